What follows belongs to an exercise in optimizing a design on an open flow for small area; a production flow would make more cautious choices. RTL that was checked went through simulation tests only; none was proved equivalent to the original. Order is by start time. A run may have started before the one above it ended, and the first run may already hold edits. Some runs may be left out. An edit can pass the tests and still lose a function that they never use. No functional check of the RTL was part of runs 4 to 6. Power is estimated from default activity; no workload was simulated.

===== flow/config.mk =====
export PLATFORM = sky130hd
export DESIGN_NAME = fifo
export DESIGN_NICKNAME = fifo
export VERILOG_FILES = /design/flow/design.v
export SDC_FILE = /design/flow/constraint.sdc
export NUM_CORES = 4
export LEC_CHECK = 0
export CAP_MARGIN = 20
export CORE_MARGIN = 2
export CORE_UTILIZATION = 40
export SLEW_MARGIN = 20

===== flow/constraint.sdc =====
create_clock -name core_clock -period 4.0 [get_ports {clk}]
set_input_delay 0.8000 -clock core_clock [delete_from_list [all_inputs] [get_ports {clk}]]
set_output_delay 0.8000 -clock core_clock [all_outputs]
set_load 0.01 [all_outputs]

===== flow/design.v =====
module fifo(
    input clk,
    input rst_n,
    input input_valid,
    output input_enable,
    output output_valid,
    input output_enable,
    input [15:0] data_in,
    output reg [7:0] data_out
);
reg [15:0] mem [15:0];           
reg [3:0] write_addr;           
reg [3:0] read_addr;            
reg rd_byte_sel;                
reg [4:0] word_count;           
wire fifo_full;
wire fifo_empty;
wire [3:0] next_write_addr;
wire [3:0] next_read_addr;
wire do_write;
wire do_pop;
assign next_write_addr = (write_addr == 4'd15) ? 4'd0 : write_addr + 1'b1;
assign next_read_addr = (read_addr == 4'd15) ? 4'd0 : read_addr + 1'b1;
assign fifo_full = (word_count == 5'd16);       
assign fifo_empty = (word_count == 5'd0);       
assign input_enable = !fifo_full;              
assign output_valid = !fifo_empty;             
assign do_write = input_valid && !fifo_full;
assign do_pop = output_enable && !fifo_empty && rd_byte_sel;
always @(posedge clk or negedge rst_n) begin
    if (!rst_n) begin
        for (integer i = 0; i < 16; i = i + 1) begin
            mem[i] <= 16'd0;
        end
        write_addr   <= 4'd0;
        read_addr    <= 4'd0;
        rd_byte_sel  <= 1'b0;
        word_count   <= 5'd0;
        data_out     <= 8'd0;
    end else begin
        if (do_write) begin
            mem[write_addr] <= data_in;
            write_addr <= next_write_addr;
        end
        if (output_enable && !fifo_empty) begin
            if (rd_byte_sel == 1'b0) begin
                data_out <= mem[read_addr][7:0];       
            end else begin
                data_out <= mem[read_addr][15:8];      
                read_addr <= next_read_addr;
            end
            rd_byte_sel <= ~rd_byte_sel;
        end
        if (do_write && !do_pop)
            word_count <= word_count + 1'b1;
        else if (do_pop && !do_write)
            word_count <= word_count - 1'b1;
    end
end
endmodule

===== flow/run.sh =====
#!/bin/bash
# synth_recipe.tcl (not shown) runs the flow's synth.tcl, then flattens the netlist and writes it again
# the make line also repeats each setting of config.mk as NAME=value (left out here)
make -C /OpenROAD-flow-scripts/flow DESIGN_CONFIG=/design/flow/config.mk WORK_HOME=/design/flow/orfs CLKGATE_MAP_FILE= SYNTH_SCRIPT=/design/flow/synth_recipe.tcl finish

==> results of run 1 <==
==> final timing paths <==
kind / slack [ns] / endpoint / start / depth (start not counted)
max: 1.13 / data_out[5] / read_addr[0] / 8
min: 0.22 / mem[4][8] / rst_n / 1
max reg2reg: 1.13 / data_out[5] / read_addr[0] / 8
min reg2reg: 0.49 / mem[4][5] / mem[4][5] / 1
max in group asynchronous: 2.80 / mem[2][12] / rst_n / 2
min in group core_clock: 0.49 / mem[4][5] / mem[4][5] / 1
==> registers in the layout, indices dropped and copies added (netlist names) <==
name / cells
read_addr: 4
rd_byte_sel: 1
word_count: 5
mem: 256
data_out: 8
write_addr: 4
==> placed cells by master (no fill, tap or decap), types with 8 or more instances in the layout <==
| master | count |
|---|---|
| sky130_fd_sc_hd__dfrtp_1 | 276 |
| sky130_fd_sc_hd__mux2_2 | 230 |
| sky130_fd_sc_hd__nand2_1 | 42 |
| sky130_fd_sc_hd__a22oi_1 | 31 |
| sky130_fd_sc_hd__clkbuf_16 | 31 |
| sky130_fd_sc_hd__mux2_4 | 30 |
| sky130_fd_sc_hd__a21oi_1 | 28 |
| sky130_fd_sc_hd__clkdlybuf4s50_1 | 28 |
| sky130_fd_sc_hd__buf_4 | 26 |
| sky130_fd_sc_hd__o21ai_0 | 24 |
| sky130_fd_sc_hd__nand3_1 | 23 |
| sky130_fd_sc_hd__mux2i_1 | 22 |
| sky130_fd_sc_hd__a221oi_1 | 16 |
| sky130_fd_sc_hd__a31oi_1 | 14 |
| sky130_fd_sc_hd__inv_1 | 12 |
| sky130_fd_sc_hd__nand3_4 | 12 |
| sky130_fd_sc_hd__o211ai_1 | 12 |
| sky130_fd_sc_hd__clkbuf_1 | 12 |
| sky130_fd_sc_hd__nor2_1 | 11 |
| sky130_fd_sc_hd__a22o_1 | 10 |
| sky130_fd_sc_hd__o22ai_1 | 10 |
| sky130_fd_sc_hd__xnor2_1 | 8 |
| sky130_fd_sc_hd__ha_1 | 8 |
| sky130_fd_sc_hd__clkbuf_8 | 8 |
==> power breakdown <==
part	switching, W	internal (W)	leakage, nW
clock network	0.00114	0.00157	0.478
logic	0.00252	0.00231	2.47
registers	0.000825	0.00414	3.47
total	0.00448	0.00802	6.42
==> cell families (layout without fill, tap and decap cells) <==
| kind of cell | count (synthesis) | after routing | synth area share, % |
|---|---|---|---|
| mux | 287 | 287 | 25.0 |
| compound gates | 195 | 195 | 10.5 |
| xor+xnor | 9 | 9 | 0.591 |
| fa+ha+maj | 13 | 13 | 1.28 |
| simple gates | 121 | 121 | 5.89 |
| flops | 278 | 278 | 52.2 |
| buf+inv | 99 | 126 | 4.49 |
==> routing by layer <==
metal | share of wire, % | GRT usage, %
met2 | 46 | 33.0
met1 | 46 | 30.6
met5 | 0 | 0
met4 | 2.1 | 5.04
met3 | 5.0 | 2.56
==> final cells by class <==
| cell class | instances | area share [%] |
|---|---|---|
| clock inverters | 6 | 0.228 |
| inverters | 13 | 0.329 |
| clock buffers | 51 | 6.28 |
| repair buffers | 56 | 3.44 |
| flip-flops and latches | 278 | 46.9 |
| multi-input cells | 625 | 39.1 |
| well taps | 442 | 3.73 |
==> cell usage after synthesis, types with 6 or more instances <==
cell type,number,area [um^2]
sky130_fd_sc_hd__a21oi_1,28,140
sky130_fd_sc_hd__a221oi_1,16,140
sky130_fd_sc_hd__a22o_1,10,87.6
sky130_fd_sc_hd__a22oi_1,31,233
sky130_fd_sc_hd__a31oi_1,14,87.6
sky130_fd_sc_hd__buf_1,16,60.1
sky130_fd_sc_hd__buf_2,17,85.1
sky130_fd_sc_hd__buf_4,7,52.6
sky130_fd_sc_hd__buf_6,6,67.6
sky130_fd_sc_hd__buf_8,9,135
sky130_fd_sc_hd__clkbuf_1,29,109
sky130_fd_sc_hd__dfrtp_1,278,6960
sky130_fd_sc_hd__ha_1,12,150
sky130_fd_sc_hd__inv_1,12,45.0
sky130_fd_sc_hd__mux2_2,230,2590
sky130_fd_sc_hd__mux2_4,30,450
sky130_fd_sc_hd__mux2i_1,22,220
sky130_fd_sc_hd__nand2_1,42,158
sky130_fd_sc_hd__nand3_1,23,115
sky130_fd_sc_hd__nand3_4,12,210
sky130_fd_sc_hd__nor2_1,11,41.3
sky130_fd_sc_hd__o211ai_1,12,90.1
sky130_fd_sc_hd__o21ai_0,24,120
sky130_fd_sc_hd__o22ai_1,10,62.6
sky130_fd_sc_hd__xnor2_1,8,70.1
==> stage by stage <==
stage	power [W]	hold slack (ns)
2_1_floorplan	0.00831	0.464
3_3_place_gp	0.00967	0.474
3_5_place_dp	0.00979	0.485
4_1_cts	0.0125	0.267
5_1_grt	0.0132	0.287
6_report	0.0125	0.216
==> worst register-to-register path, delay by kind of cell, from the launching register on <==
| family | cells | cell delay, ns |
|---|---|---|
| adder cells (fa/ha/maj) | 1 | 0.76 |
| flip-flops | 1 | 0.42 |
| AO/OA/AOI/OAI | 4 | 0.58 |
| buffers and inverters | 2 | 0.56 |
| multiplexers | 1 | 0.48 |
==> impl_metrics.yaml, run 1 <==
clock_network:
  cts_sinks: 278
  cts.hold.buffers_added: 0
  clk-insertion-delay-late_ns: 0.57
  resized_cells_post_cts: 0
  h-tree-depth: 1
  cts-buffers-inserted: 31
  clk_path_buf_depth: 3
  cts.repair_timing.setup_buffer_count: 0
  clock-root-buffer: "sky130_fd_sc_hd__clkbuf_16"
  cts_tree: "done"
  cts.reportedPaths.clkPinSlew_ns: 0.06
sta:
  min_period_over_period_pct: 71.9
  layout_min_cycle_time_ns: 2.87
  slew-limit-headroom_pct: 27.4
  achievable-frequency_ghz: 0.348
  timing_hold_violations_final: 0
  final.setup.tns_ns: 0
  grt_setup_unrepaired: "false"
  timing.clock.skew_ns: 0.0141
  setup_violations: 0
  fin_ws_ns: 1.13
  max_transition_viols_final: 0
  tightestPinTransition_ns: 1.09
detailed_routing:
  drt-total-wl_um: 36300
  detail_route.iter0.violations: 654
  drt-vias-per-instance: 5.80
  drc_violations: 0
  routed-via-count: 8527
  avgRoutedWirePerCell_um: 24.7
  dr_pass1_iterations: 5
  drt.antenna.violating_nets: 0
grt:
  grt_antenna_before_repair: 0
  overflow: 0
  grt_pass1_wl_um: 55700
  grt_usage_pct: 20.9
  maximum_number_of_pins_on_one_net_before_global_route_repair: 87
  via_count_of_the_first_global_routing_pass: 8521
worst_setup_path:
  crit_path_cell_trace: "inv_1 -> ha_2 -> buf_4 -> a22o_1 -> a221oi_1 -> mux4_2 -> a31oi_1 -> a221o_1"
  timing.critical_path.buf_inv: 2
  path_delay_family: "adder cells"
  critPathLaunchType: "flip-flop"
  worstPathMaxFanout: 29
  timing.critical_path.arrival_ns: 3.37
  setup.worst_path.end_class: "flip-flop"
  setup_cp_type: "reg2reg"
  critPathMaxStageDelay_ns: 0.76
  cell_with_the_biggest_individual_delay_on_the_critical_path: "sky130_fd_sc_hd__ha_2"
  crit_required_ns: 4.50
place:
  placement.io_buffers: 29
  place_congestion: 0.748
  post_dp_cell_area_mm2: 0.0139
  preCtsSetupSlack_ns: 0.723
  place_hpwl_um: 20700
  placed_cells_incl_taps: 1414
floorplanning:
  initial_utilization_pct: 40.8
  die_width_um: 187
  die_h_um: 187
  design.die.area_mm2: 0.0348
  rows: 66
  core_area_mm2: 0.0327
  design.portCount: 30
finish:
  fillers: 3057
  nNetsFinal: 1038
  seqCellArea_mm2: 0.00696
  fin_area_mm2: 0.0148
  share_of_post_route_cells_with_drive_strength_above_1_pct: 35.4
  n_antenna_cell: 0
  layoutNonFillerInstCount: 1471
  finish.utilization_pct: 45.4
  area_of_combinational_cells_with_multiple_inputs_mm2: 0.00580
  area_growth_pct: 11.3
synthesis:
  yosysSeqAreaShare_pct: 52.2
  seq_cells_post_synth: 278
  post_synth_num_cell_types: 71
  postSynthAreaPerCell_um2: 13.3
  synth_top_flop_cell: "sky130_fd_sc_hd__dfrtp_1"
  postSynthCellCount: 1002
  synth_area_mm2: 0.0133
  synth_enable_flop_cells: 0
  async_set_or_reset_flop_fraction_in_the_synthesized_netlist_pct: 100
  synth.net_count: 1035
  synth.yosys.warnings: 2
power:
  power.static_leakage_nw: 6.42
  power_density_relative_to_cell_area_mw_per_mm2: 843
  ir_drop_mv: 0.409
worst_hold_path:
  hold_path_class: "in2async"
job:
  max_cap_viol_count: 0
run_status:
  status: "no timing/DRC/antenna violations"
==> run 2: changes to the inputs <==
==> flow/design.v (replaced) <==
module fifo(
    input clk,
    input rst_n,
    input input_valid,
    output input_enable,
    output output_valid,
    input output_enable,
    input [15:0] data_in,
    output reg [7:0] data_out
);
reg [15:0] mem [0:15];
reg [4:0] wr_ptr;
reg [4:0] rd_ptr;
reg       rd_hi;           
wire same_idx = (wr_ptr[3:0] == rd_ptr[3:0]);
wire empty = same_idx & (wr_ptr[4] == rd_ptr[4]);
wire full  = same_idx & (wr_ptr[4] != rd_ptr[4]);
assign input_enable = !full;
assign output_valid = !empty;
wire do_write = input_valid & !full;
wire do_read  = output_enable & !empty;
always @(posedge clk) begin
    if (do_write)
        mem[wr_ptr[3:0]] <= data_in;
end
reg [15:0] rsel;
reg [15:0] rword;
integer k;
always @(*) begin
    for (k = 0; k < 16; k = k + 1)
        rsel[k] = (rd_ptr[3:0] == k);
    rword = 16'd0;
    for (k = 0; k < 16; k = k + 1)
        rword = rword | ({16{rsel[k]}} & mem[k]);
end
always @(posedge clk or negedge rst_n) begin
    if (!rst_n) begin
        wr_ptr   <= 5'd0;
        rd_ptr   <= 5'd0;
        rd_hi    <= 1'b0;
        data_out <= 8'd0;
    end else begin
        if (do_write)
            wr_ptr <= wr_ptr + 1'b1;
        if (do_read) begin
            data_out <= rd_hi ? rword[15:8] : rword[7:0];
            rd_hi <= ~rd_hi;
            if (rd_hi)
                rd_ptr <= rd_ptr + 1'b1;
        end
    end
end
endmodule
==> run 2 against run 1 <==
  * Final cell count is 26% lower
  * Sequential cell count is 3 lower
  * Largest power group unchanged
  * Total power is 25% lower
  * Sequential share of layout area is 18 points higher
  * Highest routed layer unchanged
  * Non-clock buffer count is 6 higher
  * Design area is 15% lower
==> impl_metrics.yaml, run 2 <==
floorplanning:
  design.portCount: 30
  core_area_mm2: 0.0269
  initial_utilization_pct: 40.7
  die_width_um: 169
  rows: 60
  design.die.area_mm2: 0.0287
  die_h_um: 169
sta:
  final.setup.tns_ns: 0
  slew-limit-headroom_pct: 42.8
  setup_violations: 0
  achievable-frequency_ghz: 0.322
  max_transition_viols_final: 0
  min_period_over_period_pct: 77.6
  timing.clock.skew_ns: 0.0166
  fin_ws_ns: 0.894
  tightestPinTransition_ns: 0.858
  timing.hold.ws_ns: 0.501
  layout_min_cycle_time_ns: 3.11
  timing_hold_violations_final: 0
  grt_setup_unrepaired: "false"
grt:
  grt_pass1_wl_um: 44200
  overflow: 0
  maximum_number_of_pins_on_one_net_before_global_route_repair: 55
  grt_antenna_before_repair: 0
  via_count_of_the_first_global_routing_pass: 6695
  gr-max-usage-layer: "met2"
  grt.met3_usage_pct: 3.73
  grt.met2_usage_pct: 33.6
  global_route.usage.met1_pct: 29.4
  grt_usage_pct: 20.9
worst_setup_path:
  crit_required_ns: 3.20
  setup.worst_path.end_class: "output pin"
  critPathLaunchType: "flip-flop"
  setup_cp_type: "reg2out"
  timing.critical_path.arrival_ns: 2.31
  worstPathMaxFanout: 10
worst_hold_path:
  hold_path_class: "reg2reg"
clock_network:
  cts.reportedPaths.clkPinSlew_ns: 0.07
  clk-insertion-delay-late_ns: 0.54
  resized_cells_post_cts: 0
  cts-buffers-inserted: 29
  cts.hold.buffers_added: 0
  clk_path_buf_depth: 3
  cts_tree: "done"
  h-tree-depth: 1
  cts.repair_timing.setup_buffer_count: 0
  clock-root-buffer: "sky130_fd_sc_hd__clkbuf_16"
  cts_sinks: 275
finish:
  n_antenna_cell: 0
  area_growth_pct: 15.4
  share_of_post_route_cells_with_drive_strength_above_1_pct: 15.2
  largest_reg_flops: 256
  mostFrequentLayoutCells: "sky130_fd_sc_hd__edfxtp_1 (256), sky130_fd_sc_hd__nand2_1 (36), sky130_fd_sc_hd__buf_4 (32)"
  layoutNonFillerInstCount: 1082
  fillers: 2298
  fin_area_mm2: 0.0126
  nNetsFinal: 748
  layout.cells.most_common: "sky130_fd_sc_hd__edfxtp_1"
detailed_routing:
  drt.antenna.violating_nets: 0
  detail_route.iter0.violations: 728
  routed-via-count: 6609
  drt-total-wl_um: 29700
  drt-vias-per-instance: 6.11
  drc_violations: 0
  avgRoutedWirePerCell_um: 27.5
  dr_pass1_iterations: 6
synthesis:
  post_synth_num_cell_types: 60
  synth_top_flop_cell: "sky130_fd_sc_hd__edfxtp_1"
  synth.top_cells.by_area: "sky130_fd_sc_hd__edfxtp_1 (70%), sky130_fd_sc_hd__dfrtp_1 (4.4%), sky130_fd_sc_hd__a22oi_1 (2.1%)"
  synth.largest_area_cell: "sky130_fd_sc_hd__edfxtp_1"
  ys_top_cells_by_count: "sky130_fd_sc_hd__edfxtp_1 (256), sky130_fd_sc_hd__nand2_1 (36), sky130_fd_sc_hd__a22oi_1 (31), sky130_fd_sc_hd__buf_2 (26)"
  synth_area_mm2: 0.0109
  async_set_or_reset_flop_fraction_in_the_synthesized_netlist_pct: 6.91
  synth.yosys.warnings: 1
  yosysSeqAreaShare_pct: 74.7
  synth_enable_flop_cells: 256
  post-synth-top-area-fraction_pct: 70.3
  postSynthAreaPerCell_um2: 16.2
  postSynthCellCount: 676
  seq_cells_post_synth: 275
  synth_most_common_cell: "sky130_fd_sc_hd__edfxtp_1"
  synth.net_count: 704
place:
  placement.io_buffers: 29
  post_dp_cell_area_mm2: 0.0117
  place_hpwl_um: 17400
  placed_cells_incl_taps: 1030
  preCtsSetupSlack_ns: 0.927
  place_congestion: 0.827
job:
  max_cap_viol_count: 0
power:
  power_density_relative_to_cell_area_mw_per_mm2: 744
  power.static_leakage_nw: 4.10
  ir_drop_mv: 0.367
run_status:
  status: "no timing/DRC/antenna violations"
==> run 2: cell types whose count changed after synthesis, moves of 13 or more <==
cell	previous run	this run
sky130_fd_sc_hd__mux2_2	230	8
sky130_fd_sc_hd__clkbuf_1	29	9
sky130_fd_sc_hd__dfrtp_1	278	19
sky130_fd_sc_hd__buf_1	16	3
sky130_fd_sc_hd__mux2_4	30	0
sky130_fd_sc_hd__edfxtp_1	0	256
==> run 2: kinds of logic (layout without fill, tap and decap cells) <==
| family | Yosys count | in the layout | synth area share, % |
|---|---|---|---|
| muxes | 26 | 26 | 2.70 |
| DFF | 275 | 275 | 74.7 |
| and+or+nand+nor | 115 | 115 | 5.50 |
| adders and majority gates | 8 | 8 | 0.916 |
| AOI/OAI and AO/OA | 178 | 178 | 12.1 |
| xor gates and xnor gates | 15 | 15 | 1.20 |
| buffers and inverters | 59 | 124 | 2.84 |
==> run 2: worst max-delay path, stage by stage (launching register included) <==
cell                              delay, ns
sky130_fd_sc_hd__dfrtp_1               0.62
sky130_fd_sc_hd__xor2_1                0.17
sky130_fd_sc_hd__nor4_4                0.39
sky130_fd_sc_hd__nand2_1               0.09
sky130_fd_sc_hd__clkdlybuf4s50_1       0.49
==> run 2: area by class of cell <==
class                           count  area (um^2)  area share (%)
Inverter                           10         37.5           0.298
Tap cell                          341          427            3.38
Multi-Input combinational cell    342         2510            19.9
Sequential cell                   275         8170            64.8
Timing Repair Buffer               62          551            4.37
Clock buffer                       34          754            5.98
Clock inverter                     18          165            1.31
==> run 2: final timing paths <==
kind | startpoint | to | slack [ns] | cells past startpoint
worst max-delay path | wr_ptr[3] | output_valid | 0.89 | 4
worst min-delay path | data_out[6] | data_out[6] | 0.50 | 2
max in group asynchronous | rst_n | rd_ptr[3] | 3.07 | 2
worst min register to register | data_out[6] | data_out[6] | 0.50 | 2
min in group asynchronous | rst_n | data_out[7] | 0.65 | 2
worst max register to register | rd_ptr[0] | data_out[0] | 1.09 | 9
==> run 2: power by group <==
| part | internal, W | switching (W) | total [W] |
|---|---|---|---|
| clock | 0.00153 | 0.00107 | 0.00261 |
| combinational | 0.00103 | 0.00200 | 0.00303 |
| sequential | 0.00352 | 0.000228 | 0.00375 |
| total | 0.00609 | 0.00330 | 0.00939 |
==> run 2: metrics by stage <==
stage / util, % / total power (W)
2_1_floorplan: - / 0.00568
3_3_place_gp: 43.5 / 0.00676
6_report: 46.9 / 0.00939
5_1_grt: 46.9 / 0.00976
3_5_place_dp: 43.5 / 0.00679
4_1_cts: 46.9 / 0.00939
==> run 2: metal layers <==
metal  vias up  routed length (um)
li1       2810                   -
met1      3410               12400
met3        62                2520
met5         -                   0
met4         0                 775
met2       327               14100
==> run 3: changes to the inputs <==
--- a/flow/design.v
+++ b/flow/design.v
@@ -23,16 +23,49 @@
     if (do_write)
         mem[wr_ptr[3:0]] <= data_in;
 end
-reg [15:0] rsel;
-reg [15:0] rword;
-integer k;
-always @(*) begin
-    for (k = 0; k < 16; k = k + 1)
-        rsel[k] = (rd_ptr[3:0] == k);
-    rword = 16'd0;
-    for (k = 0; k < 16; k = k + 1)
-        rword = rword | ({16{rsel[k]}} & mem[k]);
-end
+wire [3:0] pa_n;
+wire [7:0] pb_n;
+genvar i, j, b;
+generate
+    for (i = 0; i < 4; i = i + 1) begin : g_pa
+        g_nand2 u (.a(rd_ptr[0] == i[0]), .b(rd_ptr[1] == i[1]), .y(pa_n[i]));
+    end
+    for (j = 0; j < 8; j = j + 1) begin : g_pb
+        g_nand4 u (.a(do_read), .b(rd_hi == j[0]), .c(rd_ptr[2] == j[1]), .d(rd_ptr[3] == j[2]), .y(pb_n[j]));
+    end
+endgenerate
+wire [31:0] sel;
+generate
+    for (i = 0; i < 16; i = i + 1) begin : g_sel
+        g_nor2 ulo (.a(pa_n[i % 4]), .b(pb_n[{i[3:2], 1'b0}]), .y(sel[i]));
+        g_nor2 uhi (.a(pa_n[i % 4]), .b(pb_n[{i[3:2], 1'b1}]), .y(sel[16 + i]));
+    end
+endgenerate
+wire hold = !do_read;
+wire [7:0] dnext;
+generate
+    for (b = 0; b < 8; b = b + 1) begin : g_bit
+        wire [32:0] s, d;
+        for (i = 0; i < 16; i = i + 1) begin : g_in
+            assign s[i]      = sel[i];
+            assign d[i]      = mem[i][b];
+            assign s[16 + i] = sel[16 + i];
+            assign d[16 + i] = mem[i][8 + b];
+        end
+        assign s[32] = hold;
+        assign d[32] = data_out[b];
+        wire [10:0] t;
+        for (j = 0; j < 11; j = j + 1) begin : g_aoi
+            g_aoi222 u (.a1(s[3*j]), .a2(d[3*j]), .b1(s[3*j+1]), .b2(d[3*j+1]),
+                        .c1(s[3*j+2]), .c2(d[3*j+2]), .y(t[j]));
+        end
+        wire o0, o1, o2;
+        g_nand4 n0 (.a(t[0]), .b(t[1]), .c(t[2]), .d(t[3]), .y(o0));
+        g_nand4 n1 (.a(t[4]), .b(t[5]), .c(t[6]), .d(t[7]), .y(o1));
+        g_nand3 n2 (.a(t[8]), .b(t[9]), .c(t[10]), .y(o2));
+        g_or3   o  (.a(o0), .b(o1), .c(o2), .y(dnext[b]));
+    end
+endgenerate
 always @(posedge clk or negedge rst_n) begin
     if (!rst_n) begin
         wr_ptr   <= 5'd0;
@@ -40,10 +73,10 @@
         rd_hi    <= 1'b0;
         data_out <= 8'd0;
     end else begin
+        data_out <= dnext;
         if (do_write)
             wr_ptr <= wr_ptr + 1'b1;
         if (do_read) begin
-            data_out <= rd_hi ? rword[15:8] : rword[7:0];
             rd_hi <= ~rd_hi;
             if (rd_hi)
                 rd_ptr <= rd_ptr + 1'b1;
@@ -51,3 +84,21 @@
     end
 end
 endmodule
+module g_aoi222(input a1, input a2, input b1, input b2, input c1, input c2, output y);
+    assign y = ~((a1 & a2) | (b1 & b2) | (c1 & c2));
+endmodule
+module g_nand2(input a, input b, output y);
+    assign y = ~(a & b);
+endmodule
+module g_nand3(input a, input b, input c, output y);
+    assign y = ~(a & b & c);
+endmodule
+module g_nand4(input a, input b, input c, input d, output y);
+    assign y = ~(a & b & c & d);
+endmodule
+module g_nor2(input a, input b, output y);
+    assign y = ~(a | b);
+endmodule
+module g_or3(input a, input b, input c, output y);
+    assign y = a | b | c;
+endmodule
--- a/flow/config.mk
+++ b/flow/config.mk
@@ -9,3 +9,5 @@
 export CORE_MARGIN = 2
 export CORE_UTILIZATION = 40
 export SLEW_MARGIN = 20
+export SYNTH_HIERARCHICAL = 1
+export SYNTH_MINIMUM_KEEP_SIZE = 0
==> run 3 against run 2 <==
  * Still clean on timing, DRC and antenna
  * Via count is 13% lower
  * Combinational power is 57% lower
  * Synthesized cell count is 22% lower
  * Non-clock buffer count is 12 lower
  * Largest cell class unchanged
  * Largest power group unchanged
  * Highest routed layer unchanged
==> impl_metrics.yaml, run 3 <==
synthesis:
  synth-xor-area-share_pct: 1.12
  synth.yosys.warnings: 7
  synth_top_family_by_area: "compound AO/OA/AOI/OAI gates"
  compound_cell_area_share_of_the_yosys_netlist_pct: 9.85
  synth_enable_flop_cells: 256
  muxShareOfSynthArea_pct: 0.225
  async_set_or_reset_flop_fraction_in_the_synthesized_netlist_pct: 6.91
  synth_area_mm2: 0.0100
  synth-adder-area-share_pct: 0.625
  synth_top_flop_cell: "sky130_fd_sc_hd__edfxtp_1"
  synth_most_common_cell: "sky130_fd_sc_hd__edfxtp_1"
  yosysSeqAreaShare_pct: 81.5
  postSynthCellCount: 524
  synth.top_cells.by_area: "sky130_fd_sc_hd__edfxtp_1 (77%), sky130_fd_sc_hd__a222oi_1 (8.8%), sky130_fd_sc_hd__dfrtp_1 (4.7%)"
  postSynthAreaPerCell_um2: 19.1
  post_synth_num_cell_types: 33
  ys_top_cells_by_count: "sky130_fd_sc_hd__edfxtp_1 (256), sky130_fd_sc_hd__a222oi_1 (88), sky130_fd_sc_hd__nor2_1 (43), sky130_fd_sc_hd__nand4_1 (25), sky130_fd_sc_hd__dfrtp_1 (19)"
  synth.largest_area_cell: "sky130_fd_sc_hd__edfxtp_1"
  seq_cells_post_synth: 275
  yosys.area_share.simple_pct: 5.42
  synth.net_count: 549
  post-synth-top-area-fraction_pct: 76.8
finish:
  layout.cells.most_common: "sky130_fd_sc_hd__edfxtp_1"
  finish.utilization_pct: 47.6
  largest_reg_flops: 256
  area_of_combinational_cells_with_multiple_inputs_mm2: 0.00175
  mostFrequentLayoutCells: "sky130_fd_sc_hd__edfxtp_1 (256), sky130_fd_sc_hd__a222oi_1 (88), sky130_fd_sc_hd__nor2_1 (43)"
  nNetsFinal: 616
  fillers: 1991
  area_growth_pct: 16.3
  seqCellArea_mm2: 0.00816
  share_of_post_route_cells_with_drive_strength_above_1_pct: 11.9
sta:
  slew-limit-headroom_pct: 45.6
  layout_min_cycle_time_ns: 3.71
  grt_setup_unrepaired: "false"
  max_transition_viols_final: 0
  timing_hold_violations_final: 0
  fin_ws_ns: 0.286
  setup_violations: 0
  min_period_over_period_pct: 92.8
  achievable-frequency_ghz: 0.269
  timing.clock.skew_ns: 0.0131
  final.setup.tns_ns: 0
  tightestPinTransition_ns: 0.813
clock_network:
  cts-buffers-inserted: 27
  cts.repair_timing.setup_buffer_count: 0
  clk-insertion-delay-late_ns: 0.53
  cts.hold.buffers_added: 0
  cts_tree: "done"
  cts_sinks: 275
  h-tree-depth: 1
  resized_cells_post_cts: 0
  cts.reportedPaths.clkPinSlew_ns: 0.06
  clock-root-buffer: "sky130_fd_sc_hd__clkbuf_16"
  clk_path_buf_depth: 3
floorplanning:
  core_area_mm2: 0.0245
  die_h_um: 162
  design.die.area_mm2: 0.0263
  rows: 57
  initial_utilization_pct: 40.9
  die_width_um: 162
  design.portCount: 30
grt:
  maximum_number_of_pins_on_one_net_before_global_route_repair: 20
  grt_antenna_before_repair: 0
  grt_usage_pct: 18.8
  via_count_of_the_first_global_routing_pass: 5568
  overflow: 0
  grt_pass1_wl_um: 36600
detailed_routing:
  detail_route.iter0.violations: 1018
  drt-total-wl_um: 24500
  drt.antenna.violating_nets: 0
  dr_pass1_iterations: 6
  drt-vias-per-instance: 6.12
  drc_violations: 0
  avgRoutedWirePerCell_um: 26.2
  routed-via-count: 5731
worst_setup_path:
  worst_r2r_path_depth: 9
  r2r-start: "wr_ptr[2]"
  r2r_setup_slack_ns: 0.29
  timing.rr.end: "data_out[4]"
  crit_required_ns: 4.40
  setup.worst_path.end_class: "flip-flop"
  worstPathMaxFanout: 11
  critPathLaunchType: "flip-flop"
  setup_cp_type: "reg2reg"
  timing.critical_path.arrival_ns: 4.12
job:
  max_cap_viol_count: 0
place:
  place_congestion: 0.887
  place_hpwl_um: 16100
  placement.io_buffers: 29
  preCtsSetupSlack_ns: 0.353
power:
  power.static_leakage_nw: 3.73
  power_density_relative_to_cell_area_mw_per_mm2: 646
  ir_drop_mv: 0.314
run_status:
  status: "no timing/DRC/antenna violations"
worst_hold_path:
  hold_path_class: "in2async"
==> run 3: changes by cell type in the layout (fill, tap and decap cells not counted), moves of 14 or more <==
cell                       delta
sky130_fd_sc_hd__o21ai_0     -17
sky130_fd_sc_hd__a222oi_1    +81
sky130_fd_sc_hd__nand2_1     -28
sky130_fd_sc_hd__a22o_1      -16
sky130_fd_sc_hd__mux2i_1     -16
sky130_fd_sc_hd__nor2_1      +38
sky130_fd_sc_hd__a22oi_1     -31
sky130_fd_sc_hd__a31oi_1     -14
sky130_fd_sc_hd__a21oi_1     -22
sky130_fd_sc_hd__nand4_1     +22
==> run 3: worst max path at each step <==
stage                     cells past startpoint  slack, ns           from     endpoint
final                                         9       0.29      wr_ptr[2]  data_out[4]
after global routing                          9       0.13      wr_ptr[2]  data_out[0]
after global placement                        8       0.32  output_enable  data_out[4]
after floorplan                               4       1.34      rd_ptr[4]    mem[0][0]
after detailed placement                      8       0.35  output_enable  data_out[4]
after CTS                                     9       0.38      wr_ptr[2]  data_out[4]
==> run 3: critical path, stage by stage (launching register included) <==
cell and delay, ns:
sky130_fd_sc_hd__dfrtp_1 0.52, sky130_fd_sc_hd__xnor2_1 0.27, sky130_fd_sc_hd__and4_1 0.41, sky130_fd_sc_hd__a21bo_2 0.37
sky130_fd_sc_hd__inv_1 0.20, sky130_fd_sc_hd__nand4_1 0.25, sky130_fd_sc_hd__nor2_1 0.21, sky130_fd_sc_hd__a222oi_1 0.70
sky130_fd_sc_hd__nand4_1 0.24, sky130_fd_sc_hd__or3_1 0.40
==> run 3: layer usage <==
metal / global-route usage (%) / vias to the layer above / routed length (um)
met5: 0 / - / 0
li1: - / 2437 / -
met2: 30.3 / 352 / 11800
met1: 26.6 / 2902 / 9870
met4: 5.27 / 0 / 578
met3: 3.29 / 40 / 2310
==> run 3: cells by family after synthesis <==
| kind of cell | count (synthesis) |
|---|---|
| compound gates | 100 |
| xor+xnor | 12 |
| fa+ha+maj | 5 |
| buf+inv | 21 |
| flops | 275 |
| mux | 2 |
| simple gates | 109 |
==> run 3: layout make-up <==
class	instances	share of cell area (%)
Multi-Input combinational cell	228	15.0
Tap cell	324	3.48
Timing Repair Buffer	50	3.80
Antenna cell	1	0.0215
Clock inverter	16	1.36
Sequential cell	275	70.1
Inverter	9	0.290
Clock buffer	33	5.99
==> run 3: report_power, final <==
group / leakage, nW / internal [W] / switching [W] / total (W)
logic: 0.764 / 0.000469 / 0.000844 / 0.00131
registers: 2.54 / 0.00352 / 0.000244 / 0.00377
clock network: 0.422 / 0.00143 / 0.00101 / 0.00245
==> run 3: metrics by stage <==
step           cells  area (um^2)  hold WS, ns  power, W
2_1_floorplan    524        10000        0.504   0.00456
3_3_place_gp     886        10800        0.542   0.00509
3_5_place_dp     886        10800        0.560   0.00512
4_1_cts          935        11700        0.573   0.00756
5_1_grt          935        11600        0.265   0.00780
6_report         936        11700        0.238   0.00753
==> run 3: per-module statistics from Yosys, one instance, submodules excluded <==
module | copies in the design | cell area, um^2
g_nand2 | 4 | 3.75
g_or3 | 8 | 6.26
fifo | 1 | 8760
g_nor2 | 32 | 3.75
g_aoi222 | 88 | 10.0
g_nand3 | 8 | 5.00
g_nand4 | 24 | 6.26
==> run 4: changes to the inputs <==
--- a/flow/design.v
+++ b/flow/design.v
@@ -9,20 +9,34 @@
     output reg [7:0] data_out
 );
 reg [15:0] mem [0:15];
-reg [4:0] wr_ptr;
-reg [4:0] rd_ptr;
+reg [3:0] wr_ptr;
+reg [3:0] rd_ptr;
 reg       rd_hi;           
-wire same_idx = (wr_ptr[3:0] == rd_ptr[3:0]);
-wire empty = same_idx & (wr_ptr[4] == rd_ptr[4]);
-wire full  = same_idx & (wr_ptr[4] != rd_ptr[4]);
+reg       full_eq;         
+wire same_idx = (wr_ptr == rd_ptr);
+wire empty = same_idx & !full_eq;
+wire full  = same_idx & full_eq;
 assign input_enable = !full;
 assign output_valid = !empty;
 wire do_write = input_valid & !full;
 wire do_read  = output_enable & !empty;
-always @(posedge clk) begin
-    if (do_write)
-        mem[wr_ptr[3:0]] <= data_in;
-end
+wire [3:0] qa_n;
+wire [3:0] qb_n;
+wire [15:0] we;
+genvar w;
+generate
+    for (w = 0; w < 4; w = w + 1) begin : g_wdec
+        g_nand2 ua (.a(wr_ptr[0] == w[0]), .b(wr_ptr[1] == w[1]), .y(qa_n[w]));
+        g_nand3 ub (.a(do_write), .b(wr_ptr[2] == w[0]), .c(wr_ptr[3] == w[1]), .y(qb_n[w]));
+    end
+    for (w = 0; w < 16; w = w + 1) begin : g_we
+        g_nor2 u (.a(qa_n[w % 4]), .b(qb_n[w / 4]), .y(we[w]));
+        always @(posedge clk) begin
+            if (we[w])
+                mem[w] <= data_in;
+        end
+    end
+endgenerate
 wire [3:0] pa_n;
 wire [7:0] pb_n;
 genvar i, j, b;
@@ -68,9 +82,10 @@
 endgenerate
 always @(posedge clk or negedge rst_n) begin
     if (!rst_n) begin
-        wr_ptr   <= 5'd0;
-        rd_ptr   <= 5'd0;
+        wr_ptr   <= 4'd0;
+        rd_ptr   <= 4'd0;
         rd_hi    <= 1'b0;
+        full_eq  <= 1'b0;
         data_out <= 8'd0;
     end else begin
         data_out <= dnext;
@@ -81,6 +96,10 @@
             if (rd_hi)
                 rd_ptr <= rd_ptr + 1'b1;
         end
+        if (do_write)
+            full_eq <= 1'b1;
+        else if (do_read & rd_hi)
+            full_eq <= 1'b0;
     end
 end
 endmodule
--- a/flow/config.mk
+++ b/flow/config.mk
@@ -8,6 +8,9 @@
 export CAP_MARGIN = 20
 export CORE_MARGIN = 2
 export CORE_UTILIZATION = 40
+export CTS_BUF_LIST = sky130_fd_sc_hd__clkbuf_16
+export CTS_CLUSTER_DIAMETER = 100
+export CTS_CLUSTER_SIZE = 30
 export SLEW_MARGIN = 20
 export SYNTH_HIERARCHICAL = 1
 export SYNTH_MINIMUM_KEEP_SIZE = 0
==> run 4 against run 3 <==
  * Critical path depth unchanged
  * Register-to-register slack worse by 0.096 ns
  * Setup slack lost 0.096 ns
  * Still clean on timing, DRC and antenna
  * Maximum frequency shrank 2.5%
  * Largest cell class unchanged
  * Worst hold slack gained 0.30 ns
  * Non-clock buffer count unchanged
==> impl_metrics.yaml, run 4 <==
run_status:
  status: "no timing/DRC/antenna violations"
worst_setup_path:
  timing.rr.end: "data_out[2]"
  worst_path_most_repeated_cell: "sky130_fd_sc_hd__nand4_1"
  r2r-start: "rd_ptr[0]"
  crit_required_ns: 4.39
  path_delay_family: "simple AND/OR/NAND/NOR gates"
  setup.worst_path.end_class: "flip-flop"
  setup_cp_type: "reg2reg"
  cell_with_the_biggest_individual_delay_on_the_critical_path: "sky130_fd_sc_hd__a222oi_1"
  worst_r2r_path_depth: 9
  r2r_setup_slack_ns: 0.19
  crit_path_cell_trace: "xor2_1 -> or4_1 -> o21ai_2 -> inv_1 -> nand4_1 -> nor2_1 -> a222oi_1 -> nand4_1 -> or3_1"
  critPathLaunchType: "flip-flop"
  timing.critical_path.arrival_ns: 4.20
  worstPathMaxFanout: 10
  timing.critical_path.buf_inv: 1
  critPathMaxStageDelay_ns: 0.60
job:
  max_cap_viol_count: 0
grt:
  overflow: 0
  grt_usage_pct: 18.0
  maximum_number_of_pins_on_one_net_before_global_route_repair: 32
  grt_pass1_wl_um: 34800
  grt_antenna_before_repair: 0
  via_count_of_the_first_global_routing_pass: 5475
floorplanning:
  design.portCount: 30
  initial_utilization_pct: 40.7
  core_area_mm2: 0.0243
  design.die.area_mm2: 0.0260
  rows: 57
  die_width_um: 161
  die_h_um: 161
clock_network:
  h-tree-depth: 1
  clk-insertion-delay-late_ns: 0.50
  cts_tree: "done"
  cts.hold.buffers_added: 0
  cts.reportedPaths.clkPinSlew_ns: 0.11
  resized_cells_post_cts: 0
  cts_sinks: 274
  clk_path_buf_depth: 3
  cts.repair_timing.setup_buffer_count: 0
  clock-root-buffer: "sky130_fd_sc_hd__clkbuf_16"
  cts-buffers-inserted: 13
sta:
  timing.hold.ws_ns: 0.538
  fin_ws_ns: 0.190
  setup_violations: 0
  timing.clock.skew_ns: 0.0334
  final.setup.tns_ns: 0
  layout_min_cycle_time_ns: 3.81
  timing_hold_violations_final: 0
  achievable-frequency_ghz: 0.262
  tightestPinTransition_ns: 0.876
  slew-limit-headroom_pct: 41.4
  min_period_over_period_pct: 95.2
  max_transition_viols_final: 0
  grt_setup_unrepaired: "false"
synthesis:
  synth_area_mm2: 0.00989
  postSynthCellCount: 523
  yosysSeqAreaShare_pct: 82.3
  post-synth-top-area-fraction_pct: 77.7
  synth_most_common_cell: "sky130_fd_sc_hd__edfxtp_1"
  async_set_or_reset_flop_fraction_in_the_synthesized_netlist_pct: 6.57
  synth_top_flop_cell: "sky130_fd_sc_hd__edfxtp_1"
  synth_enable_flop_cells: 256
  synth.top_cells.by_area: "sky130_fd_sc_hd__edfxtp_1 (78%), sky130_fd_sc_hd__a222oi_1 (8.9%), sky130_fd_sc_hd__dfrtp_1 (4.6%)"
  seq_cells_post_synth: 274
  synth.largest_area_cell: "sky130_fd_sc_hd__edfxtp_1"
  post_synth_num_cell_types: 27
  synth.net_count: 545
  ys_top_cells_by_count: "sky130_fd_sc_hd__edfxtp_1 (256), sky130_fd_sc_hd__a222oi_1 (88), sky130_fd_sc_hd__nor2_1 (49), sky130_fd_sc_hd__nand4_1 (24), sky130_fd_sc_hd__dfrtp_1 (18)"
  postSynthAreaPerCell_um2: 18.9
  synth.yosys.warnings: 8
worst_hold_path:
  hold_path_class: "reg2reg"
  hold-path-cell-count: 2
  worst_hold_startpoint: "full_eq"
  min_to: "full_eq"
detailed_routing:
  drc_violations: 0
  dr_pass1_iterations: 5
  drt-total-wl_um: 23400
  drt-vias-per-instance: 6.15
  drt.antenna.violating_nets: 0
  routed-via-count: 5587
  detail_route.iter0.violations: 983
  avgRoutedWirePerCell_um: 25.7
finish:
  largest_reg_flops: 256
  fillers: 2015
  nNetsFinal: 602
  seqCellArea_mm2: 0.00814
  n_antenna_cell: 0
  layout.cells.most_common: "sky130_fd_sc_hd__edfxtp_1"
  mostFrequentLayoutCells: "sky130_fd_sc_hd__edfxtp_1 (256), sky130_fd_sc_hd__a222oi_1 (88), sky130_fd_sc_hd__nor2_1 (49)"
  area_growth_pct: 11.9
  share_of_post_route_cells_with_drive_strength_above_1_pct: 7.01
  area_of_combinational_cells_with_multiple_inputs_mm2: 0.00165
power:
  power.static_leakage_nw: 3.47
  switching_share_pct: 29.0
  total_power_w: 0.00642
  power_density_relative_to_cell_area_mw_per_mm2: 580
  power_frac_seq_pct: 57.6
  pwr-share-clk_pct: 22.7
  ir_drop_mv: 0.258
  intPower_w: 0.00456
  power.switching_w: 0.00186
  power.share.combinational_pct: 19.6
place:
  place_congestion: 0.829
  place_hpwl_um: 15800
  preCtsSetupSlack_ns: 0.310
  placement.io_buffers: 29
## run 4: layout make-up
| class | instances | share of cell area [%] |
|---|---|---|
| flip-flops and latches | 274 | 73.5 |
| multi-input cells | 230 | 14.9 |
| repair buffers | 50 | 4.05 |
| well taps | 324 | 3.66 |
| clock buffers | 13 | 2.94 |
| clock inverters | 7 | 0.509 |
| inverters | 11 | 0.373 |
## run 4: cell families after synthesis
group	after synthesis	synth area share [%]
and+or+nand+nor	114	5.57
buffers and inverters	19	1.02
xor gates and xnor gates	12	1.06
DFF	274	82.3
adders and majority gates	2	0.253
AOI/OAI and AO/OA	102	9.83
## run 4: per-layer routing
metal  part of all wire (%)  vias to the layer above  global-route usage, %  wire [um]
met2                     49                      282                   30.0      11400
met5                      0                        -                      0          0
met1                     41                     2891                   25.4       9640
met3                    7.8                       30                   2.29       1810
met4                    2.0                        0                   4.63        473
li1                       -                     2384                      -          -
## run 4: through the flow
step | utilization [%] | cells | area (um^2)
final | 45.5 | 909 | 11100
after global routing | 45.5 | 909 | 11100
after global placement | 43.9 | 889 | 10700
after CTS | 45.5 | 909 | 11100
after detailed placement | 43.9 | 889 | 10700
after floorplan | - | 523 | 9890
## run 4: power groups by stage
stage / registers [W] / clock network [W] / logic, W
after global placement: 0.00375 / 0 / 0.00123
final: 0.00370 / 0.00146 / 0.00126
after detailed placement: 0.00376 / 0 / 0.00124
after floorplan: 0.00370 / 0 / 0.000754
after global routing: 0.00373 / 0.00160 / 0.00136
after CTS: 0.00370 / 0.00150 / 0.00125
## run 4: worst max-delay path by stage
stage,from,end,cells after the start
finish,rd_ptr[0],data_out[2],9
CTS,rd_ptr[0],data_out[2],9
global route,rd_ptr[0],data_out[2],9
global placement,rd_ptr[0],data_out[2],9
floorplan,rd_ptr[0],data_out[0],9
detailed placement,rd_ptr[0],data_out[0],9
## run 4: worst min-delay path, cell delays in order, from the launching register on
cell and delay [ns]:
sky130_fd_sc_hd__dfrtp_1 0.39, sky130_fd_sc_hd__nand2_1 0.06, sky130_fd_sc_hd__nand2_1 0.06
## run 4: per-module statistics from Yosys, one instance, submodules excluded
module,times used,area [um^2],flip-flops and latches,cells inside
g_nand4,24,6.26,0,1
g_aoi222,88,10.0,0,1
g_or3,8,6.26,0,1
g_nand3,12,5.00,0,1
g_nor2,48,3.75,0,1
g_nand2,8,3.75,0,1
fifo,1,8540,274,335
==> run 5: changes to the inputs <==
--- a/flow/config.mk
+++ b/flow/config.mk
@@ -8,9 +8,9 @@
 export CAP_MARGIN = 20
 export CORE_MARGIN = 2
 export CORE_UTILIZATION = 40
-export CTS_BUF_LIST = sky130_fd_sc_hd__clkbuf_16
-export CTS_CLUSTER_DIAMETER = 100
-export CTS_CLUSTER_SIZE = 30
+export CTS_BUF_LIST = sky130_fd_sc_hd__clkbuf_8
+export CTS_CLUSTER_DIAMETER = 60
+export CTS_CLUSTER_SIZE = 16
 export SLEW_MARGIN = 20
 export SYNTH_HIERARCHICAL = 1
 export SYNTH_MINIMUM_KEEP_SIZE = 0
==> run 5 against run 4 <==
  * Total power decreased by 1.8%
  * Utilization decreased by 0.12 points
  * Register-to-register slack about the same
  * Clock power decreased by 8%
  * Clock skew barely moved
  * Critical path type unchanged
  * Critical path depth unchanged
  * Routed wire length increased by 0.77%
  * Global-route usage rose by 0.12 points
  * Worst hold slack worse by 0.0029 ns
  * Design area decreased by 0.27%
==> impl_metrics.yaml, run 5 <==
detailed_routing:
  avgRoutedWirePerCell_um: 25.5
  drt-vias-per-instance: 6.08
  drc_violations: 0
  drt-total-wl_um: 23600
  drt.antenna.violating_nets: 0
  dr_pass1_iterations: 8
  detail_route.iter0.violations: 997
  routed-via-count: 5607
worst_setup_path:
  worst_path_most_repeated_cell: "sky130_fd_sc_hd__nand4_1"
  crit_required_ns: 4.44
  critPathLaunchType: "flip-flop"
  cell_with_the_biggest_individual_delay_on_the_critical_path: "sky130_fd_sc_hd__a222oi_1"
  setup.worst_path.end_class: "flip-flop"
  setup_cp_type: "reg2reg"
  timing.critical_path.arrival_ns: 4.24
  critPathMaxStageDelay_ns: 0.67
  worstPathMaxFanout: 10
  crit_path_cell_trace: "xor2_1 -> or4_1 -> o21ai_2 -> inv_1 -> nand4_1 -> nor2_1 -> a222oi_1 -> nand4_1 -> or3_1"
sta:
  min_period_over_period_pct: 95.1
  grt_setup_unrepaired: "false"
  layout_min_cycle_time_ns: 3.80
  achievable-frequency_ghz: 0.263
  timing_hold_violations_final: 0
  fin_ws_ns: 0.196
  slew-limit-headroom_pct: 42.4
  tightestPinTransition_ns: 0.862
  final.setup.tns_ns: 0
  timing.clock.skew_ns: 0.0338
  max_transition_viols_final: 0
  setup_violations: 0
floorplanning:
  initial_utilization_pct: 40.7
  rows: 57
  die_width_um: 161
  design.portCount: 30
  die_h_um: 161
  design.die.area_mm2: 0.0260
  core_area_mm2: 0.0243
power:
  power_density_relative_to_cell_area_mw_per_mm2: 572
  ir_drop_mv: 0.258
  power.static_leakage_nw: 3.48
grt:
  grt_pass1_wl_um: 35100
  overflow: 0
  grt_antenna_before_repair: 0
  global_route.usage.met1_pct: 25.4
  grt.met2_usage_pct: 29.9
  grt.met3_usage_pct: 2.65
  maximum_number_of_pins_on_one_net_before_global_route_repair: 19
  via_count_of_the_first_global_routing_pass: 5551
  grt_usage_pct: 18.1
  gr-max-usage-layer: "met2"
place:
  place_congestion: 0.829
  preCtsSetupSlack_ns: 0.310
  placed_cells_incl_taps: 889
  placement.io_buffers: 29
  place_hpwl_um: 15800
finish:
  mostFrequentLayoutCells: "sky130_fd_sc_hd__edfxtp_1 (256), sky130_fd_sc_hd__a222oi_1 (88), sky130_fd_sc_hd__nor2_1 (49)"
  fillers: 2032
  largest_reg_flops: 256
  share_of_post_route_cells_with_drive_strength_above_1_pct: 8.19
  area_growth_pct: 11.6
  n_antenna_cell: 0
  seqCellArea_mm2: 0.00814
  layout.cells.most_common: "sky130_fd_sc_hd__edfxtp_1"
  nNetsFinal: 610
  layoutNonFillerInstCount: 922
  area_of_combinational_cells_with_multiple_inputs_mm2: 0.00165
synthesis:
  muxShareOfSynthArea_pct: 0
  synth.net_count: 545
  yosys.area_share.simple_pct: 5.57
  synth_top_flop_cell: "sky130_fd_sc_hd__edfxtp_1"
  post_synth_num_cell_types: 27
  synth.yosys.warnings: 8
  postSynthCellCount: 523
  synth-xor-area-share_pct: 1.06
  compound_cell_area_share_of_the_yosys_netlist_pct: 9.83
  post-synth-top-area-fraction_pct: 77.7
  postSynthAreaPerCell_um2: 18.9
  synth.top_cells.by_area: "sky130_fd_sc_hd__edfxtp_1 (78%), sky130_fd_sc_hd__a222oi_1 (8.9%), sky130_fd_sc_hd__dfrtp_1 (4.6%)"
  synth_enable_flop_cells: 256
  synth-adder-area-share_pct: 0.253
  synth_most_common_cell: "sky130_fd_sc_hd__edfxtp_1"
  synth.largest_area_cell: "sky130_fd_sc_hd__edfxtp_1"
  async_set_or_reset_flop_fraction_in_the_synthesized_netlist_pct: 6.57
  synth_top_family_by_area: "compound AO/OA/AOI/OAI gates"
  ys_top_cells_by_count: "sky130_fd_sc_hd__edfxtp_1 (256), sky130_fd_sc_hd__a222oi_1 (88), sky130_fd_sc_hd__nor2_1 (49), sky130_fd_sc_hd__nand4_1 (24), sky130_fd_sc_hd__dfrtp_1 (18)"
  yosysSeqAreaShare_pct: 82.3
  synth_area_mm2: 0.00989
  seq_cells_post_synth: 274
clock_network:
  cts_sinks: 274
  cts.hold.buffers_added: 0
  h-tree-depth: 1
  resized_cells_post_cts: 0
  cts.reportedPaths.clkPinSlew_ns: 0.10
  clock-root-buffer: "sky130_fd_sc_hd__clkbuf_8"
  clk_path_buf_depth: 3
  cts.repair_timing.setup_buffer_count: 0
  clk-insertion-delay-late_ns: 0.55
  cts-buffers-inserted: 21
  cts_tree: "done"
run_status:
  status: "no timing/DRC/antenna violations"
worst_hold_path:
  hold_path_class: "reg2reg"
job:
  max_cap_viol_count: 0
run 5: power by group:
part | total, W | switching, W | internal [W]
clock | 0.00135 | 0.000850 | 0.000497
sequential | 0.00370 | 0.000189 | 0.00351
combinational | 0.00126 | 0.000832 | 0.000430
run 5: cells by family after synthesis:
logic type,after synthesis
adders and majority gates,2
xor gates and xnor gates,12
AOI/OAI and AO/OA,102
buffers and inverters,19
and+or+nand+nor,114
DFF,274
run 5: layout make-up:
| type | count | area share (%) |
|---|---|---|
| flip-flops and latches | 274 | 73.7 |
| multi-input cells | 230 | 15.0 |
| repair buffers | 50 | 4.06 |
| well taps | 324 | 3.67 |
| clock buffers | 21 | 2.62 |
| clock inverters | 12 | 0.567 |
| inverters | 11 | 0.374 |
run 5: path summary, 6_finish.rpt:
path / start / endpoint / slack [ns] / cells after the start
max: rd_ptr[0] / data_out[2] / 0.20 / 9
min: full_eq / full_eq / 0.54 / 2
max reg2reg: rd_ptr[0] / data_out[2] / 0.20 / 9
min reg2reg: full_eq / full_eq / 0.54 / 2
max in group asynchronous: rst_n / wr_ptr[0] / 2.71 / 1
min in group asynchronous: rst_n / rd_ptr[0] / 0.73 / 1
run 5: Yosys stat by module (local to each module, per instance):
module | cell area [um^2] | cells | flip-flops and latches
g_or3 | 6.26 | 1 | 0
g_aoi222 | 10.0 | 1 | 0
g_nor2 | 3.75 | 1 | 0
g_nand3 | 5.00 | 1 | 0
g_nand2 | 3.75 | 1 | 0
g_nand4 | 6.26 | 1 | 0
fifo | 8540 | 335 | 274
run 5: critical path, delay by kind of cell, from the launching register on:
family / cells / cell delay, ns
xor+xnor: 1 / 0.21
compound gates: 2 / 1.10
flops: 1 / 0.47
simple gates: 5 / 1.66
buf+inv: 1 / 0.24
run 5: through the flow:
| step | area [um^2] | power, W | utilization [%] | hold WS, ns |
|---|---|---|---|---|
| 6_report | 11000 | 0.00631 | 45.4 | 0.535 |
| 5_1_grt | 11000 | 0.00658 | 45.4 | 0.587 |
| 4_1_cts | 11000 | 0.00632 | 45.4 | 0.538 |
| 3_5_place_dp | 10700 | 0.00500 | 43.9 | 0.514 |
| 3_3_place_gp | 10700 | 0.00499 | 43.9 | 0.537 |
| 2_1_floorplan | 9890 | 0.00445 | - | 0.474 |
run 5: metal layers:
layer / share of wire, % / vias to the layer above
met4: 2.1 / 0
met5: 0 / -
met2: 49 / 260
li1: - / 2406
met3: 7.3 / 33
met1: 42 / 2908
==> run 6: changes to the inputs <==
==> flow/flow/run.sh (new file) <==
#!/bin/bash
# Standard layout, with a leaner clock tree (no dummy loads, larger clusters)
# and small port buffers.
set -euo pipefail
export CTS_ARGS="-sink_clustering_enable -repair_clock_nets -dont_use_dummy_load -buf_list sky130_fd_sc_hd__clkbuf_16 -sink_clustering_size 30 -sink_clustering_max_diameter 100"
export BUFFER_PORTS_ARGS="-buffer_cell sky130_fd_sc_hd__buf_1"
bash standard.sh > standard.log 2>&1
==> flow/standard.sh (new file) <==
#!/bin/bash
# synth_recipe.tcl (not shown) runs the flow's synth.tcl, then flattens the netlist and writes it again
# the make line also repeats each setting of config.mk as NAME=value (left out here)
make -C /OpenROAD-flow-scripts/flow DESIGN_CONFIG=/design/flow/config.mk WORK_HOME=/design/flow/orfs CLKGATE_MAP_FILE= SYNTH_SCRIPT=/design/flow/synth_recipe.tcl "${@:-finish}"
--- a/flow/config.mk
+++ b/flow/config.mk
@@ -8,9 +8,6 @@
 export CAP_MARGIN = 20
 export CORE_MARGIN = 2
 export CORE_UTILIZATION = 40
-export CTS_BUF_LIST = sky130_fd_sc_hd__clkbuf_8
-export CTS_CLUSTER_DIAMETER = 60
-export CTS_CLUSTER_SIZE = 16
 export SLEW_MARGIN = 20
 export SYNTH_HIERARCHICAL = 1
 export SYNTH_MINIMUM_KEEP_SIZE = 0
removed: flow/run.sh
==> run 6 against run 5 <==
  * Via count fell by 1.4%
  * Total power fell by 1.1%
  * Largest power group unchanged
  * Critical path type unchanged
  * Still clean
  * Highest routed layer unchanged
  * Non-clock buffer count fell by 5
  * Synthesized cell count did not move
==> impl_metrics.yaml, run 6 <==
power:
  power.static_leakage_nw: 3.32
  ir_drop_mv: 0.280
  total_power_w: 0.00624
  power_density_relative_to_cell_area_mw_per_mm2: 578
synthesis:
  ys_top_cells_by_count: "sky130_fd_sc_hd__edfxtp_1 (256), sky130_fd_sc_hd__a222oi_1 (88), sky130_fd_sc_hd__nor2_1 (49), sky130_fd_sc_hd__nand4_1 (24), sky130_fd_sc_hd__dfrtp_1 (18)"
  async_set_or_reset_flop_fraction_in_the_synthesized_netlist_pct: 6.57
  synth.largest_area_cell: "sky130_fd_sc_hd__edfxtp_1"
  synth.top_cells.by_area: "sky130_fd_sc_hd__edfxtp_1 (78%), sky130_fd_sc_hd__a222oi_1 (8.9%), sky130_fd_sc_hd__dfrtp_1 (4.6%)"
  postSynthCellCount: 523
  postSynthAreaPerCell_um2: 18.9
  post-synth-top-area-fraction_pct: 77.7
  synth_area_mm2: 0.00989
  yosysSeqAreaShare_pct: 82.3
  synth_enable_flop_cells: 256
  synth.yosys.warnings: 8
  synth.net_count: 545
  synth_most_common_cell: "sky130_fd_sc_hd__edfxtp_1"
  post_synth_num_cell_types: 27
  seq_cells_post_synth: 274
  synth_top_flop_cell: "sky130_fd_sc_hd__edfxtp_1"
finish:
  n_antenna_cell: 0
  share_of_post_route_cells_with_drive_strength_above_1_pct: 5.93
  layout.cells.most_common: "sky130_fd_sc_hd__edfxtp_1"
  largest_reg_flops: 256
  fin_area_mm2: 0.0108
  mostFrequentLayoutCells: "sky130_fd_sc_hd__edfxtp_1 (256), sky130_fd_sc_hd__a222oi_1 (88), sky130_fd_sc_hd__nor2_1 (49)"
  area_growth_pct: 9.11
  fillers: 2087
  nNetsFinal: 597
detailed_routing:
  detail_route.iter0.violations: 927
  drt.antenna.violating_nets: 0
  dr_pass1_iterations: 6
  drc_violations: 0
  routed-via-count: 5527
  drt-total-wl_um: 23200
  avgRoutedWirePerCell_um: 25.8
  drt-vias-per-instance: 6.16
place:
  placement.io_buffers: 29
  place_congestion: 0.823
  post_dp_cell_area_mm2: 0.0105
  place_hpwl_um: 15700
sta:
  tightestPinTransition_ns: 1.01
  timing.clock.skew_ns: 0.0652
  grt_setup_unrepaired: "false"
  max_transition_viols_final: 0
  final.setup.tns_ns: 0
  achievable-frequency_ghz: 0.268
  slew-limit-headroom_pct: 32.3
  min_period_over_period_pct: 93.4
  layout_min_cycle_time_ns: 3.74
  timing_hold_violations_final: 0
  setup_violations: 0
grt:
  grt_usage_pct: 18.0
  grt.met2_usage_pct: 29.7
  grt.met3_usage_pct: 2.41
  gr-max-usage-layer: "met2"
  via_count_of_the_first_global_routing_pass: 5522
  overflow: 0
  maximum_number_of_pins_on_one_net_before_global_route_repair: 31
  grt_pass1_wl_um: 34900
  grt_antenna_before_repair: 0
  global_route.usage.met1_pct: 24.7
floorplanning:
  initial_utilization_pct: 40.7
  die_width_um: 161
  design.die.area_mm2: 0.0260
  rows: 57
  design.portCount: 30
  die_h_um: 161
  core_area_mm2: 0.0243
worst_hold_path:
  hold_path_class: "in2async"
clock_network:
  cts.hold.buffers_added: 0
  cts.reportedPaths.clkPinSlew_ns: 0.11
  clock-root-buffer: "sky130_fd_sc_hd__clkbuf_16"
  cts_tree: "done"
  h-tree-depth: 1
  cts-buffers-inserted: 13
  resized_cells_post_cts: 0
  cts.repair_timing.setup_buffer_count: 0
  clk-insertion-delay-late_ns: 0.50
  cts_sinks: 274
  clk_path_buf_depth: 3
worst_setup_path:
  critPathMaxStageDelay_ns: 0.56
  worst_r2r_path_depth: 9
  setup.worst_path.end_class: "flip-flop"
  crit_path_cell_trace: "xor2_1 -> or4_1 -> o21ai_2 -> inv_1 -> nand4_1 -> nor2_1 -> a222oi_1 -> nand4_1 -> or3_1"
  timing.critical_path.arrival_ns: 4.12
  worstPathMaxFanout: 10
  worst_path_most_repeated_cell: "sky130_fd_sc_hd__nand4_1"
  setup_cp_type: "reg2reg"
  crit_required_ns: 4.38
  cell_with_the_biggest_individual_delay_on_the_critical_path: "sky130_fd_sc_hd__or4_1"
  critPathLaunchType: "flip-flop"
job:
  max_cap_viol_count: 0
run_status:
  status: "no timing/DRC/antenna violations"
run 6: cell families (layout without fill, tap and decap cells):
group	Yosys count	in the layout	synth area share [%]
AO/OA/AOI/OAI	102	102	9.83
XOR/XNOR	12	12	1.06
adder cells (fa/ha/maj)	2	2	0.253
buffers and inverters	19	69	1.02
flip-flops	274	274	82.3
AND/OR/NAND/NOR	114	114	5.57
run 6: per-stage QoR:
step | setup slack, ns | hold WS, ns | util [%] | std cells
3_5_place_dp | 0.276 | 0.523 | 43.0 | 884
5_1_grt | 0.0654 | 0.271 | 44.4 | 897
4_1_cts | 0.252 | 0.523 | 44.4 | 897
2_1_floorplan | 1.15 | 0.474 | - | 523
3_3_place_gp | 0.387 | 0.532 | 43.0 | 884
6_report | 0.263 | 0.263 | 44.4 | 897
run 6: area by class of cell:
class / count / area, um^2 / share of cell area (%)
Clock buffer: 13 / 325 / 3.01
Inverter: 11 / 41.3 / 0.383
Multi-Input combinational cell: 230 / 1650 / 15.3
Sequential cell: 274 / 8140 / 75.4
Tap cell: 324 / 405 / 3.76
Timing Repair Buffer: 45 / 230 / 2.13
run 6: where the power goes:
part / switching (W) / internal, W
Clock: 0.000785 / 0.000588
Combinational: 0.000802 / 0.000350
Sequential: 0.000205 / 0.00351
Total: 0.00179 / 0.00445
run 6: worst max-delay path: cells and delay by family, from the launching register on:
kind | cells | cell delay, ns
flops | 1 | 0.47
simple gates | 5 | 1.73
xor+xnor | 1 | 0.21
compound gates | 2 | 0.95
buf+inv | 1 | 0.27
run 6: routing by layer:
layer	share of wire, %	up-vias
met5	0	-
li1	-	2374
met2	49	290
met3	8.2	42
met4	3.0	0
met1	40	2821
run 6: per-module statistics from Yosys, one instance, submodules excluded:
module,cells inside,times used
g_nand3,1,12
g_nand2,1,8
g_or3,1,8
g_nand4,1,24
fifo,335,1
g_nor2,1,48
g_aoi222,1,88
run 6: final timing paths:
path / endpoint / startpoint / slack (ns)
max: data_out[2] / rd_ptr[0] / 0.26
min: wr_ptr[3] / rst_n / 0.26
max reg2reg: data_out[2] / rd_ptr[0] / 0.26
min reg2reg: full_eq / full_eq / 0.54
max in group asynchronous: full_eq / rst_n / 3.31
min in group core_clock: full_eq / full_eq / 0.54
==> run 7: changes to the inputs <==
--- a/flow/design.v
+++ b/flow/design.v
@@ -23,6 +23,7 @@
 wire [3:0] qa_n;
 wire [3:0] qb_n;
 wire [15:0] we;
+wire [15:0] we_hi;
 genvar w;
 generate
     for (w = 0; w < 4; w = w + 1) begin : g_wdec
@@ -30,10 +31,13 @@
         g_nand3 ub (.a(do_write), .b(wr_ptr[2] == w[0]), .c(wr_ptr[3] == w[1]), .y(qb_n[w]));
     end
     for (w = 0; w < 16; w = w + 1) begin : g_we
-        g_nor2 u (.a(qa_n[w % 4]), .b(qb_n[w / 4]), .y(we[w]));
+        g_nor2 ulo (.a(qa_n[w % 4]), .b(qb_n[w / 4]), .y(we[w]));
+        g_nor2 uhi (.a(qa_n[w % 4]), .b(qb_n[w / 4]), .y(we_hi[w]));
         always @(posedge clk) begin
             if (we[w])
-                mem[w] <= data_in;
+                mem[w][7:0] <= data_in[7:0];
+            if (we_hi[w])
+                mem[w][15:8] <= data_in[15:8];
         end
     end
 endgenerate
==> run 7 against run 6 <==
  * Critical path depth stayed put
  * Synthesized area is 0.61% higher
  * Sequential power hardly changed
  * Clock power hardly changed
  * Global-route usage is 0.62 points higher
  * First-iteration DRC count is 9.0% higher
  * Final cell count is 0.11% higher
  * Total power is 1.6% higher
  * Non-clock buffer count is 15 lower
  * Combinational power is 9.6% higher
  * Synthesized cell count is 3.1% higher
  * Critical endpoint is now data_out[6]
  * Highest routed layer unchanged
==> impl_metrics.yaml, run 7 <==
run_status:
  status: "no timing/DRC/antenna violations"
place:
  placement.io_buffers: 29
  preCtsSetupSlack_ns: 0.245
  place_hpwl_um: 16300
  place_congestion: 0.864
clock_network:
  cts_tree: "done"
  h-tree-depth: 1
  resized_cells_post_cts: 0
  cts.hold.buffers_added: 0
  cts.reportedPaths.clkPinSlew_ns: 0.11
  cts-buffers-inserted: 13
  cts_sinks: 274
  clock-root-buffer: "sky130_fd_sc_hd__clkbuf_16"
  cts.repair_timing.setup_buffer_count: 0
  clk-insertion-delay-late_ns: 0.49
  clk_path_buf_depth: 3
sta:
  achievable-frequency_ghz: 0.267
  slew-limit-headroom_pct: 33.5
  fin_ws_ns: 0.250
  max_transition_viols_final: 0
  timing.clock.skew_ns: 0.0769
  layout_min_cycle_time_ns: 3.75
  grt_setup_unrepaired: "false"
  final.setup.tns_ns: 0
  timing_hold_violations_final: 0
  min_period_over_period_pct: 93.7
  tightestPinTransition_ns: 0.997
  setup_violations: 0
finish:
  fillers: 2133
  largest_reg_flops: 256
  n_antenna_cell: 0
  layout.cells.most_common: "sky130_fd_sc_hd__edfxtp_1"
  area_growth_pct: 8.00
  mostFrequentLayoutCells: "sky130_fd_sc_hd__edfxtp_1 (256), sky130_fd_sc_hd__a222oi_1 (88), sky130_fd_sc_hd__nor2_1 (65)"
  nNetsFinal: 598
  share_of_post_route_cells_with_drive_strength_above_1_pct: 3.31
grt:
  maximum_number_of_pins_on_one_net_before_global_route_repair: 31
  grt_antenna_before_repair: 0
  grt_usage_pct: 18.6
  grt_pass1_wl_um: 36200
  via_count_of_the_first_global_routing_pass: 5578
  overflow: 0
worst_setup_path:
  critPathLaunchType: "flip-flop"
  setup_cp_type: "reg2reg"
  worstPathMaxFanout: 10
  crit_end: "data_out[6]"
  setup.worst_path.end_class: "flip-flop"
  r2r_setup_slack_ns: 0.25
  crit_path_start: "rd_ptr[0]"
  timing.critical_path.arrival_ns: 4.13
  r2r-start: "rd_ptr[0]"
  timing.rr.end: "data_out[6]"
  crit_required_ns: 4.38
  worst_r2r_path_depth: 9
floorplanning:
  core_area_mm2: 0.0244
  die_width_um: 162
  design.portCount: 30
  rows: 57
  design.die.area_mm2: 0.0262
  die_h_um: 162
  initial_utilization_pct: 40.8
detailed_routing:
  detail_route.iter0.violations: 1010
  drt.antenna.violating_nets: 0
  drt-total-wl_um: 24300
  drc_violations: 0
  routed-via-count: 5674
  drt-vias-per-instance: 6.32
  dr_pass1_iterations: 6
  avgRoutedWirePerCell_um: 27.1
synthesis:
  synth.net_count: 561
  synth_most_common_cell: "sky130_fd_sc_hd__edfxtp_1"
  yosysSeqAreaShare_pct: 81.8
  synth_top_flop_cell: "sky130_fd_sc_hd__edfxtp_1"
  postSynthCellCount: 539
  synth_area_mm2: 0.00995
  synth.largest_area_cell: "sky130_fd_sc_hd__edfxtp_1"
  ys_top_cells_by_count: "sky130_fd_sc_hd__edfxtp_1 (256), sky130_fd_sc_hd__a222oi_1 (88), sky130_fd_sc_hd__nor2_1 (65), sky130_fd_sc_hd__nand4_1 (24), sky130_fd_sc_hd__dfrtp_1 (18)"
  async_set_or_reset_flop_fraction_in_the_synthesized_netlist_pct: 6.57
  seq_cells_post_synth: 274
  post-synth-top-area-fraction_pct: 77.2
  synth_enable_flop_cells: 256
  synth.yosys.warnings: 8
  post_synth_num_cell_types: 27
  postSynthAreaPerCell_um2: 18.5
  synth.top_cells.by_area: "sky130_fd_sc_hd__edfxtp_1 (77%), sky130_fd_sc_hd__a222oi_1 (8.9%), sky130_fd_sc_hd__dfrtp_1 (4.5%)"
worst_hold_path:
  hold_path_class: "in2async"
power:
  ir_drop_mv: 0.246
  power.static_leakage_nw: 3.26
  power_density_relative_to_cell_area_mw_per_mm2: 590
job:
  max_cap_viol_count: 0
==> run 7: modules after synthesis, one instance, submodules excluded <==
module	cell area, um^2	times used	cells inside	flip-flops and latches
fifo	8540	1	335	274
g_aoi222	10.0	88	1	0
g_nand2	3.75	8	1	0
g_or3	6.26	8	1	0
g_nand3	5.00	12	1	0
g_nor2	3.75	64	1	0
g_nand4	6.26	24	1	0
==> run 7: per-stage QoR <==
step / total power (W) / utilization (%) / cell area, um^2 / std cells / hold slack (ns)
after floorplan: 0.00448 / - / 9950 / 539 / 0.474
after global placement: 0.00498 / 42.7 / 10400 / 885 / 0.541
after detailed placement: 0.00501 / 42.7 / 10400 / 885 / 0.536
after CTS: 0.00635 / 44.0 / 10700 / 898 / 0.254
after global routing: 0.00658 / 44.1 / 10700 / 898 / 0.268
final: 0.00634 / 44.1 / 10700 / 898 / 0.243
==> run 7: final cells by class <==
type	count	area (um^2)	share of cell area [%]
clock buffers	13	325	3.03
inverters	11	41.3	0.384
multi-input cells	246	1720	16.0
flip-flops and latches	274	8140	75.7
well taps	324	405	3.77
repair buffers	30	118	1.09
==> run 7: kinds of logic after synthesis <==
family | share of synthesized area, %
xor gates and xnor gates | 1.06
AOI/OAI and AO/OA | 9.77
and+or+nand+nor | 6.14
adders and majority gates | 0.251
buffers and inverters | 1.02
DFF | 81.8
==> run 7: critical path, stage by stage (launching register included) <==
cell and delay [ns]:
sky130_fd_sc_hd__dfrtp_1 0.47, sky130_fd_sc_hd__xor2_1 0.21, sky130_fd_sc_hd__or4_1 0.59, sky130_fd_sc_hd__o21ai_4 0.31, sky130_fd_sc_hd__inv_1 0.20, sky130_fd_sc_hd__nand4_1 0.27
sky130_fd_sc_hd__nor2_1 0.21, sky130_fd_sc_hd__a222oi_1 0.59, sky130_fd_sc_hd__nand4_1 0.34, sky130_fd_sc_hd__or3_1 0.44
==> run 7: worst min path at each step <==
stage,cells past startpoint,startpoint,endpoint,slack (ns)
floorplan,2,full_eq,full_eq,0.47
global placement,2,full_eq,full_eq,0.54
detailed placement,2,full_eq,full_eq,0.54
CTS,1,rst_n,data_out[3],0.25
global route,1,rst_n,wr_ptr[1],0.27
finish,1,rst_n,rd_hi,0.24
==> run 7: power by group <==
part	leakage, nW	total [W]	internal (W)	switching [W]
registers	2.53	0.00371	0.00351	0.000193
clock network	0.160	0.00137	0.000587	0.000783
logic	0.573	0.00126	0.000334	0.000927
==> run 7: metal layers <==
metal | GRT usage, % | up-vias | routed length, um
met2 | 30.2 | 321 | 11700
met1 | 26.8 | 2933 | 10100
met4 | 4.30 | 0 | 422
li1 | - | 2392 | -
met5 | 0 | - | 0
met3 | 2.86 | 28 | 2080
==> run 8: changes to the inputs <==
==> flow/flow/run.sh (replaced) <==
#!/bin/bash
# Standard layout, with a leaner clock tree (no dummy loads, clusters of up to
# 18 sinks on clkbuf_8, small root and tree buffers) and small port buffers.
set -euo pipefail
export CTS_ARGS="-sink_clustering_enable -repair_clock_nets -dont_use_dummy_load -buf_list sky130_fd_sc_hd__clkbuf_8 -sink_clustering_size 18 -sink_clustering_max_diameter 70 -root_buf sky130_fd_sc_hd__clkbuf_4 -tree_buf sky130_fd_sc_hd__clkbuf_4"
export BUFFER_PORTS_ARGS="-buffer_cell sky130_fd_sc_hd__buf_1"
bash standard.sh > standard.log 2>&1
==> run 8 against run 7 <==
  * Maximum frequency fell by 0.10%
  * Combinational power about the same
  * Total power is 3.0% lower
==> impl_metrics.yaml, run 8 <==
run_status:
  status: "no timing/DRC/antenna violations"
detailed_routing:
  wl_met1_um: 10300
  met3_wl_post_dr_um: 1920
  avgRoutedWirePerCell_um: 27.1
  detail_route.iter0.violations: 994
  dr_pass1_iterations: 6
  drc_violations: 0
  drt-vias-per-instance: 6.28
  drt-total-wl_um: 24500
  wl_met2_um: 11800
  drt.antenna.violating_nets: 0
  highest_metal_layer_with_signal_wires: "met4"
  routed-via-count: 5682
grt:
  grt_usage_pct: 18.8
  grt_pass1_wl_um: 36600
  overflow: 0
  grt_antenna_before_repair: 1
  via_count_of_the_first_global_routing_pass: 5622
  maximum_number_of_pins_on_one_net_before_global_route_repair: 19
synthesis:
  synth.yosys.warnings: 8
  synth_area_mm2: 0.00995
  yosysSeqAreaShare_pct: 81.8
  synth_top_flop_cell: "sky130_fd_sc_hd__edfxtp_1"
  ys_top_cells_by_count: "sky130_fd_sc_hd__edfxtp_1 (256), sky130_fd_sc_hd__a222oi_1 (88), sky130_fd_sc_hd__nor2_1 (65), sky130_fd_sc_hd__nand4_1 (24), sky130_fd_sc_hd__dfrtp_1 (18)"
  seq_cells_post_synth: 274
  post_synth_num_cell_types: 27
  synth_enable_flop_cells: 256
  synth.top_cells.by_area: "sky130_fd_sc_hd__edfxtp_1 (77%), sky130_fd_sc_hd__a222oi_1 (8.9%), sky130_fd_sc_hd__dfrtp_1 (4.5%)"
  postSynthAreaPerCell_um2: 18.5
  post-synth-top-area-fraction_pct: 77.2
  async_set_or_reset_flop_fraction_in_the_synthesized_netlist_pct: 6.57
  synth.largest_area_cell: "sky130_fd_sc_hd__edfxtp_1"
  postSynthCellCount: 539
  synth.net_count: 561
  synth_most_common_cell: "sky130_fd_sc_hd__edfxtp_1"
sta:
  max_transition_viols_final: 0
  final.setup.tns_ns: 0
  setup_violations: 0
  min_period_over_period_pct: 93.8
  layout_min_cycle_time_ns: 3.75
  timing.clock.skew_ns: 0.0947
  achievable-frequency_ghz: 0.266
  slew-limit-headroom_pct: 31.0
  timing_hold_violations_final: 0
  tightestPinTransition_ns: 1.03
  grt_setup_unrepaired: "false"
power:
  power_density_relative_to_cell_area_mw_per_mm2: 577
  ir_drop_mv: 0.247
  power.switching_w: 0.00191
  power.static_leakage_nw: 3.23
  pwr-share-clk_pct: 19.2
  power.share.combinational_pct: 20.5
  total_power_w: 0.00615
  intPower_w: 0.00424
  switching_share_pct: 31.0
  power_frac_seq_pct: 60.3
floorplanning:
  core_area_mm2: 0.0244
  die_h_um: 162
  design.portCount: 30
  die_width_um: 162
  design.die.area_mm2: 0.0262
  rows: 57
  initial_utilization_pct: 40.8
worst_setup_path:
  critPathLaunchType: "flip-flop"
  timing.critical_path.arrival_ns: 4.24
  crit_path_cell_trace: "xor2_1 -> or4_1 -> o21ai_2 -> inv_1 -> nand4_1 -> nor2_1 -> a222oi_1 -> nand4_1 -> or3_1"
  setup_cp_type: "reg2reg"
  critPathMaxStageDelay_ns: 0.56
  r2r-start: "rd_ptr[0]"
  crit_path_start: "rd_ptr[0]"
  setup.worst_path.end_class: "flip-flop"
  worstPathMaxFanout: 10
  crit_required_ns: 4.49
  cell_with_the_biggest_individual_delay_on_the_critical_path: "sky130_fd_sc_hd__or4_1"
  worst_path_most_repeated_cell: "sky130_fd_sc_hd__nand4_1"
finish:
  share_of_post_route_cells_with_drive_strength_above_1_pct: 4.31
  nNetsFinal: 604
  finish.utilization_pct: 43.7
  largest_reg_flops: 256
  mostFrequentLayoutCells: "sky130_fd_sc_hd__edfxtp_1 (256), sky130_fd_sc_hd__a222oi_1 (88), sky130_fd_sc_hd__nor2_1 (65)"
  layout.cells.most_common: "sky130_fd_sc_hd__edfxtp_1"
  fin_area_mm2: 0.0107
  area_growth_pct: 7.12
  layoutNonFillerInstCount: 905
place:
  placed_cells_incl_taps: 885
  placement.io_buffers: 29
  post_dp_cell_area_mm2: 0.0104
  place_hpwl_um: 16300
  place_congestion: 0.864
job:
  max_cap_viol_count: 0
clock_network:
  cts.reportedPaths.clkPinSlew_ns: 0.11
  cts_sinks: 274
  cts.repair_timing.setup_buffer_count: 0
  clock-root-buffer: "sky130_fd_sc_hd__clkbuf_4"
  clk-insertion-delay-late_ns: 0.69
  resized_cells_post_cts: 0
  cts_tree: "done"
  clk_path_buf_depth: 3
  h-tree-depth: 1
  cts.hold.buffers_added: 0
  cts-buffers-inserted: 19
worst_hold_path:
  hold_path_class: "in2async"
[run 8: area by class of cell]
class	instances	area [um^2]
inverters	11	41.3
flip-flops and latches	274	8140
clock buffers	19	243
multi-input cells	246	1710
well taps	324	405
diodes	1	2.50
fillers	2149	13700
repair buffers	30	118
[run 8: modules after synthesis, one instance, submodules excluded]
module	area, um^2	cells
fifo	8540	335
g_aoi222	10.0	1
g_nand4	6.26	1
g_or3	6.26	1
g_nand3	5.00	1
g_nand2	3.75	1
g_nor2	3.75	1
[run 8: path summary, 6_finish.rpt]
| path | to | slack [ns] | depth (start not counted) |
|---|---|---|---|
| setup reg to reg | data_out[0] | 0.25 | 9 |
| hold / removal | rd_hi | 0.04 | 1 |
| max in group asynchronous | wr_ptr[2] | 3.56 | 1 |
| setup / recovery | data_out[0] | 0.25 | 9 |
| min in group core_clock | wr_ptr[3] | 0.52 | 3 |
| hold reg to reg | full_eq | 0.56 | 2 |
[run 8: critical path: cells and delay by family, from the launching register on]
family	cells	cell delay, ns
DFF	1	0.47
xor gates and xnor gates	1	0.21
buffers and inverters	1	0.24
AOI/OAI and AO/OA	2	0.93
and+or+nand+nor	5	1.78
[run 8: power by group through the flow]
stage / Sequential (W) / Combinational [W] / Clock [W]
final: 0.00371 / 0.00126 / 0.00118
after global routing: 0.00374 / 0.00135 / 0.00130
after CTS: 0.00371 / 0.00125 / 0.00121
after detailed placement: 0.00377 / 0.00124 / 0
after global placement: 0.00376 / 0.00122 / 0
after floorplan: 0.00370 / 0.000785 / 0
[run 8: per-stage QoR]
stage / setup WS (ns) / hold WS, ns
2_1_floorplan: 1.15 / 0.474
3_3_place_gp: 0.321 / 0.541
3_5_place_dp: 0.245 / 0.536
4_1_cts: 0.270 / 0.0380
5_1_grt: 0.0561 / 0.0744
6_report: 0.246 / 0.0403
[run 8: cell families (layout without fill, tap and decap cells)]
group,Yosys count,count (layout),share of synthesized area [%]
buffers and inverters,19,60,1.02
adders and majority gates,2,2,0.251
AOI/OAI and AO/OA,102,102,9.77
DFF,274,274,81.8
xor gates and xnor gates,12,12,1.06
other,0,1,0
and+or+nand+nor,130,130,6.14
[run 8: per-layer routing]
metal,track usage (%),up-vias
met4,4.71,0
met3,2.30,38
met1,27.3,2951
li1,-,2397
met2,30.6,296
met5,0,-
==> run 9: changes to the inputs <==
==> flow/design.v (replaced) <==
module fifo(
    input clk,
    input rst_n,
    input input_valid,
    output input_enable,
    output output_valid,
    input output_enable,
    input [15:0] data_in,
    output reg [7:0] data_out
);
reg [15:0] mem [0:15];
reg [4:0] cnt;             
reg       rd_hi;           
wire full  = cnt[4];
wire empty = (cnt == 5'd0);
assign input_enable = !full;
assign output_valid = !empty;
wire do_write = input_valid & !full;
wire do_read  = output_enable & !empty;
wire do_pop   = do_read & rd_hi;
integer k;
always @(posedge clk) begin
    if (do_write) begin
        mem[0] <= data_in;
        for (k = 1; k < 16; k = k + 1)
            mem[k] <= mem[k - 1];
    end
end
wire [3:0] pa_n;
wire [7:0] pb_n;
genvar i, j, b;
generate
    for (i = 0; i < 4; i = i + 1) begin : g_pa
        g_nand2 u (.a(cnt[0] == i[0]), .b(cnt[1] == i[1]), .y(pa_n[i]));
    end
    for (j = 0; j < 8; j = j + 1) begin : g_pb
        g_nand4 u (.a(do_read), .b(rd_hi == j[0]), .c(cnt[2] == j[1]), .d(cnt[3] == j[2]), .y(pb_n[j]));
    end
endgenerate
wire [31:0] sel;
generate
    for (i = 0; i < 16; i = i + 1) begin : g_sel
        localparam [3:0] C = i + 1;
        g_nor2 ulo (.a(pa_n[C[1:0]]), .b(pb_n[{C[3:2], 1'b0}]), .y(sel[i]));
        g_nor2 uhi (.a(pa_n[C[1:0]]), .b(pb_n[{C[3:2], 1'b1}]), .y(sel[16 + i]));
    end
endgenerate
wire hold = !do_read;
wire [7:0] dnext;
generate
    for (b = 0; b < 8; b = b + 1) begin : g_bit
        wire [32:0] s, d;
        for (i = 0; i < 16; i = i + 1) begin : g_in
            assign s[i]      = sel[i];
            assign d[i]      = mem[i][b];
            assign s[16 + i] = sel[16 + i];
            assign d[16 + i] = mem[i][8 + b];
        end
        assign s[32] = hold;
        assign d[32] = data_out[b];
        wire [10:0] t;
        for (j = 0; j < 11; j = j + 1) begin : g_aoi
            g_aoi222 u (.a1(s[3*j]), .a2(d[3*j]), .b1(s[3*j+1]), .b2(d[3*j+1]),
                        .c1(s[3*j+2]), .c2(d[3*j+2]), .y(t[j]));
        end
        wire o0, o1, o2;
        g_nand4 n0 (.a(t[0]), .b(t[1]), .c(t[2]), .d(t[3]), .y(o0));
        g_nand4 n1 (.a(t[4]), .b(t[5]), .c(t[6]), .d(t[7]), .y(o1));
        g_nand3 n2 (.a(t[8]), .b(t[9]), .c(t[10]), .y(o2));
        g_or3   o  (.a(o0), .b(o1), .c(o2), .y(dnext[b]));
    end
endgenerate
always @(posedge clk or negedge rst_n) begin
    if (!rst_n) begin
        cnt      <= 5'd0;
        rd_hi    <= 1'b0;
        data_out <= 8'd0;
    end else begin
        data_out <= dnext;
        if (do_read)
            rd_hi <= ~rd_hi;
        if (do_write & !do_pop)
            cnt <= cnt + 1'b1;
        else if (do_pop & !do_write)
            cnt <= cnt - 1'b1;
    end
end
endmodule
module g_aoi222(input a1, input a2, input b1, input b2, input c1, input c2, output y);
    assign y = ~((a1 & a2) | (b1 & b2) | (c1 & c2));
endmodule
module g_nand2(input a, input b, output y);
    assign y = ~(a & b);
endmodule
module g_nand3(input a, input b, input c, output y);
    assign y = ~(a & b & c);
endmodule
module g_nand4(input a, input b, input c, input d, output y);
    assign y = ~(a & b & c & d);
endmodule
module g_nor2(input a, input b, output y);
    assign y = ~(a | b);
endmodule
module g_or3(input a, input b, input c, output y);
    assign y = a | b | c;
endmodule
==> run 9 against run 8 <==
  * Routed wire length down 17%
  * Synthesized area down 2.6%
  * Combinational power down 5%
  * Register-to-register slack better by 0.56 ns
  * Critical endpoint is now data_out[5]
  * Synthesized cell count shrank 9.5%
  * Still clean
  * Die area down 2.6%
  * Non-clock buffer count rose by 2
  * Setup slack improved by 0.56 ns
  * Maximum frequency up 18%
  * Final cell count decreased by 6.1%
==> impl_metrics.yaml, run 9 <==
synthesis:
  yosys.area_share.simple_pct: 4.92
  postSynthAreaPerCell_um2: 19.9
  postSynthCellCount: 488
  muxShareOfSynthArea_pct: 0.220
  async_set_or_reset_flop_fraction_in_the_synthesized_netlist_pct: 5.19
  synth-adder-area-share_pct: 0.723
  yosysSeqAreaShare_pct: 83.0
  synth_area_mm2: 0.00969
  synth_top_flop_cell: "sky130_fd_sc_hd__edfxtp_1"
  ys_top_cells_by_count: "sky130_fd_sc_hd__edfxtp_1 (256), sky130_fd_sc_hd__a222oi_1 (88), sky130_fd_sc_hd__nor2_1 (32), sky130_fd_sc_hd__nand4_1 (24), sky130_fd_sc_hd__dfrtp_1 (14)"
  post_synth_num_cell_types: 29
  synth-xor-area-share_pct: 0.349
  post-synth-top-area-fraction_pct: 79.3
  synth.yosys.warnings: 8
  synth.largest_area_cell: "sky130_fd_sc_hd__edfxtp_1"
  seq_cells_post_synth: 270
  compound_cell_area_share_of_the_yosys_netlist_pct: 9.83
  synth_enable_flop_cells: 256
  synth.top_cells.by_area: "sky130_fd_sc_hd__edfxtp_1 (79%), sky130_fd_sc_hd__a222oi_1 (9.1%), sky130_fd_sc_hd__dfrtp_1 (3.6%)"
  synth.net_count: 513
  synth_top_family_by_area: "compound AO/OA/AOI/OAI gates"
  synth_most_common_cell: "sky130_fd_sc_hd__edfxtp_1"
floorplanning:
  core_area_mm2: 0.0236
  initial_utilization_pct: 41.0
  design.portCount: 30
  die_h_um: 160
  rows: 56
  design.die.area_mm2: 0.0255
  die_width_um: 160
power:
  ir_drop_mv: 0.415
  power.static_leakage_nw: 3.26
  pwr-share-clk_pct: 17.5
  power.switching_w: 0.00201
  intPower_w: 0.00478
  power_density_relative_to_cell_area_mw_per_mm2: 651
  switching_share_pct: 29.6
  power.share.combinational_pct: 17.7
  power_frac_seq_pct: 64.9
clock_network:
  resized_cells_post_cts: 0
  cts.hold.buffers_added: 0
  cts-buffers-inserted: 19
  cts.repair_timing.setup_buffer_count: 0
  clk-insertion-delay-late_ns: 0.64
  cts_sinks: 270
  clk_path_buf_depth: 3
  cts.reportedPaths.clkPinSlew_ns: 0.12
  h-tree-depth: 1
  cts_tree: "done"
  clock-root-buffer: "sky130_fd_sc_hd__clkbuf_4"
grt:
  overflow: 0
  via_count_of_the_first_global_routing_pass: 5032
  grt_usage_pct: 15.6
  grt_antenna_before_repair: 1
  grt_pass1_wl_um: 30900
  maximum_number_of_pins_on_one_net_before_global_route_repair: 149
sta:
  max_transition_viols_final: 0
  timing_hold_violations_final: 0
  grt_setup_unrepaired: "false"
  slew-limit-headroom_pct: 31.8
  layout_min_cycle_time_ns: 3.19
  timing.clock.skew_ns: 0.0544
  achievable-frequency_ghz: 0.313
  min_period_over_period_pct: 79.8
  tightestPinTransition_ns: 1.02
  setup_violations: 0
place:
  placement.io_buffers: 29
  place_congestion: 0.834
  post_dp_cell_area_mm2: 0.0102
  place_hpwl_um: 13200
detailed_routing:
  detail_route.iter0.violations: 1040
  drt-total-wl_um: 20400
  routed-via-count: 5227
  avgRoutedWirePerCell_um: 24.0
  drt-vias-per-instance: 6.15
  drt.antenna.violating_nets: 0
  dr_pass1_iterations: 9
  drc_violations: 0
worst_setup_path:
  path_delay_family: "simple AND/OR/NAND/NOR gates"
  critPathMaxStageDelay_ns: 0.55
  crit_path_cell_trace: "or4_4 -> o21a_4 -> nand4_1 -> nor2_1 -> a222oi_1 -> nand4_1 -> or3_1"
  worstPathMaxFanout: 11
  crit_required_ns: 4.54
  timing.critical_path.buf_inv: 0
  timing.critical_path.arrival_ns: 3.73
  worst_path_most_repeated_cell: "sky130_fd_sc_hd__nand4_1"
  setup_cp_type: "reg2reg"
  setup.worst_path.end_class: "flip-flop"
  cell_with_the_biggest_individual_delay_on_the_critical_path: "sky130_fd_sc_hd__or4_4"
  critPathLaunchType: "flip-flop"
finish:
  nNetsFinal: 557
  share_of_post_route_cells_with_drive_strength_above_1_pct: 5.47
  layout.cells.most_common: "sky130_fd_sc_hd__edfxtp_1"
  largest_reg_flops: 256
  fin_area_mm2: 0.0104
  area_growth_pct: 7.62
  mostFrequentLayoutCells: "sky130_fd_sc_hd__edfxtp_1 (256), sky130_fd_sc_hd__a222oi_1 (88), sky130_fd_sc_hd__nor2_1 (32)"
  finish.utilization_pct: 44.2
job:
  max_cap_viol_count: 0
run_status:
  status: "no timing/DRC/antenna violations"
worst_hold_path:
  hold_path_class: "in2async"
## run 9: area by class of cell
cell class | instances | area (um^2)
Sequential cell | 270 | 8040
Timing Repair Buffer | 32 | 144
Tap cell | 319 | 399
Antenna cell | 1 | 2.50
Multi-Input combinational cell | 200 | 1570
Inverter | 9 | 33.8
Clock buffer | 19 | 243
Fill cell | 2082 | 13200
## run 9: cell families after synthesis
family | count (synthesis)
buffers and inverters | 18
AO/OA/AOI/OAI | 98
XOR/XNOR | 3
adder cells (fa/ha/maj) | 5
multiplexers | 2
flip-flops | 270
AND/OR/NAND/NOR | 92
## run 9: per-layer routing
metal | vias up | wire length, um | global-route usage (%) | share of wire [%]
met5 | - | 0 | 0 | 0
met4 | 0 | 566 | 4.26 | 2.8
met3 | 37 | 1600 | 2.44 | 7.9
met2 | 262 | 9580 | 24.7 | 47
met1 | 2686 | 8630 | 22.5 | 42
li1 | 2242 | - | - | -
## run 9: modules after synthesis (local to each module, per instance)
module / cells inside / times used / area [um^2]
g_aoi222: 1 / 88 / 10.0
g_or3: 1 / 8 / 6.26
g_nor2: 1 / 32 / 3.75
g_nand3: 1 / 8 / 5.00
fifo: 324 / 1 / 8430
g_nand2: 1 / 4 / 3.75
g_nand4: 1 / 24 / 6.26
## run 9: worst register-to-register path: stages, from the launching register on
cell	delay (ns)
sky130_fd_sc_hd__dfrtp_1	0.48
sky130_fd_sc_hd__or4_4	0.55
sky130_fd_sc_hd__o21a_4	0.26
sky130_fd_sc_hd__nand4_1	0.22
sky130_fd_sc_hd__nor2_1	0.29
sky130_fd_sc_hd__a222oi_1	0.51
sky130_fd_sc_hd__nand4_1	0.34
sky130_fd_sc_hd__or3_1	0.44
## run 9: final timing paths
path / cells past startpoint / to / slack [ns] / start
hold reg to reg: 0 / mem[14][1] / 0.42 / mem[13][1]
hold / removal: 1 / data_out[5] / 0.25 / rst_n
setup reg to reg: 7 / data_out[5] / 0.81 / cnt[0]
min in group core_clock: 1 / mem[0][5] / 0.33 / data_in[5]
setup / recovery: 7 / data_out[5] / 0.81 / cnt[0]
max in group asynchronous: 1 / data_out[6] / 3.19 / rst_n
## run 9: power groups by stage
stage | registers [W] | clock network [W] | logic (W)
after floorplan | 0.00431 | 0 | 0.000872
after global placement | 0.00443 | 0 | 0.00117
after detailed placement | 0.00447 | 0 | 0.00120
after CTS | 0.00441 | 0.00123 | 0.00121
after global routing | 0.00448 | 0.00133 | 0.00132
final | 0.00441 | 0.00119 | 0.00120
## run 9: stage by stage
step	total power, W	setup TNS (ns)	setup WS (ns)	instances	hold slack [ns]
after floorplan	0.00518	-1.51	-0.510	488	0.425
after global placement	0.00560	0	0.838	830	0.430
after detailed placement	0.00567	0	0.818	830	0.433
after CTS	0.00684	0	0.792	849	0.248
after global routing	0.00713	0	0.728	850	0.285
final	0.00679	0	0.810	850	0.249
==> run 10: changes to the inputs <==
--- a/flow/design.v
+++ b/flow/design.v
@@ -46,6 +46,8 @@
     end
 endgenerate
 wire hold = !do_read;
+wire [4:0] cnt_next;
+fifo_count u_count (.cnt(cnt), .up(do_write), .dn(do_pop), .cnt_next(cnt_next));
 wire [7:0] dnext;
 generate
     for (b = 0; b < 8; b = b + 1) begin : g_bit
@@ -79,10 +81,7 @@
         data_out <= dnext;
         if (do_read)
             rd_hi <= ~rd_hi;
-        if (do_write & !do_pop)
-            cnt <= cnt + 1'b1;
-        else if (do_pop & !do_write)
-            cnt <= cnt - 1'b1;
+        cnt <= cnt_next;
     end
 end
 endmodule
@@ -104,3 +103,14 @@
 module g_or3(input a, input b, input c, output y);
     assign y = a | b | c;
 endmodule
+module fifo_count(input [4:0] cnt, input up, input dn, output [4:0] cnt_next);
+    wire inc = up & !dn;
+    wire dec = dn & !up;
+    wire [4:0] t;
+    assign t[0] = up ^ dn;
+    assign t[1] = (inc &  cnt[0])            | (dec & !cnt[0]);
+    assign t[2] = (inc & (&cnt[1:0]))        | (dec & !(|cnt[1:0]));
+    assign t[3] = (inc & (&cnt[2:0]))        | (dec & !(|cnt[2:0]));
+    assign t[4] = (inc & (&cnt[3:0]))        | (dec & !(|cnt[3:0]));
+    assign cnt_next = cnt ^ t;
+endmodule
==> run 10 against run 9 <==
  * Clock skew decreased by 0.017 ns
  * Highest routed layer unchanged
  * Final cell count fell by 1.2%
  * Largest power group unchanged
  * Via count decreased by 2.6%
  * Routed wire length is 5.3% lower
  * Synthesized cell count fell by 2.5%
  * Critical endpoint is now data_out[4]
  * Global-route usage is 0.83 points lower
  * Synthesized area down 1.1%
  * Count of clock-buffer cells in the layout unchanged
  * Non-clock buffer count grew 1
  * Sequential cell count did not move
  * Total power fell by 3.0%
  * Critical path depth rose by 1
==> impl_metrics.yaml, run 10 <==
sta:
  grt_setup_unrepaired: "false"
  timing.hold.ws_ns: 0.271
  tightestPinTransition_ns: 0.894
  setup_violations: 0
  timing.clock.skew_ns: 0.0374
  timing_hold_violations_final: 0
  fin_ws_ns: 0.870
  min_period_over_period_pct: 78.3
  slew-limit-headroom_pct: 40.4
  final.setup.tns_ns: 0
  max_transition_viols_final: 0
  achievable-frequency_ghz: 0.319
  layout_min_cycle_time_ns: 3.13
power:
  intPower_w: 0.00469
  power_density_relative_to_cell_area_mw_per_mm2: 638
  power_frac_seq_pct: 66.8
  power.share.combinational_pct: 15.5
  power.switching_w: 0.00190
  power.static_leakage_nw: 3.24
  pwr-share-clk_pct: 17.7
  ir_drop_mv: 0.338
  switching_share_pct: 28.8
floorplanning:
  rows: 56
  die_h_um: 159
  core_area_mm2: 0.0235
  design.die.area_mm2: 0.0252
  die_width_um: 159
  initial_utilization_pct: 40.8
  design.portCount: 30
synthesis:
  synth.largest_area_cell: "sky130_fd_sc_hd__edfxtp_1"
  synth_enable_flop_cells: 256
  postSynthCellCount: 476
  synth.yosys.warnings: 8
  seq_cells_post_synth: 270
  synth_area_mm2: 0.00958
  ys_top_cells_by_count: "sky130_fd_sc_hd__edfxtp_1 (256), sky130_fd_sc_hd__a222oi_1 (88), sky130_fd_sc_hd__nor2_1 (34), sky130_fd_sc_hd__nand4_1 (25), sky130_fd_sc_hd__dfrtp_1 (14)"
  synth_top_flop_cell: "sky130_fd_sc_hd__edfxtp_1"
  post_synth_num_cell_types: 21
  post-synth-top-area-fraction_pct: 80.2
  postSynthAreaPerCell_um2: 20.1
  yosysSeqAreaShare_pct: 83.9
  async_set_or_reset_flop_fraction_in_the_synthesized_netlist_pct: 5.19
  synth_most_common_cell: "sky130_fd_sc_hd__edfxtp_1"
  synth.top_cells.by_area: "sky130_fd_sc_hd__edfxtp_1 (80%), sky130_fd_sc_hd__a222oi_1 (9.2%), sky130_fd_sc_hd__dfrtp_1 (3.7%)"
  synth.net_count: 498
detailed_routing:
  drt-vias-per-instance: 6.06
  detail_route.iter0.violations: 1071
  avgRoutedWirePerCell_um: 23.0
  drc_violations: 0
  drt-total-wl_um: 19300
  drt.antenna.violating_nets: 0
  dr_pass1_iterations: 8
  routed-via-count: 5090
clock_network:
  clock-root-buffer: "sky130_fd_sc_hd__clkbuf_4"
  clk_path_buf_depth: 3
  cts_sinks: 270
  resized_cells_post_cts: 0
  cts_tree: "done"
  cts.reportedPaths.clkPinSlew_ns: 0.11
  clk-insertion-delay-late_ns: 0.64
  cts.hold.buffers_added: 0
  cts.repair_timing.setup_buffer_count: 0
  cts-buffers-inserted: 19
  h-tree-depth: 1
job:
  max_cap_viol_count: 0
grt:
  maximum_number_of_pins_on_one_net_before_global_route_repair: 92
  via_count_of_the_first_global_routing_pass: 5011
  grt_usage_pct: 14.7
  grt_antenna_before_repair: 2
  overflow: 0
  grt_pass1_wl_um: 29200
finish:
  nNetsFinal: 544
  largest_reg_flops: 256
  area_growth_pct: 7.82
  finish.utilization_pct: 44.0
  layout.cells.most_common: "sky130_fd_sc_hd__edfxtp_1"
  seqCellArea_mm2: 0.00804
  mostFrequentLayoutCells: "sky130_fd_sc_hd__edfxtp_1 (256), sky130_fd_sc_hd__a222oi_1 (88), sky130_fd_sc_hd__nor2_1 (34)"
  fillers: 2027
  share_of_post_route_cells_with_drive_strength_above_1_pct: 5.38
  area_of_combinational_cells_with_multiple_inputs_mm2: 0.00145
worst_setup_path:
  crit_required_ns: 4.51
  crit_path_cell_trace: "nor3_2 -> a21bo_4 -> inv_1 -> nand4_1 -> nor2_1 -> a222oi_1 -> nand4_1 -> or3_1"
  critPathLaunchType: "flip-flop"
  worstPathMaxFanout: 11
  worst_path_most_repeated_cell: "sky130_fd_sc_hd__nand4_1"
  setup.worst_path.end_class: "flip-flop"
  r2r_setup_slack_ns: 0.87
  setup_cp_type: "reg2reg"
  timing.critical_path.arrival_ns: 3.64
  critPathMaxStageDelay_ns: 0.54
  cell_with_the_biggest_individual_delay_on_the_critical_path: "sky130_fd_sc_hd__a222oi_1"
place:
  place_congestion: 0.795
  place_hpwl_um: 12700
  preCtsSetupSlack_ns: 0.846
  placement.io_buffers: 29
worst_hold_path:
  hold_path_class: "in2async"
run_status:
  status: "no timing/DRC/antenna violations"
-- run 10: cell types whose count changed after synthesis, sizes merged, moves of 2 or more --
cell	previous run	this run
ha	4	2
o211ai	2	0
or4	3	0
xor2	0	4
nor2	32	34
a21oi	4	0
nor3b	2	0
-- run 10: power groups by stage --
| stage | clock network [W] | logic (W) | registers, W |
|---|---|---|---|
| finish | 0.00117 | 0.00102 | 0.00440 |
| global route | 0.00130 | 0.00111 | 0.00447 |
| CTS | 0.00122 | 0.00102 | 0.00440 |
| detailed placement | 0 | 0.00102 | 0.00445 |
| global placement | 0 | 0.000998 | 0.00443 |
| floorplan | 0 | 0.000723 | 0.00432 |
-- run 10: cell families (layout without fill, tap and decap cells) --
kind of cell / after synthesis / in the layout / synth area share [%]
XOR/XNOR: 6 / 6 / 0.549
other: 0 / 1 / 0
flip-flops: 270 / 270 / 83.9
buffers and inverters: 17 / 61 / 0.979
adder cells (fa/ha/maj): 2 / 2 / 0.261
AND/OR/NAND/NOR: 89 / 89 / 4.65
AO/OA/AOI/OAI: 92 / 92 / 9.66
-- run 10: worst max-delay path: cells and delay by family (launching register included) --
| kind | cells | cell delay, ns |
|---|---|---|
| flops | 1 | 0.52 |
| simple gates | 5 | 1.50 |
| compound gates | 2 | 0.82 |
| buf+inv | 1 | 0.17 |
-- run 10: Yosys stat by module (local to each module, per instance) --
module,cell area (um^2),cells inside,flops+latches,times used
fifo,8180,292,270,1
fifo_count,145,20,0,1
g_aoi222,10.0,1,0,88
g_nand4,6.26,1,0,24
g_or3,6.26,1,0,8
g_nand3,5.00,1,0,8
g_nand2,3.75,1,0,4
g_nor2,3.75,1,0,32
-- run 10: path summary, 6_finish.rpt --
| path | startpoint | to | cells past startpoint |
|---|---|---|---|
| setup / recovery | cnt[1] | data_out[4] | 8 |
| hold / removal | rst_n | cnt[3] | 1 |
| setup reg to reg | cnt[1] | data_out[4] | 8 |
| hold reg to reg | mem[9][3] | mem[10][3] | 0 |
| max in group asynchronous | rst_n | data_out[3] | 1 |
| min in group core_clock | data_in[0] | mem[0][0] | 1 |
-- run 10: layout make-up --
type	instances	area share, %
Clock buffer	19	2.35
Inverter	9	0.327
Antenna cell	1	0.0242
Multi-Input combinational cell	189	14.0
Timing Repair Buffer	33	1.59
Tap cell	319	3.86
Sequential cell	270	77.8
-- run 10: stage by stage --
| step | std cells | power (W) | area, um^2 |
|---|---|---|---|
| 3_3_place_gp | 820 | 0.00543 | 10100 |
| 6_report | 840 | 0.00659 | 10300 |
| 3_5_place_dp | 820 | 0.00547 | 10100 |
| 4_1_cts | 839 | 0.00663 | 10300 |
| 5_1_grt | 839 | 0.00688 | 10300 |
| 2_1_floorplan | 476 | 0.00504 | 9580 |
-- run 10: layer usage --
layer / share of wire, % / routed length [um] / global-route usage [%]
met4: 1.9 / 373 / 3.75
met3: 8.3 / 1610 / 2.40
met1: 42 / 8090 / 21.2
met5: 0 / 0 / 0
met2: 48 / 9220 / 23.5
==> run 11: changes to the inputs <==
--- a/flow/config.mk
+++ b/flow/config.mk
@@ -7,7 +7,8 @@
 export LEC_CHECK = 0
 export CAP_MARGIN = 20
 export CORE_MARGIN = 2
-export CORE_UTILIZATION = 40
+export CORE_UTILIZATION = 65
+export PLACE_DENSITY = 0.8
 export SLEW_MARGIN = 20
 export SYNTH_HIERARCHICAL = 1
 export SYNTH_MINIMUM_KEEP_SIZE = 0
==> run 11 against run 10 <==
  * Largest power group unchanged
  * Sequential cell count did not move
  * Highest routed layer is now met5
  * Sequential share of layout area is 1.4 points higher
  * Clock skew increased by 0.047 ns
  * Utilization is 26 points higher
  * Still clean
  * Clock power fell by 4%
  * First-iteration DRC count shrank 5.3%
  * Via count is 1.4% higher
  * Non-clock buffer count fell by 1
  * Register-to-register slack better by 0.17 ns
  * Count of clock-buffer cells in the layout decreased by 1
  * Synthesized area unchanged
  * Critical path type unchanged
==> impl_metrics.yaml, run 11 <==
grt:
  grt_antenna_before_repair: 3
  via_count_of_the_first_global_routing_pass: 5038
  grt_pass1_wl_um: 28400
  overflow: 0
  grt_usage_pct: 23.4
  maximum_number_of_pins_on_one_net_before_global_route_repair: 108
floorplanning:
  initial_utilization_pct: 66.2
  rows: 44
  design.die.area_mm2: 0.0157
  die_h_um: 125
  die_width_um: 125
  design.portCount: 30
  core_area_mm2: 0.0145
sta:
  setup_violations: 0
  slew-limit-headroom_pct: 41.7
  min_period_over_period_pct: 74.1
  tightestPinTransition_ns: 0.875
  timing_hold_violations_final: 0
  timing.clock.skew_ns: 0.0844
  max_transition_viols_final: 0
  achievable-frequency_ghz: 0.338
  final.setup.tns_ns: 0
  layout_min_cycle_time_ns: 2.96
  grt_setup_unrepaired: "false"
synthesis:
  post-synth-top-area-fraction_pct: 80.2
  yosysSeqAreaShare_pct: 83.9
  synth_area_mm2: 0.00958
  postSynthCellCount: 476
  synth.net_count: 498
  postSynthAreaPerCell_um2: 20.1
  synth_most_common_cell: "sky130_fd_sc_hd__edfxtp_1"
  synth.largest_area_cell: "sky130_fd_sc_hd__edfxtp_1"
  post_synth_num_cell_types: 21
  seq_cells_post_synth: 270
  ys_top_cells_by_count: "sky130_fd_sc_hd__edfxtp_1 (256), sky130_fd_sc_hd__a222oi_1 (88), sky130_fd_sc_hd__nor2_1 (34), sky130_fd_sc_hd__nand4_1 (25), sky130_fd_sc_hd__dfrtp_1 (14)"
  synth_enable_flop_cells: 256
  synth.top_cells.by_area: "sky130_fd_sc_hd__edfxtp_1 (80%), sky130_fd_sc_hd__a222oi_1 (9.2%), sky130_fd_sc_hd__dfrtp_1 (3.7%)"
  synth.yosys.warnings: 8
  async_set_or_reset_flop_fraction_in_the_synthesized_netlist_pct: 5.19
  synth_top_flop_cell: "sky130_fd_sc_hd__edfxtp_1"
finish:
  layout.cells.most_common: "sky130_fd_sc_hd__edfxtp_1"
  share_of_post_route_cells_with_drive_strength_above_1_pct: 5.02
  largest_reg_flops: 256
  fillers: 862
  mostFrequentLayoutCells: "sky130_fd_sc_hd__edfxtp_1 (256), sky130_fd_sc_hd__a222oi_1 (88), sky130_fd_sc_hd__nor2_1 (34)"
  nNetsFinal: 542
  area_of_combinational_cells_with_multiple_inputs_mm2: 0.00145
  area_growth_pct: 5.86
  seqCellArea_mm2: 0.00804
worst_hold_path:
  hold_path_class: "in2async"
detailed_routing:
  drt-total-wl_um: 18400
  avgRoutedWirePerCell_um: 26.1
  drt-vias-per-instance: 7.33
  dr_pass1_iterations: 9
  detail_route.iter0.violations: 1014
  drc_violations: 0
  drt.antenna.violating_nets: 0
  routed-via-count: 5159
worst_setup_path:
  crit_path_cell_trace: "nor3_2 -> a21bo_4 -> inv_1 -> nand4_1 -> nor2_1 -> a222oi_1 -> nand4_1 -> or3_1"
  worstPathMaxFanout: 11
  cell_with_the_biggest_individual_delay_on_the_critical_path: "sky130_fd_sc_hd__dfrtp_1"
  timing.critical_path.arrival_ns: 3.44
  setup_cp_type: "reg2reg"
  worst_path_most_repeated_cell: "sky130_fd_sc_hd__nand4_1"
  crit_required_ns: 4.48
  path_delay_family: "simple AND/OR/NAND/NOR gates"
  timing.critical_path.buf_inv: 1
  critPathLaunchType: "flip-flop"
  setup.worst_path.end_class: "flip-flop"
  critPathMaxStageDelay_ns: 0.51
power:
  power.static_leakage_nw: 3.23
  power_density_relative_to_cell_area_mw_per_mm2: 644
  intPower_w: 0.00467
  total_power_w: 0.00653
  power_frac_seq_pct: 67.6
  pwr-share-clk_pct: 17.2
  power.share.combinational_pct: 15.2
  power.switching_w: 0.00186
  ir_drop_mv: 0.422
  switching_share_pct: 28.5
clock_network:
  clk_path_buf_depth: 3
  resized_cells_post_cts: 0
  cts.reportedPaths.clkPinSlew_ns: 0.11
  clk-insertion-delay-late_ns: 0.66
  cts-buffers-inserted: 18
  cts_tree: "done"
  cts_sinks: 270
  clock-root-buffer: "sky130_fd_sc_hd__clkbuf_4"
  cts.repair_timing.setup_buffer_count: 0
  h-tree-depth: 1
  cts.hold.buffers_added: 0
place:
  placement.io_buffers: 29
  place_congestion: 0.871
  place_hpwl_um: 12300
job:
  max_cap_viol_count: 0
run_status:
  status: "no timing/DRC/antenna violations"
==> run 11: cell counts after synthesis <==
No cell type changed its count.
==> run 11: power by group through the flow <==
stage	Clock, W	Sequential (W)	Combinational, W
floorplan	0	0.00432	0.000723
finish	0.00112	0.00442	0.000989
global placement	0	0.00442	0.000944
CTS	0.00116	0.00441	0.000979
detailed placement	0	0.00447	0.000981
global route	0.00125	0.00448	0.00108
==> run 11: routing by layer <==
metal | GRT usage, % | vias up | share of wire [%]
met5 | 0 | - | 0.087
met4 | 6.86 | 2 | 2.3
met3 | 5.13 | 38 | 9.7
met2 | 37.8 | 359 | 50
met1 | 32.8 | 2563 | 38
li1 | - | 2197 | -
==> run 11: path summary, 6_finish.rpt <==
path	to	startpoint	cells past startpoint	slack, ns
setup / recovery	data_out[5]	cnt[1]	8	1.04
hold / removal	data_out[2]	rst_n	1	0.22
setup reg to reg	data_out[5]	cnt[1]	8	1.04
hold reg to reg	mem[4][9]	mem[3][9]	0	0.39
max in group asynchronous	data_out[1]	rst_n	1	3.17
min in group core_clock	mem[0][14]	data_in[14]	1	0.30
==> run 11: area by class of cell <==
| class | count | area share, % |
|---|---|---|
| antenna | 2 | 0.0493 |
| clock buffer | 18 | 2.26 |
| inverter | 9 | 0.333 |
| multi-input combinational | 189 | 14.3 |
| sequential | 270 | 79.3 |
| tap | 184 | 2.27 |
| timing repair buffer | 32 | 1.54 |
==> run 11: cells by family after synthesis <==
| logic type | after synthesis | synth area share (%) |
|---|---|---|
| buf+inv | 17 | 0.979 |
| xor+xnor | 6 | 0.549 |
| compound gates | 92 | 9.66 |
| flops | 270 | 83.9 |
| fa+ha+maj | 2 | 0.261 |
| simple gates | 89 | 4.65 |
==> run 11: per-module statistics from Yosys, one instance, submodules excluded <==
module      flip-flops and latches  area (um^2)  cells  copies in the design
fifo                           270         8180    292                     1
fifo_count                       0          145     20                     1
g_aoi222                         0         10.0      1                    88
g_nand2                          0         3.75      1                     4
g_nand3                          0         5.00      1                     8
g_nand4                          0         6.26      1                    24
g_nor2                           0         3.75      1                    32
g_or3                            0         6.26      1                     8
==> run 11: stage by stage <==
step / std cells / util (%) / hold slack [ns] / worst slack (ns) / cell area, um^2
floorplan: 476 / - / 0.425 / 0.230 / 9580
detailed placement: 684 / 68.4 / 0.433 / 0.911 / 9910
global route: 703 / 70.0 / 0.252 / 0.883 / 10100
CTS: 702 / 70.0 / 0.216 / 1.06 / 10100
global placement: 684 / 68.4 / 0.429 / 0.991 / 9910
finish: 704 / 70.0 / 0.220 / 1.04 / 10100
==> run 12: changes to the inputs <==
--- a/flow/design.v
+++ b/flow/design.v
@@ -11,12 +11,14 @@
 reg [15:0] mem [0:15];
 reg [4:0] cnt;             
 reg       rd_hi;           
-wire full  = cnt[4];
-wire empty = (cnt == 5'd0);
+wire full = cnt[4];
+wire nonempty;
+g_or5 u_ne (.a(cnt), .y(nonempty));
 assign input_enable = !full;
-assign output_valid = !empty;
-wire do_write = input_valid & !full;
-wire do_read  = output_enable & !empty;
+assign output_valid = nonempty;
+wire do_write, do_read;
+g_andn u_wr (.a(input_valid), .b(full), .y(do_write));
+g_and2 u_rd (.a(output_enable), .b(nonempty), .y(do_read));
 wire do_pop   = do_read & rd_hi;
 integer k;
 always @(posedge clk) begin
@@ -114,3 +116,12 @@
     assign t[4] = (inc & (&cnt[3:0]))        | (dec & !(|cnt[3:0]));
     assign cnt_next = cnt ^ t;
 endmodule
+module g_or5(input [4:0] a, output y);
+    assign y = |a;
+endmodule
+module g_and2(input a, input b, output y);
+    assign y = a & b;
+endmodule
+module g_andn(input a, input b, output y);
+    assign y = a & ~b;
+endmodule
==> flow/flow/run.sh (replaced) <==
#!/bin/bash
# Standard layout, with a leaner clock tree (no dummy loads, clusters of up to
# 20 sinks on clkbuf_8, small root and tree buffers) and small port buffers.
set -euo pipefail
export CTS_ARGS="-sink_clustering_enable -repair_clock_nets -dont_use_dummy_load -buf_list sky130_fd_sc_hd__clkbuf_8 -sink_clustering_size 20 -sink_clustering_max_diameter 60 -root_buf sky130_fd_sc_hd__clkbuf_4 -tree_buf sky130_fd_sc_hd__clkbuf_4"
export BUFFER_PORTS_ARGS="-buffer_cell sky130_fd_sc_hd__buf_1"
bash standard.sh > standard.log 2>&1
==> run 12 against run 11 <==
  * Still clean on timing, DRC and antenna
  * Setup slack better by 0.20 ns
  * Final cell count down 0.28%
  * Sequential cell count unchanged
  * Worst hold slack better by 0.057 ns
  * Utilization down 0.15 points
  * Synthesized area about the same
  * Critical path type unchanged
  * Critical endpoint is now data_out[4]
==> impl_metrics.yaml, run 12 <==
grt:
  grt_pass1_wl_um: 28000
  grt_antenna_before_repair: 1
  maximum_number_of_pins_on_one_net_before_global_route_repair: 133
  grt_usage_pct: 22.7
  via_count_of_the_first_global_routing_pass: 5048
  overflow: 0
detailed_routing:
  drc_violations: 0
  drt-total-wl_um: 18000
  drt.antenna.violating_nets: 0
  detail_route.iter0.violations: 997
  dr_pass1_iterations: 7
  drt-vias-per-instance: 7.29
  routed-via-count: 5121
  avgRoutedWirePerCell_um: 25.6
worst_setup_path:
  crit_path_cell_trace: "nor3_1 -> nand2_1 -> and2_1 -> nand4_1 -> nor2_1 -> a222oi_1 -> nand4_1 -> or3_1"
  timing.critical_path.arrival_ns: 3.23
  path_delay_family: "simple AND/OR/NAND/NOR gates"
  cell_with_the_biggest_individual_delay_on_the_critical_path: "sky130_fd_sc_hd__dfrtp_1"
  worstPathMaxFanout: 11
  crit_required_ns: 4.47
  worst_path_most_repeated_cell: "sky130_fd_sc_hd__nand4_1"
  r2r_setup_slack_ns: 1.24
  timing.critical_path.buf_inv: 0
  r2r-start: "cnt[1]"
  critPathLaunchType: "flip-flop"
  critPathMaxStageDelay_ns: 0.51
  setup_cp_type: "reg2reg"
  worst_r2r_path_depth: 8
  setup.worst_path.end_class: "flip-flop"
  timing.rr.end: "data_out[4]"
clock_network:
  cts_tree: "done"
  clk_path_buf_depth: 3
  cts.hold.buffers_added: 0
  clk-insertion-delay-late_ns: 0.63
  cts_sinks: 270
  cts.reportedPaths.clkPinSlew_ns: 0.12
  clock-root-buffer: "sky130_fd_sc_hd__clkbuf_4"
  cts-buffers-inserted: 17
  h-tree-depth: 1
  resized_cells_post_cts: 0
  cts.repair_timing.setup_buffer_count: 0
place:
  place_hpwl_um: 12200
  place_congestion: 0.908
  preCtsSetupSlack_ns: 1.22
  placement.io_buffers: 29
synthesis:
  postSynthAreaPerCell_um2: 20.1
  async_set_or_reset_flop_fraction_in_the_synthesized_netlist_pct: 5.19
  synth_area_mm2: 0.00957
  synth_enable_flop_cells: 256
  yosysSeqAreaShare_pct: 84.0
  post-synth-top-area-fraction_pct: 80.3
  synth.yosys.warnings: 8
  post_synth_num_cell_types: 22
  synth_top_flop_cell: "sky130_fd_sc_hd__edfxtp_1"
  seq_cells_post_synth: 270
  postSynthCellCount: 476
  synth_most_common_cell: "sky130_fd_sc_hd__edfxtp_1"
  synth.top_cells.by_area: "sky130_fd_sc_hd__edfxtp_1 (80%), sky130_fd_sc_hd__a222oi_1 (9.2%), sky130_fd_sc_hd__dfrtp_1 (3.7%)"
  synth.largest_area_cell: "sky130_fd_sc_hd__edfxtp_1"
  synth.net_count: 498
  ys_top_cells_by_count: "sky130_fd_sc_hd__edfxtp_1 (256), sky130_fd_sc_hd__a222oi_1 (88), sky130_fd_sc_hd__nor2_1 (33), sky130_fd_sc_hd__nand4_1 (25), sky130_fd_sc_hd__dfrtp_1 (14)"
finish:
  area_growth_pct: 5.71
  seqCellArea_mm2: 0.00804
  layout.cells.most_common: "sky130_fd_sc_hd__edfxtp_1"
  nNetsFinal: 541
  largest_reg_flops: 256
  area_of_combinational_cells_with_multiple_inputs_mm2: 0.00145
  share_of_post_route_cells_with_drive_strength_above_1_pct: 4.84
  fillers: 870
  mostFrequentLayoutCells: "sky130_fd_sc_hd__edfxtp_1 (256), sky130_fd_sc_hd__a222oi_1 (88), sky130_fd_sc_hd__nor2_1 (33)"
floorplanning:
  core_area_mm2: 0.0145
  initial_utilization_pct: 66.1
  design.portCount: 30
  die_width_um: 125
  rows: 44
  design.die.area_mm2: 0.0157
  die_h_um: 125
power:
  ir_drop_mv: 0.377
  total_power_w: 0.00648
  power_density_relative_to_cell_area_mw_per_mm2: 640
  power.static_leakage_nw: 3.21
job:
  max_cap_viol_count: 0
sta:
  tightestPinTransition_ns: 0.949
  final.setup.tns_ns: 0
  timing_hold_violations_final: 0
  achievable-frequency_ghz: 0.362
  slew-limit-headroom_pct: 36.8
  timing.hold.ws_ns: 0.277
  min_period_over_period_pct: 69.1
  setup_violations: 0
  timing.clock.skew_ns: 0.0609
  layout_min_cycle_time_ns: 2.76
  fin_ws_ns: 1.24
  grt_setup_unrepaired: "false"
  max_transition_viols_final: 0
run_status:
  status: "no timing/DRC/antenna violations"
worst_hold_path:
  hold_path_class: "in2async"
run 12: metrics by stage:
stage / util (%) / cells / cell area, um^2
after floorplan: - / 476 / 9580
after CTS: 69.9 / 701 / 10100
after global placement: 68.4 / 684 / 9900
after detailed placement: 68.4 / 684 / 9900
final: 69.9 / 702 / 10100
after global routing: 69.9 / 702 / 10100
run 12: cells by family (layout without fill, tap and decap cells):
kind of cell | Yosys count | in the layout | synth area share (%)
flip-flops | 270 | 270 | 84.0
AO/OA/AOI/OAI | 91 | 91 | 9.50
AND/OR/NAND/NOR | 90 | 90 | 4.76
buffers and inverters | 17 | 58 | 0.980
XOR/XNOR | 6 | 6 | 0.549
adder cells (fa/ha/maj) | 2 | 2 | 0.261
other | 0 | 1 | 0
run 12: layer usage:
metal	GRT usage [%]	wire (um)	vias to the layer above
met5	0	0	-
met4	5.62	401	0
met3	4.24	1520	34
met2	37.2	8940	279
met1	32.6	7110	2617
li1	-	-	2191
run 12: how the worst max path moves through the flow:
stage                        to  slack (ns)     startpoint  depth (start not counted)
floorplan                cnt[4]       -1.64    input_valid                          5
global placement    data_out[1]        1.24  output_enable                          7
detailed placement  data_out[4]        1.22  output_enable                          7
CTS                 data_out[1]        1.28         cnt[1]                          8
global route        data_out[4]        1.04         cnt[1]                          8
finish              data_out[4]        1.24         cnt[1]                          8
run 12: power by group:
part | switching [W] | internal [W]
Clock | 0.000750 | 0.000350
Combinational | 0.000685 | 0.000296
Sequential | 0.000409 | 0.00399
Total | 0.00184 | 0.00464
run 12: modules after synthesis, one instance, submodules excluded, a selection:
module,cells inside,flops+latches,cell area [um^2]
g_and2,1,0,6.26
g_nor2,1,0,3.75
g_andn,1,0,13.8
g_or3,1,0,6.26
g_aoi222,1,0,10.0
g_nand4,1,0,6.26
fifo_count,20,0,145
g_nand3,1,0,5.00
fifo,287,270,8140
g_or5,3,0,12.5
run 12: cell type report:
| class | count | area share, % |
|---|---|---|
| Inverter | 9 | 0.334 |
| Antenna cell | 1 | 0.0247 |
| Sequential cell | 270 | 79.4 |
| Tap cell | 184 | 2.27 |
| Clock buffer | 17 | 2.13 |
| Multi-Input combinational cell | 189 | 14.3 |
| Timing Repair Buffer | 32 | 1.55 |

## static timing again, ports no longer ideal
The results above use ideal ports. As a check the final layouts listed here were re-extracted and re-timed, cells and wires unchanged.
Step 1, drivers: a clkbuf_16 drives clk and a buf_2 each remaining input, both assumed.
Step 2 times the ports against the registers' clock, not the clock port: input delays grow and output delays shrink by t, the midpoint of the rising clock arrivals with the driver on.
Slacks: no drivers / after step 1 / after step 2; pairs: no drivers / after step 1.
run | t (ns) | setup slack, ns | worst setup path after step 2 | cell pins on the clock port's net
run 1 | 0.613 | 1.126 / 1.126 / 0.693 | input to register | 1
run 2 | 0.585 | 0.894 / 0.845 / 0.876 | input to register | 1
run 3 | 0.567 | 0.286 / 0.286 / 0.219 | input to register | 1
run 4 | 0.534 | 0.190 / 0.190 / 0.190 | register to register | 1
run 5 | 0.579 | 0.196 / 0.196 / 0.196 | register to register | 1
run 6 | 0.508 | 0.263 / 0.263 / 0.263 | register to register | 1
run 7 | 0.493 | 0.250 / 0.250 / 0.250 | register to register | 1
run 8 | 0.681 | 0.246 / 0.246 / 0.246 | register to register | 1
run 9 | 0.653 | 0.810 / 0.810 / 0.810 | register to register | 1
run 10 | 0.659 | 0.870 / 0.870 / 0.732 | input to register | 1
run 11 | 0.660 | 1.038 / 1.038 / 0.840 | input to register | 1
run 12 | 0.641 | 1.238 / 1.238 / 1.138 | input to register | 1
After both steps setup and hold are still met in every run listed. For run 1, which loses most, drivers alone change the setup slack by 0.000 ns; drivers and shift together by -0.433 ns.
